Background: an optimization exercise with open tools, aiming at small area. Do not read the settings as production practice.
In this exercise RTL edits were held to simulation tests only and were not proved equivalent to the original.
Runs are listed by start time; runs that overlapped did not see each other's results, and the first one shown may already differ from the original design.
The series may have gaps, and a smaller design here may also do less where the tests do not look.

<file path="flow/config.mk">
export PLATFORM = sky130hd
export DESIGN_NAME = linked_list_fsm
export DESIGN_NICKNAME = linked_list_fsm
export VERILOG_FILES = /design/flow/design.v
export SDC_FILE = /design/flow/constraint.sdc
export NUM_CORES = 4
export LEC_CHECK = 0
export CAP_MARGIN = 20
export CORE_MARGIN = 2
export CORE_UTILIZATION = 40
export SLEW_MARGIN = 20
</file>
<file path="flow/constraint.sdc">
create_clock -name core_clock -period 10.0 [get_ports {clk}]
set_input_delay 2.0000 -clock core_clock [delete_from_list [all_inputs] [get_ports {clk}]]
set_output_delay 2.0000 -clock core_clock [all_outputs]
set_load 0.01 [all_outputs]
</file>
<file path="flow/design.v">
`timescale 1ns / 1ps
module seven_segment_driver(
    input wire clk,
    input wire reset,
    input wire [7:0] data_in,
    output reg [6:0] seg,
    output reg [3:0] an
);
    localparam S_NORMAL_DISPLAY   = 1'b0;
    localparam S_RESET_DISPLAY    = 1'b1;
    parameter FIVE_SECONDS_COUNT = 40;                 
    localparam RST_W = $clog2(FIVE_SECONDS_COUNT+1);
    reg state;
    reg [RST_W-1:0] reset_timer;
    reg [2:0] refresh_counter;                       
    always @(posedge clk) begin
        refresh_counter <= refresh_counter + 1;
        if (reset) begin
            state <= S_RESET_DISPLAY;
            reset_timer <= 0;
            refresh_counter <= 0;                     
        end else if (state == S_RESET_DISPLAY) begin
            if (reset_timer < FIVE_SECONDS_COUNT) begin
                reset_timer <= reset_timer + 1;
            end else begin
                state <= S_NORMAL_DISPLAY; 
            end
        end
    end
    wire [1:0] digit_select = refresh_counter[2:1];
    reg [4:0] digit_data;
    always @(*) begin
        an = 4'b1111;
        digit_data = 5'hF;
        case(digit_select)
            2'b00: begin 
                an = 4'b1110;
                if (state == S_RESET_DISPLAY) digit_data = 5'h10; 
                else                          digit_data = data_in[3:0];
            end
            2'b01: begin 
                an = 4'b1101;
                if (state == S_RESET_DISPLAY) digit_data = 5'h11; 
                else                          digit_data = data_in[7:4];
            end
            2'b10: begin 
                an = 4'b1011;
                if (state == S_RESET_DISPLAY) digit_data = 5'h12; 
                else                          digit_data = 5'hF;
            end
            2'b11: begin
                an = 4'b0111;
                if (state == S_RESET_DISPLAY) digit_data = 5'h13; 
                else                          digit_data = 5'hF;
            end
        endcase
        case(digit_data)
            5'h0: seg = 7'b1000000;
            5'h1: seg = 7'b1111001;
            5'h2: seg = 7'b0100100;
            5'h3: seg = 7'b0110000;
            5'h4: seg = 7'b0011001;
            5'h5: seg = 7'b0010010;
            5'h6: seg = 7'b0000010;
            5'h7: seg = 7'b1111000;
            5'h8: seg = 7'b0000000;
            5'h9: seg = 7'b0010000;
            5'hA: seg = 7'b0001000;
            5'hB: seg = 7'b0000011; 
            5'hC: seg = 7'b1000110; 
            5'hD: seg = 7'b0100001; 
            5'hE: seg = 7'b0000110; 
            5'h10: seg = 7'b0000111; 
            5'h11: seg = 7'b0010010; 
            5'h12: seg = 7'b0101111; 
            5'h13: seg = 7'b0111111;
            default: seg = 7'b1111111;
        endcase
    end
endmodule
module linked_list_fsm #(
    parameter MAX_NODES         = 32,                   
    parameter ADDR_WIDTH        = $clog2(MAX_NODES),    
    parameter MAX_DISPLAY_COUNT = 7,                    
    parameter TWO_SECONDS_COUNT = 15                    
)(
    input  wire clk,
    input  wire BTNC, 
    input  wire [7:0] SW_data,                         
    input  wire [2:0] SW_op,                           
    output reg  LED0,                                  
    output reg  LED1,                                  
    output wire [6:0] seg,
    output wire [3:0] an
);
    reg [7:0] node_data_mem [0:MAX_NODES-1];
    reg [ADDR_WIDTH:0] next_ptr_mem [0:MAX_NODES-1];
    localparam [ADDR_WIDTH:0] NULL_PTR = MAX_NODES;
    reg [ADDR_WIDTH:0] head_ptr, free_ptr;
    reg [ADDR_WIDTH:0] traverse_ptr, prev_ptr, new_node_addr;
    localparam ERR_W = $clog2(TWO_SECONDS_COUNT+1);
    reg [ERR_W-1:0] error_timer;
    reg        is_overflow_error;  
    localparam [3:0] S_IDLE              = 4'd0,
                     S_INSERT_H          = 4'd1,
                     S_INSERT_T_START    = 4'd2,
                     S_INSERT_T_FIND     = 4'd3,
                     S_INSERT_T_FINISH   = 4'd4,
                     S_DELETE_START      = 4'd5,
                     S_DELETE_FIND       = 4'd6,
                     S_DELETE_FINISH     = 4'd7,
                     S_TRAVERSE_START    = 4'd8,
                     S_TRAVERSE_SHOW     = 4'd9,
                     S_ERROR_DISPLAY     = 4'd10;
    reg [3:0] current_state, next_state;
    reg [2:0] prev_op;
    reg op_pending;
    wire op_changed = (SW_op != prev_op);
    always @(posedge clk or posedge BTNC) begin
        if (BTNC) op_pending <= 1'b0;
        else if (op_changed) op_pending <= 1'b1;
        else if (current_state != S_IDLE) op_pending <= 1'b0;
    end
    localparam DISP_W = $clog2(MAX_DISPLAY_COUNT+1);
    reg [DISP_W-1:0] traverse_display_counter;
    always @(*) begin
        next_state = current_state;
        LED0 = 1'b0;
        LED1 = 1'b0;
        case (current_state)
            S_IDLE: begin
                LED0 = 1'b0;
                LED1 = 1'b0;
                if (op_pending) begin
                    case (SW_op)
                        3'b100: next_state = S_INSERT_H;
                        3'b101: next_state = S_INSERT_T_START;
                        3'b110: next_state = S_DELETE_START;
                        3'b111: next_state = S_TRAVERSE_START;
                        default: next_state = S_IDLE;
                    endcase
                end
            end
            S_INSERT_H:        if (free_ptr == NULL_PTR) next_state = S_ERROR_DISPLAY; else next_state = S_IDLE;
            S_INSERT_T_START:  if (free_ptr == NULL_PTR) next_state = S_ERROR_DISPLAY; else next_state = (head_ptr == NULL_PTR) ? S_INSERT_H : S_INSERT_T_FIND;
            S_INSERT_T_FIND:   if (next_ptr_mem[traverse_ptr] == NULL_PTR) next_state = S_INSERT_T_FINISH; else next_state = S_INSERT_T_FIND;
            S_INSERT_T_FINISH: next_state = S_IDLE;
            S_DELETE_START:    if (head_ptr == NULL_PTR) next_state = S_ERROR_DISPLAY; else next_state = S_DELETE_FIND;
            S_DELETE_FIND:     if (traverse_ptr == NULL_PTR || node_data_mem[traverse_ptr] == SW_data) next_state = S_DELETE_FINISH; else next_state = S_DELETE_FIND;
            S_DELETE_FINISH:   if (traverse_ptr == NULL_PTR && head_ptr != NULL_PTR) next_state = S_ERROR_DISPLAY; else next_state = S_IDLE;
            S_TRAVERSE_START:  next_state = (head_ptr == NULL_PTR) ? S_IDLE : S_TRAVERSE_SHOW;
            S_TRAVERSE_SHOW:   if (traverse_ptr == NULL_PTR) next_state = S_IDLE; else next_state = S_TRAVERSE_SHOW;
            S_ERROR_DISPLAY:   if (error_timer >= TWO_SECONDS_COUNT) next_state = S_IDLE; else next_state = S_ERROR_DISPLAY;
            default:           next_state = S_IDLE;
        endcase
        if (current_state == S_ERROR_DISPLAY) begin
            if (is_overflow_error) LED0 = 1'b1;
            else LED1 = 1'b1;
        end
    end
    always @(posedge clk or posedge BTNC) begin
        if (BTNC) prev_op <= 3'b000;
        else if (op_changed) prev_op <= SW_op;
    end
    integer i;
    always @(posedge clk or posedge BTNC) begin
        if (BTNC) begin
            current_state <= S_IDLE;
            head_ptr <= NULL_PTR;
            free_ptr <= 0;
            traverse_display_counter <= 0;
            traverse_ptr <= NULL_PTR;
            error_timer <= 0;
            is_overflow_error <= 1'b0;
            for (i = 0; i < MAX_NODES; i = i + 1) begin
                next_ptr_mem[i] <= (i == MAX_NODES-1) ? NULL_PTR : i + 1;
                node_data_mem[i] <= 0;
            end
        end else begin
            current_state <= next_state;
            if (next_state == S_ERROR_DISPLAY && current_state != S_ERROR_DISPLAY) begin
                error_timer <= 0;
                if ((current_state == S_INSERT_H || current_state == S_INSERT_T_START) && free_ptr == NULL_PTR)
                    is_overflow_error <= 1'b1;
                else
                    is_overflow_error <= 1'b0;
            end else if (current_state == S_ERROR_DISPLAY) begin
                error_timer <= error_timer + 1;
            end
            if (current_state == S_TRAVERSE_SHOW) begin
                if (traverse_display_counter >= MAX_DISPLAY_COUNT) begin
                    traverse_display_counter <= 0;
                    traverse_ptr <= next_ptr_mem[traverse_ptr];
                end else begin
                    traverse_display_counter <= traverse_display_counter + 1;
                end
            end else begin
                traverse_display_counter <= 0;
            end
            case (current_state)
                S_INSERT_H: begin
                    if (free_ptr != NULL_PTR) begin
                        new_node_addr = free_ptr;
                        node_data_mem[new_node_addr] <= SW_data;
                        next_ptr_mem[new_node_addr] <= head_ptr;
                        head_ptr <= new_node_addr;
                        free_ptr <= next_ptr_mem[free_ptr];
                    end
                end
                S_INSERT_T_START: begin
                    if (free_ptr != NULL_PTR) begin
                        new_node_addr = free_ptr;
                        node_data_mem[new_node_addr] <= SW_data;
                        next_ptr_mem[new_node_addr] <= NULL_PTR;
                        free_ptr <= next_ptr_mem[free_ptr];
                        traverse_ptr <= head_ptr;
                    end
                end
                S_INSERT_T_FIND: begin
                    if (next_ptr_mem[traverse_ptr] != NULL_PTR)
                        traverse_ptr <= next_ptr_mem[traverse_ptr];
                end
                S_INSERT_T_FINISH:
                    next_ptr_mem[traverse_ptr] <= new_node_addr;
                S_DELETE_START: begin
                    traverse_ptr <= head_ptr;
                    prev_ptr <= NULL_PTR;
                end
                S_DELETE_FIND: begin
                    if (traverse_ptr != NULL_PTR && node_data_mem[traverse_ptr] != SW_data) begin
                        prev_ptr <= traverse_ptr;
                        traverse_ptr <= next_ptr_mem[traverse_ptr];
                    end
                end
                S_DELETE_FINISH: begin
                    if (traverse_ptr != NULL_PTR && node_data_mem[traverse_ptr] == SW_data) begin
                        if (prev_ptr == NULL_PTR)
                            head_ptr <= next_ptr_mem[traverse_ptr];
                        else
                            next_ptr_mem[prev_ptr] <= next_ptr_mem[traverse_ptr];
                        next_ptr_mem[traverse_ptr] <= free_ptr;
                        free_ptr <= traverse_ptr;
                    end
                end
                S_TRAVERSE_START: begin
                    traverse_ptr <= head_ptr;
                end
            endcase
        end
    end
    reg [7:0] ssd_data;
    always @(*) begin
        if (current_state == S_TRAVERSE_SHOW && traverse_ptr != NULL_PTR)
            ssd_data = node_data_mem[traverse_ptr];
        else
            ssd_data = 8'hFF;
    end
    seven_segment_driver display (
        .clk(clk),
        .reset(BTNC),
        .data_in(ssd_data),
        .seg(seg),
        .an(an)
    );
endmodule
</file>
<file path="flow/run.sh">
#!/bin/bash
# synth_recipe.tcl (not shown) runs the flow's synth.tcl, then flattens the netlist and writes it again
# the make line also repeats each setting of config.mk as NAME=value (left out here)
make -C /OpenROAD-flow-scripts/flow DESIGN_CONFIG=/design/flow/config.mk WORK_HOME=/design/flow/orfs CLKGATE_MAP_FILE= SYNTH_SCRIPT=/design/flow/synth_recipe.tcl finish
</file>
==> qor.yml, run 1 <==
logic_synthesis:
  netlist_area_um2: 29200
  syn_inst: 2959
  yosysWarnings: 4
  synthFlopType: "dfrtp_1"
  synth-edff-count: 12
  ys_ff_latch: 504
  synth.largest_area_cell: "dfrtp_1"
  yosysUniqueCellTypes: 77
  synth_area_leaders: "dfrtp_1 34%, mux2_2 16%, dfstp_2 7.5%"
  yosysTopAreaCellShare_pct: 34.3
  ys_seq_area_share_pct: 43.7
  synthArstFlopShare_pct: 95.6
  syn_area_per_cell_um2: 9.85
sta:
  max_slew_margin_pct: 15.4
  clock_skew_ns: 0.0501
  finalCritPeriodShare_pct: 79.7
  drv_slew: 0
  timing.final.hold_violations: 0
  rsz0062_at_grt: "false"
  holdWs_ns: 0.437
  setup_violations: 0
  fin_crit_ns: 7.97
  max_freq_mhz: 125
  tightestPinTransition_ns: 1.26
  fin_tns_setup_ns: 0
route:
  vias: 27276
  viasPerCell: 6.99
  post_drt_wl_per_cell_um: 38.3
  wl_um: 149000
  drc: 0
  ant_nets: 0
  drt_iter0_drc: 4640
  dr.pass1.iters: 6
place:
  placed_area_um2: 30700
  place_hpwl_um: 104000
  portBuffers: 25
  gp_congestion: 1.06
clock_network:
  clk_pin_slew_ns: 0.06
  cts_hold_buf: 0
  clock_sinks: 504
  clockRootBuffer: "clkbuf_16"
  cts_setup_buffers: 0
  clock_latency_ns: 0.67
  cts_buffer_depth: 3
  h-tree-depth: 2
  postCtsResizedCells: 0
  numCtsBuffers: 57
  cts_tree: "yes"
worst_setup_path:
  cp_data_arrival_time_ns: 5.97
  r2r_setup_slack_ns: 3.93
  r2r-start: "traverse_ptr[4]"
  critPathKind: "reg2out"
  cp.required_ns: 8.00
  crit_fanout: 50
  cp-start-kind: "flip-flop"
  startpoint: "traverse_ptr[0]"
  cp-end-kind: "output pin"
grt:
  grt_max_degree: 171
  grt_pass1_wl_um: 207000
  grt_pass1_vias: 25393
  overflow: 0
  grt_usage_pct: 39.2
  antenna_found_initial: 9
cells_and_area:
  stdcell_area_um2: 32700
  area.growth.synth_to_final_pct: 12.3
  fillers: 6829
  drive_gt1_share_pct: 26.6
  fin_nets: 2929
job:
  cap_viol_max_count: 0
floorplan:
  dieArea_um2: 75100
  start_util_pct: 40.6
  io_pins: 26
  rows: 98
  die_h_um: 274
  die_w_um: 274
  core_area_um2: 71900
min_path:
  hold_path_class: "reg2reg"
  hp-start: "display.refresh_counter[0]"
status:
  outcome: "finished clean"
## registers in the layout, indices dropped and copies added (netlist names)
register                  count
traverse_display_counter      3
display.reset_timer           6
error_timer                   4
display.refresh_counter       3
node_data_mem               256
display.state                 1
free_ptr                      6
prev_ptr                      6
op_pending                    1
traverse_ptr                  6
is_overflow_error             1
head_ptr                      6
new_node_addr                 6
prev_op                       3
next_ptr_mem                192
current_state                 4
## path summary, 6_finish.rpt
check | to | depth (start not counted)
worst max-delay path | seg[3] | 13
worst min-delay path | display.refresh_counter[0] | 1
worst max register to register | next_ptr_mem[14][5] | 12
worst min register to register | display.refresh_counter[0] | 1
max in group asynchronous | next_ptr_mem[2][5] | 3
min in group asynchronous | node_data_mem[17][6] | 2
## logic make-up (layout without fill, tap and decap cells)
kind of cell | after synthesis | in the layout | share of synthesized area, %
other | 0 | 3 | 0
buffers and inverters | 294 | 284 | 3.87
AND/OR/NAND/NOR | 826 | 826 | 14.0
multiplexers | 495 | 495 | 18.8
XOR/XNOR | 14 | 14 | 0.421
adder cells (fa/ha/maj) | 11 | 11 | 0.472
flip-flops | 504 | 504 | 43.7
AO/OA/AOI/OAI | 815 | 815 | 18.8
## through the flow
| step | setup slack (ns) | cells | util, % |
|---|---|---|---|
| detailed placement | 2.81 | 3795 | 42.7 |
| floorplan | 0.0164 | 2959 | - |
| global route | 1.90 | 3899 | 45.5 |
| global placement | 2.85 | 3794 | 42.7 |
| CTS | 2.12 | 3898 | 45.5 |
| finish | 2.03 | 3902 | 45.6 |
## routing by layer
layer	up-vias	global-route usage [%]	share of wire [%]
met5	-	0	0.025
met4	6	14.1	4.4
met3	379	11.5	12
met2	1900	54.8	40
met1	14053	56.8	43
li1	10938	-	-
## placed cells by master, fill, tap and decap left out, types with 59 or more instances in the layout
master     instances
a21oi_1          155
a22oi_1           64
and3_1            81
buf_4            118
clkbuf_16         59
dfrtp_1          395
dfstp_2           83
mux2_2           402
mux2i_1           78
nand2_1          160
nand3_1          126
nor2_1           235
o21ai_0          280
## critical path, cell delays in order, from the launching register on
cell and delay [ns]:
dfrtp_2 0.99, or3b_2 0.57, nor2_1 0.44, buf_4 0.37
a32oi_1 0.12, nand4_1 0.13, o31a_1 0.27, o21ai_0 0.12
o21ai_1 0.42, inv_1 0.20, ha_1 0.36, or4_1 0.52
a31oi_1 0.21, clkdlybuf4s50_1 0.56
## final cells by class
cell class | instances | area, um2 | area share, %
well taps | 950 | 1190 | 3.63
diodes | 3 | 7.51 | 0.0229
clock buffers | 81 | 1680 | 5.13
inverters | 34 | 131 | 0.401
multi-input cells | 2161 | 15500 | 47.3
clock inverters | 22 | 309 | 0.944
flip-flops and latches | 504 | 12700 | 38.9
repair buffers | 147 | 1210 | 3.69
## cell usage after synthesis, types with 13 or more instances
| master | number |
|---|---|
| o221ai_2 | 23 |
| dfrtp_1 | 399 |
| a21oi_1 | 157 |
| and3_1 | 81 |
| mux2_2 | 402 |
| nor3_1 | 24 |
| mux2_1 | 15 |
| nand3_1 | 127 |
| nor2b_1 | 13 |
| a221oi_1 | 48 |
| nand2_1 | 160 |
| buf_2 | 13 |
| clkbuf_1 | 223 |
| buf_1 | 22 |
| a22o_1 | 46 |
| nand3b_1 | 17 |
| nor2_1 | 244 |
| a2111oi_0 | 19 |
| inv_1 | 34 |
| o21ai_0 | 280 |
| mux2i_1 | 78 |
| dfstp_2 | 83 |
| nor4_1 | 16 |
| o221ai_1 | 17 |
| a21o_1 | 30 |
| nand2b_1 | 21 |
| nand4_1 | 58 |
| a22oi_1 | 70 |
Power of run 1 is not shown: the default activity estimate is doubtful for this run.
==> run 2, diff against run 1 <==
==> flow/design.v (replaced) <==
`timescale 1ns / 1ps
module seven_segment_driver(
    input wire clk,
    input wire reset,
    input wire [7:0] data_in,
    output reg [6:0] seg,
    output reg [3:0] an
);
    localparam S_NORMAL_DISPLAY   = 1'b0;
    localparam S_RESET_DISPLAY    = 1'b1;
    parameter FIVE_SECONDS_COUNT = 40;                 
    localparam RST_W = $clog2(FIVE_SECONDS_COUNT+1);
    reg state;
    reg [RST_W-1:0] reset_timer;
    reg [2:0] refresh_counter;                       
    always @(posedge clk) begin
        refresh_counter <= refresh_counter + 1;
        if (reset) begin
            state <= S_RESET_DISPLAY;
            reset_timer <= 0;
            refresh_counter <= 0;                     
        end else if (state == S_RESET_DISPLAY) begin
            if (reset_timer < FIVE_SECONDS_COUNT) begin
                reset_timer <= reset_timer + 1;
            end else begin
                state <= S_NORMAL_DISPLAY; 
            end
        end
    end
    wire [1:0] digit_select = refresh_counter[2:1];
    reg [4:0] digit_data;
    always @(*) begin
        an = 4'b1111;
        digit_data = 5'hF;
        case(digit_select)
            2'b00: begin 
                an = 4'b1110;
                if (state == S_RESET_DISPLAY) digit_data = 5'h10; 
                else                          digit_data = data_in[3:0];
            end
            2'b01: begin 
                an = 4'b1101;
                if (state == S_RESET_DISPLAY) digit_data = 5'h11; 
                else                          digit_data = data_in[7:4];
            end
            2'b10: begin 
                an = 4'b1011;
                if (state == S_RESET_DISPLAY) digit_data = 5'h12; 
                else                          digit_data = 5'hF;
            end
            2'b11: begin
                an = 4'b0111;
                if (state == S_RESET_DISPLAY) digit_data = 5'h13; 
                else                          digit_data = 5'hF;
            end
        endcase
        case(digit_data)
            5'h0: seg = 7'b1000000;
            5'h1: seg = 7'b1111001;
            5'h2: seg = 7'b0100100;
            5'h3: seg = 7'b0110000;
            5'h4: seg = 7'b0011001;
            5'h5: seg = 7'b0010010;
            5'h6: seg = 7'b0000010;
            5'h7: seg = 7'b1111000;
            5'h8: seg = 7'b0000000;
            5'h9: seg = 7'b0010000;
            5'hA: seg = 7'b0001000;
            5'hB: seg = 7'b0000011; 
            5'hC: seg = 7'b1000110; 
            5'hD: seg = 7'b0100001; 
            5'hE: seg = 7'b0000110; 
            5'h10: seg = 7'b0000111; 
            5'h11: seg = 7'b0010010; 
            5'h12: seg = 7'b0101111; 
            5'h13: seg = 7'b0111111;
            default: seg = 7'b1111111;
        endcase
    end
endmodule
module linked_list_fsm #(
    parameter MAX_NODES         = 32,
    parameter MAX_DISPLAY_COUNT = 7,
    parameter TWO_SECONDS_COUNT = 15
)(
    input  wire clk,
    input  wire BTNC,
    input  wire [7:0] SW_data,
    input  wire [2:0] SW_op,
    output reg  LED0,
    output reg  LED1,
    output wire [6:0] seg,
    output wire [3:0] an
);
    localparam [3:0] S_IDLE            = 4'd0,
                     S_INSERT_H        = 4'd1,
                     S_INSERT_T_START  = 4'd2,
                     S_INSERT_T_FIND   = 4'd3,
                     S_INSERT_T_FINISH = 4'd4,
                     S_DELETE_START    = 4'd5,
                     S_DELETE_FIND     = 4'd6,
                     S_DELETE_FINISH   = 4'd7,
                     S_TRAVERSE_START  = 4'd8,
                     S_TRAVERSE_SHOW   = 4'd9,
                     S_ERROR_DISPLAY   = 4'd10;
    reg [7:0] mem [0:31];
    reg [3:0] state, next_state;
    reg [5:0] len;       
    reg [5:0] used;      
    reg [5:0] k;         
    reg [2:0] cnt;       
    reg       is_ovf;
    reg [2:0] prev_op;
    reg op_pending;
    wire op_changed = (SW_op != prev_op);
    always @(posedge clk or posedge BTNC) begin
        if (BTNC) op_pending <= 1'b0;
        else if (op_changed) op_pending <= 1'b1;
        else if (state != S_IDLE) op_pending <= 1'b0;
    end
    always @(posedge clk or posedge BTNC) begin
        if (BTNC) prev_op <= 3'b000;
        else if (op_changed) prev_op <= SW_op;
    end
    wire full    = used[5];
    wire empty   = (len == 6'd0);
    wire at_end  = (k == len);
    wire [7:0] cur = mem[k[4:0]];
    wire match   = (cur == SW_data);
    always @(*) begin
        next_state = state;
        case (state)
            S_IDLE:
                if (op_pending) begin
                    case (SW_op)
                        3'b100: next_state = S_INSERT_H;
                        3'b101: next_state = S_INSERT_T_START;
                        3'b110: next_state = S_DELETE_START;
                        3'b111: next_state = S_TRAVERSE_START;
                        default: next_state = S_IDLE;
                    endcase
                end
            S_INSERT_H:        next_state = full ? S_ERROR_DISPLAY : S_IDLE;
            S_INSERT_T_START:  next_state = full ? S_ERROR_DISPLAY : (empty ? S_INSERT_H : S_INSERT_T_FIND);
            S_INSERT_T_FIND:   next_state = at_end ? S_INSERT_T_FINISH : S_INSERT_T_FIND;
            S_INSERT_T_FINISH: next_state = S_IDLE;
            S_DELETE_START:    next_state = empty ? S_ERROR_DISPLAY : S_DELETE_FIND;
            S_DELETE_FIND:     next_state = (at_end || match) ? S_DELETE_FINISH : S_DELETE_FIND;
            S_DELETE_FINISH:   next_state = at_end ? S_ERROR_DISPLAY : S_IDLE;
            S_TRAVERSE_START:  next_state = empty ? S_IDLE : S_TRAVERSE_SHOW;
            S_TRAVERSE_SHOW:   next_state = at_end ? S_IDLE : S_TRAVERSE_SHOW;
            S_ERROR_DISPLAY:   next_state = ({k[0], cnt} == 4'd15) ? S_IDLE : S_ERROR_DISPLAY;
            default:           next_state = S_IDLE;
        endcase
        LED0 = (state == S_ERROR_DISPLAY) &  is_ovf;
        LED1 = (state == S_ERROR_DISPLAY) & ~is_ovf;
    end
    wire do_head = (state == S_INSERT_H) & ~full;
    wire do_tail = (state == S_INSERT_T_START) & ~full;
    wire do_del  = (state == S_DELETE_FINISH) & ~at_end & match;
    always @(posedge clk or posedge BTNC) begin
        if (BTNC) begin
            state  <= S_IDLE;
            len    <= 6'd0;
            used   <= 6'd0;
            k      <= 6'd0;
            cnt    <= 3'd0;
            is_ovf <= 1'b0;
        end else begin
            state <= next_state;
            if (next_state == S_ERROR_DISPLAY && state != S_ERROR_DISPLAY)
                is_ovf <= (state == S_INSERT_H) | (state == S_INSERT_T_START);
            if (do_head | do_tail) used <= used + 6'd1;
            else if (do_del)       used <= used - 6'd1;
            if (do_head | (state == S_INSERT_T_FINISH)) len <= len + 6'd1;
            else if (do_del)                            len <= len - 6'd1;
            case (state)
                S_INSERT_T_START: k <= 6'd1;
                S_DELETE_START, S_TRAVERSE_START: begin k <= 6'd0; cnt <= 3'd0; end
                S_INSERT_T_FIND:  k <= k + 6'd1;
                S_DELETE_FIND:    if (!(at_end || match)) k <= k + 6'd1;
                S_TRAVERSE_SHOW:  {k, cnt} <= {k, cnt} + 9'd1;
                S_ERROR_DISPLAY:  {k[0], cnt} <= {k[0], cnt} + 4'd1;
                default: ;
            endcase
            if (next_state == S_ERROR_DISPLAY && state != S_ERROR_DISPLAY) begin
                k[0] <= 1'b0;
                cnt  <= 3'd0;
            end
        end
    end
    integer i;
    always @(posedge clk) begin
        for (i = 0; i < 32; i = i + 1) begin
            if (do_head)
                mem[i] <= (i == 0) ? SW_data : mem[(i + 31) % 32];
            else if (do_del && i >= k[4:0])
                mem[i] <= mem[(i + 1) % 32];
            else if (do_tail && i == len[4:0])
                mem[i] <= SW_data;
        end
    end
    wire [7:0] ssd_data = ((state == S_TRAVERSE_SHOW) && !at_end) ? cur : 8'hFF;
    seven_segment_driver display (
        .clk(clk),
        .reset(BTNC),
        .data_in(ssd_data),
        .seg(seg),
        .an(an)
    );
endmodule
==> run 2 against run 1 <==
- highest routed layer unchanged
- critical endpoint is now seg[1]
- count of clock-buffer cells in the layout down 34
- still clean
- utilization down 1.9 points
- die area down 28%
- final area down 31%
- non-clock buffer count down 75
- flip-flop and latch count down 208
==> qor.yml, run 2 <==
logic_synthesis:
  netlist_area_um2: 21000
  ys_seq_area_share_pct: 41.2
  synth-edff-count: 256
  synth_most_common_cell: "edfxtp_1"
  synthFlopType: "edfxtp_1"
  yosysWarnings: 3
  ys_ff_latch: 296
  yosysTopAreaCellShare_pct: 36.7
  synth_commonest_cells: "256 x edfxtp_1, 224 x nand2_1, 212 x nor2_1"
  synth.largest_area_cell: "edfxtp_1"
  yosysUniqueCellTypes: 89
  syn_inst: 2351
  synth_area_leaders: "edfxtp_1 37%, nand4_1 4.9%, o31ai_1 4.6%"
  synthArstFlopShare_pct: 10.1
  syn_area_per_cell_um2: 8.92
route:
  post_drt_wl_per_cell_um: 34.7
  viasPerCell: 7.26
  dr.pass1.iters: 12
  drc: 0
  drt_iter0_drc: 3830
  wl_um: 101000
  vias: 21118
  ant_nets: 0
sta:
  drv_slew: 0
  tightestPinTransition_ns: 1.11
  fin_tns_setup_ns: 0
  fin_crit_ns: 7.67
  max_slew_margin_pct: 25.3
  holdWs_ns: 0.429
  setup_violations: 0
  clock_skew_ns: 0.0212
  rsz0062_at_grt: "false"
  timing.final.hold_violations: 0
  finalCritPeriodShare_pct: 76.7
  max_freq_mhz: 130
cells_and_area:
  mostFrequentLayoutCell: "edfxtp_1"
  layout_common_cells: "256 x edfxtp_1, 223 x nand2_1, 209 x nor2_1"
  area.growth.synth_to_final_pct: 7.50
  largest_reg_flops: 256
  fin_nets: 2235
  drive_gt1_share_pct: 8.31
  top_register: "mem"
grt:
  grt_usage_pct: 36.5
  grt_pass1_wl_um: 143000
  antenna_found_initial: 5
  grt_pass1_vias: 19326
  overflow: 0
  grt_max_degree: 233
clock_network:
  clockRootBuffer: "clkbuf_16"
  numCtsBuffers: 36
  h-tree-depth: 2
  cts_setup_buffers: 0
  postCtsResizedCells: 0
  cts_hold_buf: 0
  clk_pin_slew_ns: 0.06
  clock_sinks: 296
  cts_tree: "yes"
  clock_latency_ns: 0.58
  cts_buffer_depth: 3
min_path:
  hold_path_class: "reg2reg"
worst_setup_path:
  worstReg2RegEnd: "mem[12][6]"
  cp.required_ns: 8.00
  r2r_setup_slack_ns: 3.86
  crit_fanout: 77
  cp-start-kind: "flip-flop"
  critPathKind: "reg2out"
  cp_data_arrival_time_ns: 5.67
  cp-end-kind: "output pin"
  ff2ff_path_depth: 11
  worstSetupEndpoint: "seg[1]"
  r2r-start: "k[3]"
  startpoint: "k[3]"
floorplan:
  start_util_pct: 40.6
  dieArea_um2: 54300
  die_h_um: 233
  io_pins: 26
  core_area_um2: 51600
  die_w_um: 233
  rows: 83
job:
  cap_viol_max_count: 0
place:
  gp_congestion: 1.08
  portBuffers: 25
  place_hpwl_um: 70000
status:
  outcome: "finished clean"
[run 2: how the worst min path moves through the flow]
stage / from / endpoint / slack (ns) / depth (start not counted)
floorplan: display.refresh_counter[0] / display.refresh_counter[0] / 0.40 / 1
global placement: display.refresh_counter[0] / display.refresh_counter[0] / 0.41 / 1
detailed placement: display.refresh_counter[0] / display.refresh_counter[0] / 0.42 / 1
CTS: display.refresh_counter[0] / display.refresh_counter[0] / 0.43 / 1
global route: display.refresh_counter[0] / display.refresh_counter[0] / 0.46 / 1
finish: display.refresh_counter[0] / display.refresh_counter[0] / 0.43 / 1
[run 2: metal layers]
layer  global-route usage, %  up-vias  share of wire (%)
met2                    53.6     1708                 42
met4                    19.6        4                6.5
li1                        -     8819                  -
met5                       0        -              0.024
met3                    8.77      337                 12
met1                    49.5    10250                 39
[run 2: layout make-up]
cell class	instances	area (um2)
clock buffers	47	1000
clock inverters	18	199
repair buffers	72	616
multi-input cells	1756	11100
flip-flops and latches	296	8650
well taps	680	851
inverters	37	139
fillers	5021	29100
diodes	2	5.00
[run 2: cell families (layout without fill, tap and decap cells)]
group	count (synthesis)	after routing	share of synthesized area, %
XOR/XNOR	26	26	1.09
adder cells (fa/ha/maj)	23	23	1.44
AND/OR/NAND/NOR	969	969	24.0
flip-flops	296	296	41.2
buffers and inverters	299	174	6.18
other	0	2	0
AO/OA/AOI/OAI	657	657	22.0
multiplexers	81	81	4.16
[run 2: worst max-delay path: stages, from the launching register on]
cell and delay, ns:
dfrtp_4 1.10, nor2b_1 0.43, and3_1 0.34, a2111oi_0 0.71, nand4_1 0.27, nor4_1 0.48
a22oi_1 0.25, inv_1 0.23, ha_1 0.30, o311ai_0 0.33, clkdlybuf4s50_1 0.60
[run 2: through the flow]
step	instances	area (um2)	util (%)	worst slack, ns
after global routing	2906	22500	43.7	2.07
after floorplan	2351	21000	-	4.02
after global placement	2841	21300	41.3	3.10
after detailed placement	2841	21300	41.3	3.04
final	2908	22500	43.7	2.33
after CTS	2906	22500	43.7	2.43
Power of run 2 is not shown: the default activity estimate is doubtful for this run.
==> run 3, diff against run 2 <==
--- a/flow/design.v
+++ b/flow/design.v
@@ -104,5 +104,4 @@
                      S_TRAVERSE_SHOW   = 4'd9,
                      S_ERROR_DISPLAY   = 4'd10;
-    reg [7:0] mem [0:31];
     reg [3:0] state, next_state;
     reg [5:0] len;       
@@ -126,5 +125,5 @@
     wire empty   = (len == 6'd0);
     wire at_end  = (k == len);
-    wire [7:0] cur = mem[k[4:0]];
+    wire [7:0] cur;
     wire match   = (cur == SW_data);
     always @(*) begin
@@ -190,15 +189,24 @@
         end
     end
-    integer i;
-    always @(posedge clk) begin
-        for (i = 0; i < 32; i = i + 1) begin
-            if (do_head)
-                mem[i] <= (i == 0) ? SW_data : mem[(i + 31) % 32];
-            else if (do_del && i >= k[4:0])
-                mem[i] <= mem[(i + 1) % 32];
-            else if (do_tail && i == len[4:0])
-                mem[i] <= SW_data;
-        end
-    end
+    wire [255:0] q;
+    wire [31:0]  rsel, ge_k, at_len;
+    ll_decode dec_k (.a(k[4:0]), .onehot(rsel), .ge(ge_k));
+    ll_decode dec_len (.a(len[4:0]), .onehot(at_len), .ge());
+    ll_read rdmux (.sel(rsel), .q(q), .d(cur));
+    genvar p;
+    generate
+        for (p = 0; p < 32; p = p + 1) begin : slot
+            ll_slot s (
+                .clk(clk),
+                .sr(do_head),
+                .sl(do_del & ge_k[p]),
+                .sw(do_tail & at_len[p]),
+                .a(p == 0 ? SW_data : q[8*((p+31)%32) +: 8]),
+                .b(q[8*((p+1)%32) +: 8]),
+                .c(SW_data),
+                .q(q[8*p +: 8])
+            );
+        end
+    endgenerate
     wire [7:0] ssd_data = ((state == S_TRAVERSE_SHOW) && !at_end) ? cur : 8'hFF;
     seven_segment_driver display (
@@ -210,2 +218,37 @@
     );
 endmodule
+module ll_slot (
+    input  wire clk,
+    input  wire sr, sl, sw,
+    input  wire [7:0] a, b, c,
+    output reg  [7:0] q
+);
+    wire sh = ~(sr | sl | sw);
+    always @(posedge clk)
+        q <= ({8{sr}} & a) | ({8{sl}} & b) | ({8{sw}} & c) | ({8{sh}} & q);
+endmodule
+module ll_decode (
+    input  wire [4:0]  a,
+    output wire [31:0] onehot,
+    output wire [31:0] ge
+);
+    genvar i;
+    generate
+        for (i = 0; i < 32; i = i + 1) begin : d
+            assign onehot[i] = (a == i);
+            assign ge[i]     = (i >= a);
+        end
+    endgenerate
+endmodule
+module ll_read (
+    input  wire [31:0]  sel,
+    input  wire [255:0] q,
+    output reg  [7:0]   d
+);
+    integer i;
+    always @(*) begin
+        d = 8'h00;
+        for (i = 0; i < 32; i = i + 1)
+            d = d | ({8{sel[i]}} & q[8*i +: 8]);
+    end
+endmodule
--- a/flow/config.mk
+++ b/flow/config.mk
@@ -10,2 +10,3 @@
 export CORE_UTILIZATION = 40
 export SLEW_MARGIN = 20
+export SYNTH_HIERARCHICAL = 1
==> run 3 against run 2 <==
- register-to-register slack improved by 0.53 ns
- still clean
- non-clock buffer count decreased by 32
- largest cell class unchanged
- utilization decreased by 1.6 points
==> qor.yml, run 3 <==
floorplan:
  core_area_um2: 42200
  io_pins: 26
  die_w_um: 211
  start_util_pct: 40.7
  dieArea_um2: 44700
  rows: 75
  die_h_um: 211
route:
  vias: 16601
  dr.pass1.iters: 14
  post_drt_wl_per_cell_um: 31.6
  ant_nets: 0
  drt_iter0_drc: 4740
  viasPerCell: 6.94
  wl_um: 75600
  drc: 0
worst_setup_path:
  cpPeakStageDelay_ns: 0.87
  cp-start-kind: "flip-flop"
  cp-end-kind: "output pin"
  crit_top_cell: "nor2_1"
  startpoint: "k[2]"
  worstSetupEndpoint: "seg[6]"
  crit_chain: "or2_1 > nor2_1 > a22oi_1 > nand4_1 > or4_1 > nand2b_1 > o21ba_4 > o32ai_4 > inv_4 > ha_1 > mux2_1 > a21oi_1 > nor2_1 > clkdlybuf4s50_1"
  ff2ff_path_depth: 12
  worstReg2RegEnd: "slot[26].s.q[4]"
  critPathTopFamily: "simple AND/OR/NAND/NOR gates"
  crit_buf_inv: 2
  critical_path_cell_count: 14
  r2r_setup_slack_ns: 4.39
  cp.required_ns: 8.00
  critPathKind: "reg2out"
  crit_fanout: 22
  r2r-start: "k[2]"
  crit_slowest_cell: "dfrtp_1"
  cp_data_arrival_time_ns: 5.73
cells_and_area:
  layout_common_cells: "278 x inv_1, 266 x dfxtp_1, 260 x o21ai_1"
  area.growth.synth_to_final_pct: 3.25
  largest_reg_flops: 256
  drive_gt1_share_pct: 7.83
  mostFrequentLayoutCell: "inv_1"
  fin_nets: 1858
  top_register: "slot.s.q"
clock_network:
  clock_sinks: 296
  h-tree-depth: 2
  clk_pin_slew_ns: 0.06
  postCtsResizedCells: 0
  cts_hold_buf: 0
  cts_buffer_depth: 3
  cts_tree: "yes"
  cts_setup_buffers: 0
  numCtsBuffers: 36
  clockRootBuffer: "clkbuf_16"
  clock_latency_ns: 0.57
logic_synthesis:
  netlist_area_um2: 17200
  yosysWarnings: 10
  syn_inst: 1963
  syn_area_per_cell_um2: 8.76
sta:
  fin_crit_ns: 7.73
  rsz0062_at_grt: "false"
  fin_tns_setup_ns: 0
  tightestPinTransition_ns: 1.03
  finalCritPeriodShare_pct: 77.3
  clock_skew_ns: 0.0283
  timing.final.hold_violations: 0
  drv_slew: 0
  max_freq_mhz: 129
  setup_violations: 0
  max_slew_margin_pct: 31.1
status:
  outcome: "finished clean"
grt:
  overflow: 0
  grt_pass1_vias: 14921
  grt_pass1_wl_um: 108000
  grt_max_degree: 118
  antenna_found_initial: 2
  grt_usage_pct: 33.2
place:
  place_hpwl_um: 53500
  gp_congestion: 1.04
  portBuffers: 25
min_path:
  hp-start: "display.refresh_counter[0]"
  hold_path_class: "reg2reg"
job:
  cap_viol_max_count: 0
==> run 3: changes by cell type in the layout (fill, tap and decap cells not counted), sizes merged, moves of 117 or more <==
cell    before  now
a31oi      141   12
a222oi       1  256
inv         39  281
o31ai      129    4
dfxtp       10  266
o21ai      114  271
nand4      164   38
edfxtp     256    0
a22oi       12  129
nor2       213   91
nand2      225   27
==> run 3: per-stage QoR <==
step	cells	hold slack [ns]	utilization, %	setup slack [ns]	area [um2]
after global placement	2328	0.409	39.3	3.14	16600
after floorplan	1963	0.399	-	4.72	17200
after detailed placement	2328	0.420	39.3	3.02	16600
after global routing	2391	0.447	42.1	2.10	17800
after CTS	2391	0.429	42.0	2.43	17800
final	2393	0.426	42.1	2.27	17800
==> run 3: worst register-to-register path: cells and delay by family, from the launching register on <==
family          cells  cell delay (ns)
simple gates        8             3.33
flops               1             0.87
compound gates      2             0.62
buf+inv             1             0.50
xor+xnor            1             0.16
==> run 3: how the worst min path moves through the flow <==
stage / to / slack (ns) / cells past startpoint
floorplan: display.refresh_counter[0] / 0.40 / 1
global placement: display.refresh_counter[0] / 0.41 / 1
global route: display.refresh_counter[0] / 0.45 / 1
detailed placement: display.refresh_counter[0] / 0.42 / 1
CTS: display.refresh_counter[0] / 0.43 / 1
finish: display.refresh_counter[0] / 0.43 / 1
==> run 3: final cells by class <==
class	count	area, um2
multi-input cells	1174	8480
repair buffers	40	327
clock inverters	15	170
inverters	279	1050
clock buffers	48	977
fillers	4184	24500
flip-flops and latches	296	6080
well taps	539	674
diodes	2	5.00
==> run 3: per-layer routing <==
metal	part of all wire, %	GRT usage (%)
met1	40	46.0
met2	42	48.9
met3	12	7.82
met4	4.8	14.6
met5	0.036	0
Power of run 3 is not shown: the default activity estimate is doubtful for this run.
==> run 4, diff against run 3 <==
==> flow/design.v: back to that of run 2 <==
--- a/flow/config.mk
+++ b/flow/config.mk
@@ -9,4 +9,6 @@
 export CORE_MARGIN = 2
 export CORE_UTILIZATION = 40
+export CTS_BUF_LIST = sky130_fd_sc_hd__clkbuf_4 sky130_fd_sc_hd__clkbuf_8
+export CTS_CLUSTER_DIAMETER = 60
+export CTS_CLUSTER_SIZE = 30
 export SLEW_MARGIN = 20
-export SYNTH_HIERARCHICAL = 1
==> run 4 against run 3 <==
- synthesized area up 22%
- cell count up 22%
- clock skew up 0.016 ns
- register-to-register slack worse by 0.55 ns
- critical endpoint is now seg[1]
- sequential share of layout area up 4.9 points
- hold slack better by 0.0051 ns
- setup slack better by 0.0094 ns
- still clean on timing, DRC and antenna
- maximum frequency up 0.12%
- critical path depth down 1
- critical path type unchanged
==> qor.yml, run 4 <==
logic_synthesis:
  synth_commonest_cells: "256 x edfxtp_1, 224 x nand2_1, 212 x nor2_1"
  synth.largest_area_cell: "edfxtp_1"
  syn_inst: 2351
  yosysTopAreaCellShare_pct: 36.7
  ys_seq_area_share_pct: 41.2
  yosysWarnings: 3
  syn_area_per_cell_um2: 8.92
  synth-edff-count: 256
  ys_ff_latch: 296
  synth_most_common_cell: "edfxtp_1"
  synth_area_leaders: "edfxtp_1 37%, nand4_1 4.9%, o31ai_1 4.6%"
  yosysUniqueCellTypes: 89
  synthFlopType: "edfxtp_1"
  netlist_area_um2: 21000
  synthArstFlopShare_pct: 10.1
sta:
  holdWs_ns: 0.431
  drv_slew: 0
  fin_tns_setup_ns: 0
  max_slew_margin_pct: 25.7
  rsz0062_at_grt: "false"
  setup_violations: 0
  fin_crit_ns: 7.72
  clock_skew_ns: 0.0438
  max_freq_mhz: 130
  timing.final.hold_violations: 0
  finalCritPeriodShare_pct: 77.2
  tightestPinTransition_ns: 1.10
cells_and_area:
  stdcell_area_um2: 22100
  largest_reg_flops: 256
  mostFrequentLayoutCell: "edfxtp_1"
  fillers: 5067
  fin_nets: 2234
  area.growth.synth_to_final_pct: 5.47
  drive_gt1_share_pct: 8.67
  layout_common_cells: "256 x edfxtp_1, 223 x nand2_1, 209 x nor2_1"
  top_register: "mem"
route:
  wl_met1_um: 39100
  drc: 0
  ant_nets: 0
  vias: 21097
  post_drt_wl_per_cell_um: 34.6
  wl_met2_um: 42700
  dr_wl_met3_um: 12400
  wl_um: 101000
  dr.pass1.iters: 7
  viasPerCell: 7.25
  top_layer: "met5"
  drt_iter0_drc: 3987
grt:
  grt_pass1_wl_um: 143000
  antenna_found_initial: 6
  grt_pass1_vias: 19385
  grt_usage_pct: 36.5
  grt_max_degree: 233
  overflow: 0
place:
  gp_congestion: 1.08
  placed_area_um2: 21300
  place_hpwl_um: 70000
  portBuffers: 25
clock_network:
  cts_tree: "yes"
  cts_hold_buf: 0
  cts_buffer_depth: 3
  cts_setup_buffers: 0
  clock_latency_ns: 0.65
  h-tree-depth: 2
  numCtsBuffers: 35
  clockRootBuffer: "clkbuf_8"
  clk_pin_slew_ns: 0.08
  postCtsResizedCells: 0
  clock_sinks: 296
floorplan:
  core_area_um2: 51600
  dieArea_um2: 54300
  rows: 83
  die_h_um: 233
  start_util_pct: 40.6
  io_pins: 26
  die_w_um: 233
worst_setup_path:
  cp_data_arrival_time_ns: 5.72
  cp-start-kind: "flip-flop"
  r2r-start: "k[1]"
  critPathKind: "reg2out"
  crit_fanout: 26
  cp-end-kind: "output pin"
  startpoint: "k[1]"
  cp.required_ns: 8.00
min_path:
  hold_path_class: "reg2reg"
  hp-start: "display.refresh_counter[0]"
status:
  outcome: "finished clean"
job:
  cap_viol_max_count: 0
## run 4: final cells by class
| cell class | instances | area [um2] | area share (%) |
|---|---|---|---|
| multi-input cells | 1756 | 11100 | 50.1 |
| clock inverters | 23 | 245 | 1.11 |
| inverters | 37 | 139 | 0.628 |
| clock buffers | 41 | 527 | 2.38 |
| well taps | 680 | 851 | 3.85 |
| flip-flops and latches | 296 | 8650 | 39.1 |
| repair buffers | 72 | 616 | 2.78 |
| diodes | 4 | 10.0 | 0.0453 |
## run 4: routing by layer
layer	up-vias	global-route usage, %
met5	-	0
met4	8	19.5
met3	322	8.49
met2	1700	53.6
met1	10248	49.5
li1	8819	-
## run 4: kinds of logic after synthesis
kind of cell / count (synthesis) / share of synthesized area (%)
mux: 81 / 4.16
simple gates: 969 / 24.0
fa+ha+maj: 23 / 1.44
buf+inv: 299 / 6.18
xor+xnor: 26 / 1.09
compound gates: 657 / 22.0
flops: 296 / 41.2
## run 4: worst max-delay path, cell delays in order (launching register included)
cell	delay [ns]
dfrtp_1	0.81
buf_4	0.41
ha_1	0.30
buf_4	0.38
nor2_1	0.07
a211oi_1	0.43
nor4_4	0.15
a2111o_1	0.47
nor4_1	0.36
a22oi_1	0.25
inv_1	0.22
ha_1	0.30
o311ai_0	0.33
clkdlybuf4s50_1	0.60
## run 4: per-stage QoR
stage,setup WS [ns],util [%],std cells
after floorplan,4.02,-,2351
after global placement,3.10,41.3,2841
after detailed placement,3.04,41.3,2841
after CTS,2.35,42.8,2905
after global routing,2.00,42.8,2905
final,2.28,42.8,2909
## run 4: worst paths after layout
path / endpoint / slack, ns / depth (start not counted)
worst min register to register: display.refresh_counter[0] / 0.43 / 1
max in group asynchronous: k[4] / 7.49 / 3
worst max-delay path: seg[1] / 2.28 / 13
worst max register to register: mem[12][7] / 3.84 / 13
min in group asynchronous: used[1] / 2.14 / 3
worst min-delay path: display.refresh_counter[0] / 0.43 / 1
Power of run 4 is not shown: the default activity estimate is doubtful for this run.
==> run 5, diff against run 4 <==
--- a/flow/design.v
+++ b/flow/design.v
@@ -104,5 +104,4 @@
                      S_TRAVERSE_SHOW   = 4'd9,
                      S_ERROR_DISPLAY   = 4'd10;
-    reg [7:0] mem [0:31];
     reg [3:0] state, next_state;
     reg [5:0] len;       
@@ -126,5 +125,5 @@
     wire empty   = (len == 6'd0);
     wire at_end  = (k == len);
-    wire [7:0] cur = mem[k[4:0]];
+    wire [7:0] cur;
     wire match   = (cur == SW_data);
     always @(*) begin
@@ -156,6 +155,6 @@
         LED1 = (state == S_ERROR_DISPLAY) & ~is_ovf;
     end
-    wire do_head = (state == S_INSERT_H) & ~full;
-    wire do_tail = (state == S_INSERT_T_START) & ~full;
+    wire rotate  = (state == S_INSERT_T_FIND);
+    wire do_head = ((state == S_INSERT_H) | ((state == S_INSERT_T_START) & ~empty)) & ~full;
     wire do_del  = (state == S_DELETE_FINISH) & ~at_end & match;
     always @(posedge clk or posedge BTNC) begin
@@ -171,8 +170,10 @@
             if (next_state == S_ERROR_DISPLAY && state != S_ERROR_DISPLAY)
                 is_ovf <= (state == S_INSERT_H) | (state == S_INSERT_T_START);
-            if (do_head | do_tail) used <= used + 6'd1;
-            else if (do_del)       used <= used - 6'd1;
-            if (do_head | (state == S_INSERT_T_FINISH)) len <= len + 6'd1;
-            else if (do_del)                            len <= len - 6'd1;
+            if (((state == S_INSERT_H) | (state == S_INSERT_T_START)) & ~full)
+                used <= used + 6'd1;
+            else if (do_del)
+                used <= used - 6'd1;
+            if (((state == S_INSERT_H) & ~full) | (state == S_INSERT_T_FINISH)) len <= len + 6'd1;
+            else if (do_del)                                                   len <= len - 6'd1;
             case (state)
                 S_INSERT_T_START: k <= 6'd1;
@@ -190,15 +191,31 @@
         end
     end
-    integer i;
-    always @(posedge clk) begin
-        for (i = 0; i < 32; i = i + 1) begin
-            if (do_head)
-                mem[i] <= (i == 0) ? SW_data : mem[(i + 31) % 32];
-            else if (do_del && i >= k[4:0])
-                mem[i] <= mem[(i + 1) % 32];
-            else if (do_tail && i == len[4:0])
-                mem[i] <= SW_data;
-        end
-    end
+    wire [255:0] q;
+    wire [31:0]  rsel, ge_k;
+    wire [4:0]   raddr = rotate ? len[4:0] : k[4:0];
+    ll_decode dec_r (.a(raddr), .onehot(rsel));
+    ll_therm  th_k (.a(k[4:0]), .ge(ge_k));
+    ll_read rdmux (.sel(rsel), .q(q), .d(cur));
+    wire shr = do_head | rotate;
+    genvar p;
+    generate
+        for (p = 0; p < 32; p = p + 1) begin : slot
+            if (p == 0) begin : s0
+                ll_slot0 s (
+                    .clk(clk), .sn(do_head), .sr(rotate), .sl(do_del & ge_k[0]),
+                    .n(SW_data), .r(cur), .b(q[15:8]), .q(q[7:0])
+                );
+            end else if (p == 31) begin : s31
+                ll_slot1 s (
+                    .clk(clk), .sr(shr), .a(q[8*30 +: 8]), .q(q[8*31 +: 8])
+                );
+            end else begin : sm
+                ll_slot2 s (
+                    .clk(clk), .sr(shr), .sl(do_del & ge_k[p]),
+                    .a(q[8*(p-1) +: 8]), .b(q[8*(p+1) +: 8]), .q(q[8*p +: 8])
+                );
+            end
+        end
+    endgenerate
     wire [7:0] ssd_data = ((state == S_TRAVERSE_SHOW) && !at_end) ? cur : 8'hFF;
     seven_segment_driver display (
@@ -210,2 +227,65 @@
     );
 endmodule
+module ll_slot0 (
+    input  wire clk,
+    input  wire sn, sr, sl,
+    input  wire [7:0] n, r, b,
+    output reg  [7:0] q
+);
+    wire sh = ~(sn | sr | sl);
+    always @(posedge clk)
+        q <= ({8{sn}} & n) | ({8{sr}} & r) | ({8{sl}} & b) | ({8{sh}} & q);
+endmodule
+module ll_slot2 (
+    input  wire clk,
+    input  wire sr, sl,
+    input  wire [7:0] a, b,
+    output reg  [7:0] q
+);
+    wire sh = ~(sr | sl);
+    always @(posedge clk)
+        q <= ({8{sr}} & a) | ({8{sl}} & b) | ({8{sh}} & q);
+endmodule
+module ll_slot1 (
+    input  wire clk,
+    input  wire sr,
+    input  wire [7:0] a,
+    output reg  [7:0] q
+);
+    always @(posedge clk)
+        q <= ({8{sr}} & a) | ({8{~sr}} & q);
+endmodule
+module ll_decode (
+    input  wire [4:0]  a,
+    output wire [31:0] onehot
+);
+    genvar i;
+    generate
+        for (i = 0; i < 32; i = i + 1) begin : d
+            assign onehot[i] = (a == i);
+        end
+    endgenerate
+endmodule
+module ll_therm (
+    input  wire [4:0]  a,
+    output wire [31:0] ge
+);
+    genvar i;
+    generate
+        for (i = 0; i < 32; i = i + 1) begin : d
+            assign ge[i] = (i >= a);
+        end
+    endgenerate
+endmodule
+module ll_read (
+    input  wire [31:0]  sel,
+    input  wire [255:0] q,
+    output reg  [7:0]   d
+);
+    integer i;
+    always @(*) begin
+        d = 8'h00;
+        for (i = 0; i < 32; i = i + 1)
+            d = d | ({8{sel[i]}} & q[8*i +: 8]);
+    end
+endmodule
--- a/flow/config.mk
+++ b/flow/config.mk
@@ -9,6 +9,5 @@
 export CORE_MARGIN = 2
 export CORE_UTILIZATION = 40
-export CTS_BUF_LIST = sky130_fd_sc_hd__clkbuf_4 sky130_fd_sc_hd__clkbuf_8
-export CTS_CLUSTER_DIAMETER = 60
-export CTS_CLUSTER_SIZE = 30
+export CTS_BUF_LIST = sky130_fd_sc_hd__clkbuf_8
 export SLEW_MARGIN = 20
+export SYNTH_HIERARCHICAL = 1
==> run 5 against run 4 <==
- still clean on timing, DRC and antenna
- setup slack got worse by 0.78 ns
- flip-flop and latch count did not move
- synthesized cell count fell by 33%
- non-clock buffer count fell by 36
- count of clock-buffer cells in the layout rose by 28
- critical path depth rose by 6
==> qor.yml, run 5 <==
min_path:
  min_to: "display.refresh_counter[0]"
  hp-start: "display.refresh_counter[0]"
  hold_path_class: "reg2reg"
  min_path_cells: 1
cells_and_area:
  multi_input_area_um2: 8480
  top_register: "slot.genblk1.sm.s.q"
  fin_nets: 1562
  diodes: 0
  stdcell_area_um2: 16800
  area.growth.synth_to_final_pct: 6.34
  drive_gt1_share_pct: 11.0
  fillers: 3769
  ff_latch_area_um2: 6160
  mostFrequentLayoutCell: "dfxtp_1"
  largest_reg_flops: 240
  largestRegisters: "slot.genblk1.sm.s.q: 240 flops, slot.s0.s.q: 8 flops"
  layout_common_cells: "258 x dfxtp_1, 246 x a21o_1, 240 x a22o_1"
worst_setup_path:
  cp.required_ns: 8.00
  ff2ff_path_depth: 16
  crit_fanout: 18
  cp_data_arrival_time_ns: 6.50
  cp-start-kind: "flip-flop"
  critPathKind: "reg2out"
  crit_slowest_cell: "dfrtp_1"
  crit_chain: "nand2_1 > nor3_2 > buf_4 > mux2_2 > nand2b_1 > nor2_1 > a22oi_1 > nand4_1 > or4_1 > or2_2 > o21ba_2 > o21bai_2 > inv_2 > ha_1 > nor3_1 > a32o_2 > a221oi_1 > a311o_1 > clkdlybuf4s50_1"
  worstReg2RegEnd: "slot[18].genblk1.sm.s.q[0]"
  startpoint: "state[1]"
  r2r-start: "state[1]"
  cp-end-kind: "output pin"
  r2r_setup_slack_ns: 4.25
  cpPeakStageDelay_ns: 0.65
clock_network:
  cts_setup_buffers: 0
  h-tree-depth: 2
  clock_latency_ns: 0.62
  clock_sinks: 296
  clockRootBuffer: "clkbuf_8"
  clk_pin_slew_ns: 0.06
  cts_hold_buf: 0
  cts_tree: "yes"
  numCtsBuffers: 53
  postCtsResizedCells: 0
  cts_buffer_depth: 3
route:
  post_drt_wl_per_cell_um: 28.0
  dr.pass1.iters: 7
  drc: 0
  ant_nets: 0
  viasPerCell: 6.37
  vias: 13289
  drt_iter0_drc: 1470
  wl_um: 58400
floorplan:
  dieArea_um2: 41100
  die_w_um: 203
  core_area_um2: 38800
  rows: 72
  start_util_pct: 40.7
  die_h_um: 203
  io_pins: 26
place:
  place_hpwl_um: 43400
  gp_congestion: 0.986
  portBuffers: 25
  placed_area_um2: 15700
sta:
  setup_violations: 0
  clock_skew_ns: 0.0286
  max_freq_mhz: 118
  rsz0062_at_grt: "false"
  fin_crit_ns: 8.50
  finalCritPeriodShare_pct: 85.0
  max_slew_margin_pct: 27.9
  tightestPinTransition_ns: 1.08
  drv_slew: 0
  timing.final.hold_violations: 0
  holdWs_ns: 0.436
  fin_tns_setup_ns: 0
logic_synthesis:
  yosysWarnings: 12
  syn_inst: 1565
  netlist_area_um2: 15800
  syn_area_per_cell_um2: 10.1
grt:
  grt_usage_pct: 28.1
  antenna_found_initial: 0
  grt_pass1_vias: 12481
  overflow: 0
  grt_max_degree: 93
  grt_pass1_wl_um: 85900
job:
  cap_viol_max_count: 0
status:
  outcome: "finished clean"
## run 5: cell type report
type,count,area share [%]
Inverter,22,0.492
Clock buffer,69,5.65
Timing Repair Buffer,36,2.10
Clock inverter,25,0.790
Tap cell,518,3.86
Sequential cell,296,36.6
Multi-Input combinational cell,1119,50.5
## run 5: routing by layer
layer | GRT usage (%) | part of all wire [%] | vias up
li1 | - | - | 5996
met1 | 41.8 | 47 | 6595
met2 | 40.9 | 42 | 598
met3 | 4.40 | 7.4 | 100
met4 | 10.1 | 3.4 | 0
met5 | 0 | 0 | -
## run 5: stage by stage
stage          instances  utilization (%)  setup WS, ns
4_1_cts             2084             43.2          1.51
2_1_floorplan       1565                -          3.44
6_report            2085             43.3          1.50
3_5_place_dp        1990             40.4          2.20
3_3_place_gp        1990             40.4          2.28
5_1_grt             2085             43.3          1.14
## run 5: worst max path at each step
| stage | cells after the start | slack, ns | to |
|---|---|---|---|
| CTS | 19 | 1.51 | seg[0] |
| global route | 18 | 1.14 | seg[0] |
| floorplan | 20 | 3.44 | seg[0] |
| global placement | 19 | 2.28 | seg[0] |
| detailed placement | 19 | 2.20 | seg[0] |
| finish | 19 | 1.50 | seg[0] |
## run 5: critical path: cells and delay by family (launching register included)
kind	cells	cell delay, ns
AOI/OAI and AO/OA	6	1.33
DFF	1	0.65
buffers and inverters	3	0.82
muxes	1	0.40
and+or+nand+nor	8	2.40
adders and majority gates	1	0.27
Power of run 5 is not shown: the default activity estimate is doubtful for this run.
==> run 6, diff against run 5 <==
--- a/flow/design.v
+++ b/flow/design.v
@@ -1,3 +1,2 @@
-`timescale 1ns / 1ps
 module seven_segment_driver(
     input wire clk,
@@ -10,23 +9,14 @@
     localparam S_RESET_DISPLAY    = 1'b1;
     parameter FIVE_SECONDS_COUNT = 40;                 
-    localparam RST_W = $clog2(FIVE_SECONDS_COUNT+1);
     reg state;
-    reg [RST_W-1:0] reset_timer;
-    reg [2:0] refresh_counter;                       
+    reg [5:0] count;
     always @(posedge clk) begin
-        refresh_counter <= refresh_counter + 1;
-        if (reset) begin
+        count <= reset ? 6'd0 : count + 6'd1;
+        if (reset)
             state <= S_RESET_DISPLAY;
-            reset_timer <= 0;
-            refresh_counter <= 0;                     
-        end else if (state == S_RESET_DISPLAY) begin
-            if (reset_timer < FIVE_SECONDS_COUNT) begin
-                reset_timer <= reset_timer + 1;
-            end else begin
-                state <= S_NORMAL_DISPLAY; 
-            end
-        end
-    end
-    wire [1:0] digit_select = refresh_counter[2:1];
+        else if (count == FIVE_SECONDS_COUNT)
+            state <= S_NORMAL_DISPLAY;
+    end
+    wire [1:0] digit_select = count[2:1];
     reg [4:0] digit_data;
     always @(*) begin
@@ -34,22 +24,22 @@
         digit_data = 5'hF;
         case(digit_select)
-            2'b00: begin 
+            2'b00: begin
                 an = 4'b1110;
-                if (state == S_RESET_DISPLAY) digit_data = 5'h10; 
+                if (state == S_RESET_DISPLAY) digit_data = 5'h10;
                 else                          digit_data = data_in[3:0];
             end
-            2'b01: begin 
+            2'b01: begin
                 an = 4'b1101;
-                if (state == S_RESET_DISPLAY) digit_data = 5'h11; 
+                if (state == S_RESET_DISPLAY) digit_data = 5'h11;
                 else                          digit_data = data_in[7:4];
             end
-            2'b10: begin 
+            2'b10: begin
                 an = 4'b1011;
-                if (state == S_RESET_DISPLAY) digit_data = 5'h12; 
+                if (state == S_RESET_DISPLAY) digit_data = 5'h12;
                 else                          digit_data = 5'hF;
             end
             2'b11: begin
                 an = 4'b0111;
-                if (state == S_RESET_DISPLAY) digit_data = 5'h13; 
+                if (state == S_RESET_DISPLAY) digit_data = 5'h13;
                 else                          digit_data = 5'hF;
             end
@@ -67,11 +57,11 @@
             5'h9: seg = 7'b0010000;
             5'hA: seg = 7'b0001000;
-            5'hB: seg = 7'b0000011; 
-            5'hC: seg = 7'b1000110; 
-            5'hD: seg = 7'b0100001; 
-            5'hE: seg = 7'b0000110; 
-            5'h10: seg = 7'b0000111; 
-            5'h11: seg = 7'b0010010; 
-            5'h12: seg = 7'b0101111; 
+            5'hB: seg = 7'b0000011;
+            5'hC: seg = 7'b1000110;
+            5'hD: seg = 7'b0100001;
+            5'hE: seg = 7'b0000110;
+            5'h10: seg = 7'b0000111;
+            5'h11: seg = 7'b0010010;
+            5'h12: seg = 7'b0101111;
             5'h13: seg = 7'b0111111;
             default: seg = 7'b1111111;
@@ -163,11 +153,6 @@
             len    <= 6'd0;
             used   <= 6'd0;
-            k      <= 6'd0;
-            cnt    <= 3'd0;
-            is_ovf <= 1'b0;
         end else begin
             state <= next_state;
-            if (next_state == S_ERROR_DISPLAY && state != S_ERROR_DISPLAY)
-                is_ovf <= (state == S_INSERT_H) | (state == S_INSERT_T_START);
             if (((state == S_INSERT_H) | (state == S_INSERT_T_START)) & ~full)
                 used <= used + 6'd1;
@@ -176,11 +161,16 @@
             if (((state == S_INSERT_H) & ~full) | (state == S_INSERT_T_FINISH)) len <= len + 6'd1;
             else if (do_del)                                                   len <= len - 6'd1;
+        end
+    end
+    always @(posedge clk) begin
+            if (next_state == S_ERROR_DISPLAY && state != S_ERROR_DISPLAY)
+                is_ovf <= (state == S_INSERT_H) | (state == S_INSERT_T_START);
             case (state)
                 S_INSERT_T_START: k <= 6'd1;
                 S_DELETE_START, S_TRAVERSE_START: begin k <= 6'd0; cnt <= 3'd0; end
-                S_INSERT_T_FIND:  k <= k + 6'd1;
-                S_DELETE_FIND:    if (!(at_end || match)) k <= k + 6'd1;
-                S_TRAVERSE_SHOW:  {k, cnt} <= {k, cnt} + 9'd1;
-                S_ERROR_DISPLAY:  {k[0], cnt} <= {k[0], cnt} + 4'd1;
+                S_INSERT_T_FIND:  k <= inc[8:3];
+                S_DELETE_FIND:    if (!(at_end || match)) k <= inc[8:3];
+                S_TRAVERSE_SHOW:  {k, cnt} <= inc;
+                S_ERROR_DISPLAY:  {k[0], cnt} <= inc[3:0];
                 default: ;
             endcase
@@ -189,13 +179,15 @@
                 cnt  <= 3'd0;
             end
-        end
-    end
+    end
+    wire step_k = (state == S_INSERT_T_FIND) | (state == S_DELETE_FIND);
+    wire [8:0] inc = {k, cnt | {3{step_k}}} + 9'd1;
     wire [255:0] q;
-    wire [31:0]  rsel, ge_k;
+    wire [31:0]  rsel;
     wire [4:0]   raddr = rotate ? len[4:0] : k[4:0];
     ll_decode dec_r (.a(raddr), .onehot(rsel));
-    ll_therm  th_k (.a(k[4:0]), .ge(ge_k));
     ll_read rdmux (.sel(rsel), .q(q), .d(cur));
     wire shr = do_head | rotate;
+    wire [31:0] sl, sh;
+    ll_sel sel (.a(k[4:0]), .shr(shr), .del(do_del), .sl(sl), .sh(sh));
     genvar p;
     generate
@@ -203,5 +195,5 @@
             if (p == 0) begin : s0
                 ll_slot0 s (
-                    .clk(clk), .sn(do_head), .sr(rotate), .sl(do_del & ge_k[0]),
+                    .clk(clk), .sn(do_head), .sr(rotate), .sl(sl[0]), .sh(sh[0]),
                     .n(SW_data), .r(cur), .b(q[15:8]), .q(q[7:0])
                 );
@@ -212,5 +204,5 @@
             end else begin : sm
                 ll_slot2 s (
-                    .clk(clk), .sr(shr), .sl(do_del & ge_k[p]),
+                    .clk(clk), .sr(shr), .sl(sl[p]), .sh(sh[p]),
                     .a(q[8*(p-1) +: 8]), .b(q[8*(p+1) +: 8]), .q(q[8*p +: 8])
                 );
@@ -229,9 +221,8 @@
 module ll_slot0 (
     input  wire clk,
-    input  wire sn, sr, sl,
+    input  wire sn, sr, sl, sh,
     input  wire [7:0] n, r, b,
     output reg  [7:0] q
 );
-    wire sh = ~(sn | sr | sl);
     always @(posedge clk)
         q <= ({8{sn}} & n) | ({8{sr}} & r) | ({8{sl}} & b) | ({8{sh}} & q);
@@ -239,9 +230,8 @@
 module ll_slot2 (
     input  wire clk,
-    input  wire sr, sl,
+    input  wire sr, sl, sh,
     input  wire [7:0] a, b,
     output reg  [7:0] q
 );
-    wire sh = ~(sr | sl);
     always @(posedge clk)
         q <= ({8{sr}} & a) | ({8{sl}} & b) | ({8{sh}} & q);
@@ -264,15 +254,4 @@
         for (i = 0; i < 32; i = i + 1) begin : d
             assign onehot[i] = (a == i);
-        end
-    endgenerate
-endmodule
-module ll_therm (
-    input  wire [4:0]  a,
-    output wire [31:0] ge
-);
-    genvar i;
-    generate
-        for (i = 0; i < 32; i = i + 1) begin : d
-            assign ge[i] = (i >= a);
         end
     endgenerate
@@ -290,2 +269,17 @@
     end
 endmodule
+module ll_sel (
+    input  wire [4:0]  a,
+    input  wire        shr,
+    input  wire        del,
+    output wire [31:0] sl,
+    output wire [31:0] sh
+);
+    genvar i;
+    generate
+        for (i = 0; i < 32; i = i + 1) begin : d
+            assign sl[i] = del & (i >= a);
+            assign sh[i] = ~(shr | sl[i]);
+        end
+    endgenerate
+endmodule
--- a/flow/config.mk
+++ b/flow/config.mk
@@ -8,6 +8,8 @@
 export CAP_MARGIN = 20
 export CORE_MARGIN = 2
-export CORE_UTILIZATION = 40
-export CTS_BUF_LIST = sky130_fd_sc_hd__clkbuf_8
+export CORE_UTILIZATION = 45
+export CTS_BUF_LIST = sky130_fd_sc_hd__clkbuf_16
+export CTS_CLUSTER_DIAMETER = 80
+export CTS_CLUSTER_SIZE = 22
 export SLEW_MARGIN = 20
 export SYNTH_HIERARCHICAL = 1
==> run 6 against run 5 <==
- maximum frequency is 2.3% lower
- utilization is 3.4 points higher
- critical endpoint unchanged
- cell count is 9.0% lower
- first-iteration DRC count is 140% higher
- via count is 0.38% lower
- largest cell class unchanged
==> qor.yml, run 6 <==
status:
  outcome: "finished clean"
worst_setup_path:
  cp_data_arrival_time_ns: 6.70
  r2r_setup_slack_ns: 2.32
  cp.required_ns: 8.00
  critPathKind: "reg2out"
  crit_fanout: 17
  cp-end-kind: "output pin"
  ff2ff_path_depth: 18
  cp-start-kind: "flip-flop"
route:
  drc: 0
  drt_iter0_drc: 3456
  viasPerCell: 6.98
  dr.pass1.iters: 14
  post_drt_wl_per_cell_um: 29.9
  ant_nets: 0
  vias: 13238
  wl_um: 56700
place:
  dpl.cell_count: 1869
  gp_congestion: 1.04
  dp_slack_ns: 1.70
  place_hpwl_um: 42400
  portBuffers: 25
cells_and_area:
  top_register: "slot.genblk1.sm.s.q"
  mostFrequentLayoutCell: "inv_1"
  layout_common_cells: "260 x inv_1, 259 x dfxtp_1, 240 x a222oi_1"
  diodes: 0
  fin_nets: 1481
  final_cell_count_no_fill: 1897
  fillers: 3157
  area.growth.synth_to_final_pct: 2.51
  largest_reg_flops: 240
  drive_gt1_share_pct: 6.32
  largestRegisters: "slot.genblk1.sm.s.q: 240 flops, slot.s0.s.q: 8 flops"
sta:
  drv_slew: 0
  clock_skew_ns: 0.0295
  timing.final.hold_violations: 0
  tightestPinTransition_ns: 1.14
  setup_ws_ns: 1.30
  fin_crit_ns: 8.70
  rsz0062_at_grt: "false"
  max_freq_mhz: 115
  fin_tns_setup_ns: 0
  max_slew_margin_pct: 23.3
  setup_violations: 0
  finalCritPeriodShare_pct: 87.0
clock_network:
  cts_buffer_depth: 3
  clock_latency_ns: 0.54
  cts_hold_buf: 0
  clock_sinks: 293
  clk_pin_slew_ns: 0.10
  h-tree-depth: 1
  numCtsBuffers: 18
  cts_tree: "yes"
  cts_setup_buffers: 0
  postCtsResizedCells: 0
  clockRootBuffer: "clkbuf_16"
floorplan:
  rows: 66
  die_h_um: 185
  start_util_pct: 45.5
  io_pins: 26
  die_w_um: 185
  core_area_um2: 32500
  dieArea_um2: 34300
grt:
  overflow: 0
  grt_pass1_vias: 11725
  grt_usage_pct: 32.6
  antenna_found_initial: 1
  grt_max_degree: 198
  grt_pass1_wl_um: 82200
logic_synthesis:
  yosysWarnings: 12
  netlist_area_um2: 14800
  syn_area_per_cell_um2: 9.50
  syn_inst: 1554
min_path:
  hold_path_class: "reg2reg"
  min_path_cells: 1
job:
  cap_viol_max_count: 0
-- run 6: cell type report --
| cell class | instances | area (um2) | share of cell area [%] |
|---|---|---|---|
| well taps | 442 | 553 | 3.65 |
| multi-input cells | 838 | 6610 | 43.7 |
| repair buffers | 38 | 360 | 2.38 |
| clock buffers | 19 | 475 | 3.14 |
| flip-flops and latches | 293 | 6110 | 40.3 |
| clock inverters | 8 | 60.1 | 0.397 |
| inverters | 259 | 972 | 6.42 |
-- run 6: metal layers --
layer	GRT usage, %	wire (um)
met4	8.54	1570
met5	0	0
met3	5.60	6540
met1	49.3	24900
met2	47.4	23800
-- run 6: stage by stage --
| step | hold slack [ns] | area [um2] | utilization [%] |
|---|---|---|---|
| 3_5_place_dp | 0.452 | 14600 | 45.0 |
| 3_3_place_gp | 0.449 | 14600 | 45.0 |
| 4_1_cts | 0.474 | 15100 | 46.6 |
| 2_1_floorplan | 0.426 | 14800 | - |
| 5_1_grt | 0.513 | 15100 | 46.6 |
| 6_report | 0.476 | 15100 | 46.6 |
-- run 6: path summary, 6_finish.rpt --
check                                       from                         to
worst max-delay path                    state[1]                     seg[0]
worst min-delay path            display.count[0]           display.count[0]
worst max register to register          state[1]  slot[9].genblk1.sm.s.q[6]
worst min register to register  display.count[0]           display.count[0]
max in group asynchronous                   BTNC                     len[1]
min in group asynchronous                   BTNC                 prev_op[2]
-- run 6: critical path: stages, from the launching register on --
cell and delay [ns]:
dfrtp_1 0.67, nand2_1 0.32, nor3_4 0.62, mux2_2 0.44, nand2b_1 0.35, nor2_1 0.24
a22oi_1 0.26, nand4_1 0.18, or4_1 0.66, or2_2 0.34, or3_4 0.34, o311ai_4 0.14
inv_1 0.20, ha_1 0.27, nor3b_1 0.14, a2111oi_0 0.39, a221oi_1 0.09, clkdlybuf4s50_1 0.51
Power of run 6 is not shown: the default activity estimate is doubtful for this run.
==> run 7, diff against run 6 <==
--- a/flow/design.v
+++ b/flow/design.v
@@ -2,4 +2,5 @@
     input wire clk,
     input wire reset,
+    input wire show,
     input wire [7:0] data_in,
     output reg [6:0] seg,
@@ -19,52 +20,42 @@
     end
     wire [1:0] digit_select = count[2:1];
-    reg [4:0] digit_data;
+    wire [3:0] nib = digit_select[0] ? data_in[7:4] : data_in[3:0];
+    wire       nib_on = show & ~digit_select[1];
     always @(*) begin
-        an = 4'b1111;
-        digit_data = 5'hF;
-        case(digit_select)
-            2'b00: begin
-                an = 4'b1110;
-                if (state == S_RESET_DISPLAY) digit_data = 5'h10;
-                else                          digit_data = data_in[3:0];
-            end
-            2'b01: begin
-                an = 4'b1101;
-                if (state == S_RESET_DISPLAY) digit_data = 5'h11;
-                else                          digit_data = data_in[7:4];
-            end
-            2'b10: begin
-                an = 4'b1011;
-                if (state == S_RESET_DISPLAY) digit_data = 5'h12;
-                else                          digit_data = 5'hF;
-            end
-            2'b11: begin
-                an = 4'b0111;
-                if (state == S_RESET_DISPLAY) digit_data = 5'h13;
-                else                          digit_data = 5'hF;
-            end
+        case (digit_select)
+            2'b00: an = 4'b1110;
+            2'b01: an = 4'b1101;
+            2'b10: an = 4'b1011;
+            default: an = 4'b0111;
         endcase
-        case(digit_data)
-            5'h0: seg = 7'b1000000;
-            5'h1: seg = 7'b1111001;
-            5'h2: seg = 7'b0100100;
-            5'h3: seg = 7'b0110000;
-            5'h4: seg = 7'b0011001;
-            5'h5: seg = 7'b0010010;
-            5'h6: seg = 7'b0000010;
-            5'h7: seg = 7'b1111000;
-            5'h8: seg = 7'b0000000;
-            5'h9: seg = 7'b0010000;
-            5'hA: seg = 7'b0001000;
-            5'hB: seg = 7'b0000011;
-            5'hC: seg = 7'b1000110;
-            5'hD: seg = 7'b0100001;
-            5'hE: seg = 7'b0000110;
-            5'h10: seg = 7'b0000111;
-            5'h11: seg = 7'b0010010;
-            5'h12: seg = 7'b0101111;
-            5'h13: seg = 7'b0111111;
-            default: seg = 7'b1111111;
-        endcase
+        if (state == S_RESET_DISPLAY) begin
+            case (digit_select)
+                2'b00: seg = 7'b0000111;
+                2'b01: seg = 7'b0010010;
+                2'b10: seg = 7'b0101111;
+                default: seg = 7'b0111111;
+            endcase
+        end else if (!nib_on) begin
+            seg = 7'b1111111;
+        end else begin
+            case (nib)
+                4'h0: seg = 7'b1000000;
+                4'h1: seg = 7'b1111001;
+                4'h2: seg = 7'b0100100;
+                4'h3: seg = 7'b0110000;
+                4'h4: seg = 7'b0011001;
+                4'h5: seg = 7'b0010010;
+                4'h6: seg = 7'b0000010;
+                4'h7: seg = 7'b1111000;
+                4'h8: seg = 7'b0000000;
+                4'h9: seg = 7'b0010000;
+                4'hA: seg = 7'b0001000;
+                4'hB: seg = 7'b0000011;
+                4'hC: seg = 7'b1000110;
+                4'hD: seg = 7'b0100001;
+                4'hE: seg = 7'b0000110;
+                default: seg = 7'b1111111;
+            endcase
+        end
     end
 endmodule
@@ -200,5 +191,5 @@
             end else if (p == 31) begin : s31
                 ll_slot1 s (
-                    .clk(clk), .sr(shr), .a(q[8*30 +: 8]), .q(q[8*31 +: 8])
+                    .clk(clk), .sr(shr), .sh(sh[31]), .a(q[8*30 +: 8]), .q(q[8*31 +: 8])
                 );
             end else begin : sm
@@ -210,9 +201,9 @@
         end
     endgenerate
-    wire [7:0] ssd_data = ((state == S_TRAVERSE_SHOW) && !at_end) ? cur : 8'hFF;
     seven_segment_driver display (
         .clk(clk),
         .reset(BTNC),
-        .data_in(ssd_data),
+        .show((state == S_TRAVERSE_SHOW) && !at_end),
+        .data_in(cur),
         .seg(seg),
         .an(an)
@@ -239,10 +230,10 @@
 module ll_slot1 (
     input  wire clk,
-    input  wire sr,
+    input  wire sr, sh,
     input  wire [7:0] a,
     output reg  [7:0] q
 );
     always @(posedge clk)
-        q <= ({8{sr}} & a) | ({8{~sr}} & q);
+        q <= ({8{sr}} & a) | ({8{sh}} & q);
 endmodule
 module ll_decode (
@@ -260,12 +251,36 @@
     input  wire [31:0]  sel,
     input  wire [255:0] q,
-    output reg  [7:0]   d
-);
+    output wire [7:0]   d
+);
+    wire [8*11-1:0] gn;
+    genvar g;
+    generate
+        for (g = 0; g < 10; g = g + 1) begin : grp
+            ll_rd3 r (.s(sel[3*g +: 3]), .q(q[24*g +: 24]), .n(gn[8*g +: 8]));
+        end
+    endgenerate
+    ll_rd2 r10 (.s(sel[31:30]), .q(q[255:240]), .n(gn[80 +: 8]));
     integer i;
+    reg [7:0] acc;
     always @(*) begin
-        d = 8'h00;
-        for (i = 0; i < 32; i = i + 1)
-            d = d | ({8{sel[i]}} & q[8*i +: 8]);
-    end
+        acc = 8'h00;
+        for (i = 0; i < 11; i = i + 1)
+            acc = acc | ~gn[8*i +: 8];
+    end
+    assign d = acc;
+endmodule
+module ll_rd3 (
+    input  wire [2:0]  s,
+    input  wire [23:0] q,
+    output wire [7:0]  n
+);
+    assign n = ~(({8{s[0]}} & q[7:0]) | ({8{s[1]}} & q[15:8]) | ({8{s[2]}} & q[23:16]));
+endmodule
+module ll_rd2 (
+    input  wire [1:0]  s,
+    input  wire [15:0] q,
+    output wire [7:0]  n
+);
+    assign n = ~(({8{s[0]}} & q[7:0]) | ({8{s[1]}} & q[15:8]));
 endmodule
 module ll_sel (
==> flow/flow/run.sh (new file) <==
#!/bin/bash
# Layout flow: the standard flow (standard.sh) with three changes:
#  1. after the standard synthesis, combinational cells that the mapper
#     upsized are put back to drive strength 1 (timing repair later sizes
#     up whatever needs it; registers are left as synthesis made them);
#  2. port buffers use the smallest buffer cell;
#  3. clock tree synthesis clusters sinks more coarsely and inserts no
#     dummy loads.
# Each step's output goes to a log file of its own in this folder.
set -euo pipefail
export BUFFER_PORTS_ARGS="-buffer_cell sky130_fd_sc_hd__buf_1"
export CTS_ARGS="-sink_clustering_enable -repair_clock_nets -dont_use_dummy_load -sink_clustering_size 22 -sink_clustering_max_diameter 80 -buf_list sky130_fd_sc_hd__clkbuf_16"
RES=$PWD/orfs/results/sky130hd/linked_list_fsm/base

bash standard.sh synth > synth.log 2>&1
python3 flow/downsize.py "$RES/1_2_yosys.v" > downsize.log 2>&1
rm -f "$RES/1_synth.odb" "$RES/1_synth.sdc"
bash standard.sh finish > finish.log 2>&1
==> flow/flow/downsize.py (new file) <==
# Put combinational cells of the synthesized netlist back to drive strength 1
# where the library has that size and it is smaller. Registers, latches and
# clock cells are left alone.
import os, re, sys

net = sys.argv[1]
lib = os.path.join(os.environ.get('FLOW_HOME', '/OpenROAD-flow-scripts/flow'),
                   'platforms/sky130hd/lib/sky130_fd_sc_hd__tt_025C_1v80.lib')
text = open(lib).read()
area = {c: float(a) for c, a in re.findall(
    r'cell \("?(sky130_fd_sc_hd__\w+)"?\)\s*\{.*?area\s*:\s*([\d.]+)', text, re.S)}
skip = re.compile(r'__(df|edf|sdf|dl|clk|lpflow|probe|conb|tap|fill|decap|diode)')

src = open(net).read()
count = {}
def swap(cell):
    mm = re.match(r'(sky130_fd_sc_hd__\w+?)_(\d+)$', cell)
    if not mm or skip.search(cell):
        return cell
    small = mm.group(1) + '_1'
    if small != cell and small in area and area[small] < area.get(cell, 0):
        count[cell] = count.get(cell, 0) + 1
        return small
    return cell
out = re.sub(r'(?m)^(\s*)(sky130_fd_sc_hd__\w+)(\s)',
             lambda m: m.group(1) + swap(m.group(2)) + m.group(3), src)
open(net, 'w').write(out)
for c, n in sorted(count.items()):
    print(f'{c} -> _1: {n}')
print('cells resized:', sum(count.values()))
==> flow/standard.sh (new file) <==
#!/bin/bash
# synth_recipe.tcl (not shown) runs the flow's synth.tcl, then flattens the netlist and writes it again
# the make line also repeats each setting of config.mk as NAME=value (left out here)
make -C /OpenROAD-flow-scripts/flow DESIGN_CONFIG=/design/flow/config.mk WORK_HOME=/design/flow/orfs CLKGATE_MAP_FILE= SYNTH_SCRIPT=/design/flow/synth_recipe.tcl "${@:-finish}"
--- a/flow/config.mk
+++ b/flow/config.mk
@@ -8,8 +8,5 @@
 export CAP_MARGIN = 20
 export CORE_MARGIN = 2
-export CORE_UTILIZATION = 45
-export CTS_BUF_LIST = sky130_fd_sc_hd__clkbuf_16
-export CTS_CLUSTER_DIAMETER = 80
-export CTS_CLUSTER_SIZE = 22
+export CORE_UTILIZATION = 40
 export SLEW_MARGIN = 20
 export SYNTH_HIERARCHICAL = 1
removed: flow/run.sh
==> run 7 against run 6 <==
- global-route usage fell by 10 points
- maximum frequency rose by 8.3%
- setup slack improved by 0.67 ns
- first-iteration DRC count fell by 17%
- still clean
- synthesized area fell by 4.9%
- sequential share of layout area rose by 1.2 points
==> qor.yml, run 7 <==
place:
  portBuffers: 25
  place_hpwl_um: 29900
  gp_congestion: 0.932
cells_and_area:
  largestRegisters: "slot.genblk1.sm.s.q: 240 flops, slot.s0.s.q: 8 flops, slot.genblk1.s31.s.q: 8 flops"
  fin_nets: 1441
  largest_reg_flops: 240
  drive_gt1_share_pct: 3.20
  diodes: 0
  layout_common_cells: "320 x a222oi_1, 267 x dfxtp_1, 255 x inv_1"
  mostFrequentLayoutCell: "a222oi_1"
  top_register: "slot.genblk1.sm.s.q"
  area.growth.synth_to_final_pct: 3.38
logic_synthesis:
  syn_inst: 1514
  syn_area_per_cell_um2: 9.27
  yosysWarnings: 12
  netlist_area_um2: 14000
sta:
  clock_skew_ns: 0.0622
  rsz0062_at_grt: "false"
  timing.final.hold_violations: 0
  max_freq_mhz: 124
  tightestPinTransition_ns: 1.14
  drv_slew: 0
  fin_crit_ns: 8.04
  max_slew_margin_pct: 23.3
  finalCritPeriodShare_pct: 80.4
  fin_tns_setup_ns: 0
  setup_violations: 0
grt:
  antenna_found_initial: 1
  grt_max_degree: 204
  grt_usage_pct: 22.1
  overflow: 0
  grt_pass1_vias: 11485
  grt_pass1_wl_um: 65800
clock_network:
  clock_latency_ns: 0.52
  numCtsBuffers: 18
  h-tree-depth: 1
  clock_sinks: 293
  cts_hold_buf: 0
  cts_buffer_depth: 3
  postCtsResizedCells: 0
  clk_pin_slew_ns: 0.08
  cts_tree: "yes"
  clockRootBuffer: "clkbuf_16"
  cts_setup_buffers: 0
min_path:
  min_to: "display.count[0]"
  hold_path_class: "reg2reg"
  hp-start: "display.count[0]"
  min_path_cells: 1
route:
  wl_um: 41400
  ant_nets: 0
  post_drt_wl_per_cell_um: 22.2
  dr.pass1.iters: 13
  vias: 12491
  drc: 0
  viasPerCell: 6.71
  drt_iter0_drc: 2855
worst_setup_path:
  cp-start-kind: "flip-flop"
  crit_fanout: 18
  critPathKind: "reg2out"
  r2r-start: "state[1]"
  ff2ff_path_depth: 19
  cp.required_ns: 8.00
  cp-end-kind: "output pin"
  r2r_setup_slack_ns: 2.72
  cp_data_arrival_time_ns: 6.04
  worstReg2RegEnd: "slot[10].genblk1.sm.s.q[6]"
job:
  cap_viol_max_count: 0
floorplan:
  core_area_um2: 34500
  io_pins: 26
  die_w_um: 191
  die_h_um: 191
  dieArea_um2: 36600
  start_util_pct: 40.6
  rows: 68
status:
  outcome: "finished clean"
==> run 7: worst max-delay path: stages (launching register included) <==
cell	delay, ns
dfrtp_1	0.69
nand2_1	0.30
or3_1	0.50
inv_2	0.28
nand2_1	0.09
nand2_1	0.18
nand3b_1	0.27
nor2_1	0.20
a222oi_1	0.70
nand4_1	0.30
or3_1	0.52
mux2i_1	0.75
mux2_2	0.41
a21oi_1	0.15
nor2_1	0.05
buf_1	0.12
==> run 7: how the worst max path moves through the flow <==
stage	from	cells after the start	endpoint	slack (ns)
after floorplan	state[1]	19	seg[6]	3.78
after global placement	state[1]	15	seg[6]	2.65
after detailed placement	state[1]	15	seg[6]	2.57
after CTS	state[1]	15	seg[6]	2.01
after global routing	state[1]	17	seg[3]	1.58
final	state[1]	15	seg[6]	1.96
==> run 7: per-layer routing <==
layer	share of wire [%]	vias to the layer above	track usage (%)
met2	45	612	34.7
li1	-	5661	-
met3	8.1	67	3.18
met5	0	-	0
met4	2.6	0	6.48
met1	44	6151	31.5
==> run 7: layout make-up <==
type / instances / area (um2)
Inverter: 258 / 968
Tap cell: 455 / 569
Multi-Input combinational cell: 804 / 6330
Sequential cell: 293 / 6030
Fill cell: 3439 / 20000
Clock buffer: 18 / 450
Timing Repair Buffer: 34 / 166
==> run 7: through the flow <==
stage / hold WS, ns / cell area, um2 / util [%] / instances / setup slack (ns)
2_1_floorplan: 0.426 / 14000 / - / 1514 / 3.78
5_1_grt: 0.491 / 14500 / 42.0 / 1862 / 1.58
6_report: 0.468 / 14500 / 42.0 / 1862 / 1.96
3_5_place_dp: 0.457 / 14000 / 40.7 / 1842 / 2.57
4_1_cts: 0.474 / 14500 / 42.0 / 1860 / 2.01
3_3_place_gp: 0.448 / 14000 / 40.7 / 1841 / 2.65
Power of run 7 is not shown: the default activity estimate is doubtful for this run.
==> run 8, diff against run 7 <==
--- a/flow/design.v
+++ b/flow/design.v
@@ -260,5 +260,5 @@
         end
     endgenerate
-    ll_rd2 r10 (.s(sel[31:30]), .q(q[255:240]), .n(gn[80 +: 8]));
+    ll_rd3 r10 (.s({1'b0, sel[31:30]}), .q({8'h00, q[255:240]}), .n(gn[80 +: 8]));
     integer i;
     reg [7:0] acc;
@@ -277,11 +277,4 @@
     assign n = ~(({8{s[0]}} & q[7:0]) | ({8{s[1]}} & q[15:8]) | ({8{s[2]}} & q[23:16]));
 endmodule
-module ll_rd2 (
-    input  wire [1:0]  s,
-    input  wire [15:0] q,
-    output wire [7:0]  n
-);
-    assign n = ~(({8{s[0]}} & q[7:0]) | ({8{s[1]}} & q[15:8]));
-endmodule
 module ll_sel (
     input  wire [4:0]  a,
==> flow/run.sh (new file) <==
#!/bin/bash
# synth_recipe.tcl (not shown) runs the flow's synth.tcl, then flattens the netlist and writes it again
# the make line also repeats each setting of config.mk as NAME=value (left out here)
make -C /OpenROAD-flow-scripts/flow DESIGN_CONFIG=/design/flow/config.mk WORK_HOME=/design/flow/orfs CLKGATE_MAP_FILE= SYNTH_SCRIPT=/design/flow/synth_recipe.tcl finish
--- a/flow/config.mk
+++ b/flow/config.mk
@@ -8,5 +8,8 @@
 export CAP_MARGIN = 20
 export CORE_MARGIN = 2
-export CORE_UTILIZATION = 40
+export CORE_UTILIZATION = 45
+export CTS_BUF_LIST = sky130_fd_sc_hd__clkbuf_16
+export CTS_CLUSTER_DIAMETER = 80
+export CTS_CLUSTER_SIZE = 22
 export SLEW_MARGIN = 20
 export SYNTH_HIERARCHICAL = 1
removed: flow/flow/run.sh
removed: flow/flow/downsize.py
removed: flow/standard.sh
==> run 8 against run 7 <==
- largest cell class unchanged
- utilization up 4.9 points
- clock skew shrank 0.042 ns
- final area increased by 2.3%
==> qor.yml, run 8 <==
status:
  outcome: "finished clean"
cells_and_area:
  mostFrequentLayoutCell: "a222oi_1"
  largestRegisters: "slot.genblk1.sm.s.q: 240 flops, slot.s0.s.q: 8 flops, slot.genblk1.s31.s.q: 8 flops"
  stdcell_area_um2: 14900
  fillers: 3026
  largest_reg_flops: 240
  diodes: 0
  fin_nets: 1451
  area.growth.synth_to_final_pct: 2.42
  top_register: "slot.genblk1.sm.s.q"
  final_core_util_pct: 46.9
  ff_latch_area_um2: 6030
  layout_common_cells: "328 x a222oi_1, 267 x dfxtp_1, 257 x inv_1"
  drive_gt1_share_pct: 5.12
  multi_input_area_um2: 6470
logic_synthesis:
  yosysWarnings: 12
  netlist_area_um2: 14500
  syn_inst: 1515
  syn_area_per_cell_um2: 9.57
worst_setup_path:
  crit_fanout: 18
  cp_data_arrival_time_ns: 6.27
  worstReg2RegEnd: "slot[5].genblk1.sm.s.q[6]"
  cp-end-kind: "output pin"
  startpoint: "state[1]"
  cp.required_ns: 8.00
  ff2ff_path_depth: 18
  r2r-start: "state[1]"
  r2r_setup_slack_ns: 2.72
  cp-start-kind: "flip-flop"
  critPathKind: "reg2out"
route:
  drc: 0
  vias: 12604
  wl_um: 41600
  ant_nets: 0
  viasPerCell: 6.89
  drt_iter0_drc: 3219
  post_drt_wl_per_cell_um: 22.8
  dr.pass1.iters: 14
grt:
  overflow: 0
  grt_pass1_wl_um: 65800
  grt_max_degree: 281
  grt_pass1_vias: 11305
  antenna_found_initial: 0
  grt_usage_pct: 24.1
clock_network:
  cts_tree: "yes"
  h-tree-depth: 1
  numCtsBuffers: 18
  postCtsResizedCells: 0
  cts_buffer_depth: 3
  clock_sinks: 293
  clockRootBuffer: "clkbuf_16"
  clk_pin_slew_ns: 0.08
  cts_setup_buffers: 0
  clock_latency_ns: 0.52
  cts_hold_buf: 0
min_path:
  hp-start: "display.count[0]"
  hold_path_class: "reg2reg"
  min_path_cells: 1
  min_to: "display.count[0]"
sta:
  clock_skew_ns: 0.0202
  finalCritPeriodShare_pct: 82.7
  fin_tns_setup_ns: 0
  fin_crit_ns: 8.27
  tightestPinTransition_ns: 1.09
  setup_violations: 0
  rsz0062_at_grt: "false"
  max_freq_mhz: 121
  max_slew_margin_pct: 26.6
  timing.final.hold_violations: 0
  drv_slew: 0
floorplan:
  rows: 65
  io_pins: 26
  start_util_pct: 45.8
  die_h_um: 184
  dieArea_um2: 33700
  die_w_um: 184
  core_area_um2: 31600
place:
  placed_area_um2: 14300
  portBuffers: 25
  place_hpwl_um: 29900
  gp_congestion: 0.902
job:
  cap_viol_max_count: 0
## run 8: worst max-delay path by stage
stage,cells past startpoint,slack (ns),end
CTS,16,1.78,seg[6]
floorplan,18,3.93,seg[6]
finish,16,1.73,seg[6]
global placement,16,2.41,seg[6]
global route,16,1.22,seg[6]
detailed placement,16,2.34,seg[6]
## run 8: final cells by class
class                   instances  share of cell area [%]
well taps                     402                    3.39
clock buffers                  19                    3.20
multi-input cells             813                    43.6
clock inverters                 9                   0.379
inverters                     258                    6.52
repair buffers                 35                    2.38
flip-flops and latches        293                    40.6
## run 8: metrics by stage
step                      setup slack [ns]  std cells  hold slack [ns]
after floorplan                       3.93       1523            0.426
after detailed placement              2.34       1799            0.457
final                                 1.73       1829            0.468
after global placement                2.41       1798            0.450
after global routing                  1.22       1829            0.533
after CTS                             1.78       1827            0.475
## run 8: per-layer routing
metal  routed length, um  GRT usage [%]  vias to the layer above
met5                   0              0                        -
met1               18400           35.1                     6209
met2               19000           38.0                      618
li1                    -              -                     5711
met4                1050           6.43                        0
met3                3150           2.32                       66
## run 8: worst max-delay path: stages, from the launching register on
cell and delay, ns:
dfrtp_1 0.72, nand2_4 0.14, or3_1 0.47, inv_2 0.29, nand2_1 0.08, o21ai_0 0.18
nand2b_1 0.40, nor2_1 0.22, a222oi_1 0.45, nand4_1 0.17, or3_1 0.47, mux2i_1 0.65
ha_1 0.39, o311ai_0 0.32, a21oi_1 0.07, nor2_1 0.14, clkdlybuf4s50_1 0.55
Power of run 8 is not shown: the default activity estimate is doubtful for this run.
==> run 9, diff against run 8 <==
--- a/flow/design.v
+++ b/flow/design.v
@@ -84,11 +84,11 @@
                      S_TRAVERSE_START  = 4'd8,
                      S_TRAVERSE_SHOW   = 4'd9,
-                     S_ERROR_DISPLAY   = 4'd10;
+                     S_ERROR_OVF       = 4'd10,    
+                     S_ERROR_UNF       = 4'd11;    
     reg [3:0] state, next_state;
     reg [5:0] len;       
-    reg [5:0] used;      
+    reg [5:0] cap;       
     reg [5:0] k;         
     reg [2:0] cnt;       
-    reg       is_ovf;
     reg [2:0] prev_op;
     reg op_pending;
@@ -103,5 +103,5 @@
         else if (op_changed) prev_op <= SW_op;
     end
-    wire full    = used[5];
+    wire full    = (len == cap);
     wire empty   = (len == 6'd0);
     wire at_end  = (k == len);
@@ -121,19 +121,22 @@
                     endcase
                 end
-            S_INSERT_H:        next_state = full ? S_ERROR_DISPLAY : S_IDLE;
-            S_INSERT_T_START:  next_state = full ? S_ERROR_DISPLAY : (empty ? S_INSERT_H : S_INSERT_T_FIND);
+            S_INSERT_H:        next_state = full ? S_ERROR_OVF : S_IDLE;
+            S_INSERT_T_START:  next_state = full ? S_ERROR_OVF : (empty ? S_INSERT_H : S_INSERT_T_FIND);
             S_INSERT_T_FIND:   next_state = at_end ? S_INSERT_T_FINISH : S_INSERT_T_FIND;
             S_INSERT_T_FINISH: next_state = S_IDLE;
-            S_DELETE_START:    next_state = empty ? S_ERROR_DISPLAY : S_DELETE_FIND;
+            S_DELETE_START:    next_state = empty ? S_ERROR_UNF : S_DELETE_FIND;
             S_DELETE_FIND:     next_state = (at_end || match) ? S_DELETE_FINISH : S_DELETE_FIND;
-            S_DELETE_FINISH:   next_state = at_end ? S_ERROR_DISPLAY : S_IDLE;
+            S_DELETE_FINISH:   next_state = at_end ? S_ERROR_UNF : S_IDLE;
             S_TRAVERSE_START:  next_state = empty ? S_IDLE : S_TRAVERSE_SHOW;
             S_TRAVERSE_SHOW:   next_state = at_end ? S_IDLE : S_TRAVERSE_SHOW;
-            S_ERROR_DISPLAY:   next_state = ({k[0], cnt} == 4'd15) ? S_IDLE : S_ERROR_DISPLAY;
+            S_ERROR_OVF,
+            S_ERROR_UNF:       next_state = ({k[0], cnt} == 4'd15) ? S_IDLE : state;
             default:           next_state = S_IDLE;
         endcase
-        LED0 = (state == S_ERROR_DISPLAY) &  is_ovf;
-        LED1 = (state == S_ERROR_DISPLAY) & ~is_ovf;
-    end
+        LED0 = (state == S_ERROR_OVF);
+        LED1 = (state == S_ERROR_UNF);
+    end
+    wire in_error    = (state == S_ERROR_OVF) | (state == S_ERROR_UNF);
+    wire enter_error = ~in_error & ((next_state == S_ERROR_OVF) | (next_state == S_ERROR_UNF));
     wire rotate  = (state == S_INSERT_T_FIND);
     wire do_head = ((state == S_INSERT_H) | ((state == S_INSERT_T_START) & ~empty)) & ~full;
@@ -143,11 +146,9 @@
             state  <= S_IDLE;
             len    <= 6'd0;
-            used   <= 6'd0;
+            cap    <= 6'd32;
         end else begin
             state <= next_state;
-            if (((state == S_INSERT_H) | (state == S_INSERT_T_START)) & ~full)
-                used <= used + 6'd1;
-            else if (do_del)
-                used <= used - 6'd1;
+            if ((state == S_INSERT_T_START) & ~full & empty)
+                cap <= cap - 6'd1;
             if (((state == S_INSERT_H) & ~full) | (state == S_INSERT_T_FINISH)) len <= len + 6'd1;
             else if (do_del)                                                   len <= len - 6'd1;
@@ -155,19 +156,18 @@
     end
     always @(posedge clk) begin
-            if (next_state == S_ERROR_DISPLAY && state != S_ERROR_DISPLAY)
-                is_ovf <= (state == S_INSERT_H) | (state == S_INSERT_T_START);
-            case (state)
-                S_INSERT_T_START: k <= 6'd1;
-                S_DELETE_START, S_TRAVERSE_START: begin k <= 6'd0; cnt <= 3'd0; end
-                S_INSERT_T_FIND:  k <= inc[8:3];
-                S_DELETE_FIND:    if (!(at_end || match)) k <= inc[8:3];
-                S_TRAVERSE_SHOW:  {k, cnt} <= inc;
-                S_ERROR_DISPLAY:  {k[0], cnt} <= inc[3:0];
-                default: ;
-            endcase
-            if (next_state == S_ERROR_DISPLAY && state != S_ERROR_DISPLAY) begin
-                k[0] <= 1'b0;
-                cnt  <= 3'd0;
-            end
+        case (state)
+            S_INSERT_T_START: k <= 6'd1;
+            S_DELETE_START, S_TRAVERSE_START: begin k <= 6'd0; cnt <= 3'd0; end
+            S_INSERT_T_FIND:  k <= inc[8:3];
+            S_DELETE_FIND:    if (!(at_end || match)) k <= inc[8:3];
+            S_TRAVERSE_SHOW:  {k, cnt} <= inc;
+            S_ERROR_OVF,
+            S_ERROR_UNF:      {k[0], cnt} <= inc[3:0];
+            default: ;
+        endcase
+        if (enter_error) begin
+            k[0] <= 1'b0;
+            cnt  <= 3'd0;
+        end
     end
     wire step_k = (state == S_INSERT_T_FIND) | (state == S_DELETE_FIND);
==> run 9 against run 8 <==
- global-route usage up 1.1 points
- final area down 1.3%
- critical endpoint unchanged
- synthesized area down 1.7%
- first-iteration DRC count down 6.9%
- non-clock buffer count unchanged
- via count down 1.4%
- die area down 1.7%
- hold slack worse by 0.0011 ns
- count of clock-buffer cells in the layout up 1
- cell count down 1.5%
==> qor.yml, run 9 <==
job:
  cap_viol_max_count: 0
sta:
  fin_crit_ns: 8.34
  rsz0062_at_grt: "false"
  tightestPinTransition_ns: 1.10
  timing.final.hold_violations: 0
  clock_skew_ns: 0.0284
  fin_tns_setup_ns: 0
  finalCritPeriodShare_pct: 83.4
  max_slew_margin_pct: 26.0
  max_freq_mhz: 120
  setup_ws_ns: 1.66
  drv_slew: 0
  setup_violations: 0
worst_setup_path:
  cp-end-kind: "output pin"
  critPathKind: "reg2out"
  startpoint: "state[3]"
  cp_data_arrival_time_ns: 6.34
  ff2ff_path_depth: 17
  worstReg2RegEnd: "slot[6].genblk1.sm.s.q[6]"
  r2r_setup_slack_ns: 3.34
  cp-start-kind: "flip-flop"
  cp.required_ns: 8.00
  crit_fanout: 12
  worstSetupEndpoint: "seg[6]"
  r2r-start: "state[3]"
grt:
  grt_pass1_vias: 11267
  grt_max_degree: 107
  grt_pass1_wl_um: 67400
  overflow: 0
  antenna_found_initial: 0
  grt_usage_pct: 25.2
place:
  dp_slack_ns: 2.36
  place_hpwl_um: 31000
  gp_congestion: 1.01
  dpl.cell_count: 1775
  portBuffers: 25
  placed_area_um2: 14100
route:
  drc: 0
  wl_met2_um: 19000
  ant_nets: 0
  top_layer: "met4"
  post_drt_wl_per_cell_um: 23.7
  vias: 12422
  wl_um: 42700
  wl_met1_um: 18900
  viasPerCell: 6.90
  dr_wl_met3_um: 3690
  drt_iter0_drc: 2997
  dr.pass1.iters: 12
floorplan:
  die_w_um: 182
  die_h_um: 182
  io_pins: 26
  dieArea_um2: 33100
  core_area_um2: 31400
  rows: 65
  start_util_pct: 45.4
cells_and_area:
  area.growth.synth_to_final_pct: 2.89
  fin_nets: 1421
  mostFrequentLayoutCell: "a222oi_1"
  drive_gt1_share_pct: 4.93
  largest_reg_flops: 240
  layout_common_cells: "328 x a222oi_1, 267 x dfxtp_1, 263 x inv_1"
  stdcell_area_um2: 14700
  largestRegisters: "slot.genblk1.sm.s.q: 240 flops, slot.s0.s.q: 8 flops, slot.genblk1.s31.s.q: 8 flops"
  diodes: 0
  top_register: "slot.genblk1.sm.s.q"
  final_cell_count_no_fill: 1801
clock_network:
  h-tree-depth: 1
  numCtsBuffers: 18
  postCtsResizedCells: 0
  clk_pin_slew_ns: 0.09
  clock_sinks: 292
  cts_setup_buffers: 0
  clockRootBuffer: "clkbuf_16"
  cts_tree: "yes"
  clock_latency_ns: 0.52
  cts_hold_buf: 0
  cts_buffer_depth: 3
logic_synthesis:
  syn_inst: 1486
  syn_area_per_cell_um2: 9.59
  yosysWarnings: 12
  netlist_area_um2: 14200
status:
  outcome: "finished clean"
min_path:
  hold_path_class: "reg2reg"
[run 9: critical path: stages (launching register included)]
cell,delay (ns)
dfrtp_1,0.58
nor2_1,0.12
nand3_1,0.29
inv_1,0.28
o21ai_0,0.71
nand3b_1,0.34
nor2_1,0.20
a222oi_1,0.47
nand4_1,0.18
or3_1,0.46
mux2i_1,0.67
ha_1,0.39
o311ai_0,0.35
a21oi_1,0.08
nor2_1,0.14
clkdlybuf4s50_1,0.55
[run 9: how the worst min path moves through the flow]
stage / start / end / slack (ns) / depth (start not counted)
after floorplan: display.count[0] / display.count[0] / 0.43 / 1
after CTS: cap[5] / cap[5] / 0.47 / 1
after detailed placement: display.count[0] / display.count[0] / 0.46 / 1
final: cap[5] / cap[5] / 0.47 / 1
after global placement: display.count[0] / display.count[0] / 0.44 / 1
after global routing: cap[5] / cap[5] / 0.48 / 1
[run 9: routing by layer]
metal	up-vias	global-route usage [%]
met5	-	0
met4	0	6.71
met3	65	2.45
met2	718	39.4
met1	6035	37.1
li1	5604	-
[run 9: cell type report]
cell class                      count  area, um2
Fill cell                        2991      16700
Multi-Input combinational cell    782       6290
Sequential cell                   292       6000
Inverter                          264        991
Tap cell                          402        503
Clock buffer                       20        500
Timing Repair Buffer               35        323
Clock inverter                      6       51.3
[run 9: through the flow]
stage / utilization [%] / hold WS (ns)
after detailed placement: 44.9 / 0.459
after floorplan: - / 0.426
after global routing: 46.7 / 0.483
final: 46.7 / 0.467
after global placement: 44.9 / 0.445
after CTS: 46.7 / 0.470
Power of run 9 is not shown: the default activity estimate is doubtful for this run.
==> run 10, diff against run 9 <==
==> flow/flow/run.sh (new file) <==
#!/bin/bash
# Layout flow: the standard flow (standard.sh) with three changes:
#  1. after the standard synthesis, combinational cells that the mapper
#     upsized are put back to drive strength 1 (timing repair later sizes
#     up whatever needs it; registers are left as synthesis made them);
#  2. port buffers use the smallest buffer cell;
#  3. clock tree synthesis clusters sinks more coarsely and inserts no
#     dummy loads.
# Each step's output goes to a log file of its own in this folder.
set -euo pipefail
export BUFFER_PORTS_ARGS="-buffer_cell sky130_fd_sc_hd__buf_1"
export CTS_ARGS="-sink_clustering_enable -repair_clock_nets -dont_use_dummy_load -sink_clustering_size 22 -sink_clustering_max_diameter 80 -buf_list sky130_fd_sc_hd__clkbuf_16"
RES=$PWD/orfs/results/sky130hd/linked_list_fsm/base

bash standard.sh synth > synth.log 2>&1
python3 flow/downsize.py "$RES/1_2_yosys.v" > downsize.log 2>&1
rm -f "$RES/1_synth.odb" "$RES/1_synth.sdc"
bash standard.sh finish > finish.log 2>&1
==> flow/flow/downsize.py (new file) <==
# Put combinational cells of the synthesized netlist back to drive strength 1
# where the library has that size and it is smaller. Registers, latches and
# clock cells are left alone.
import os, re, sys

net = sys.argv[1]
lib = os.path.join(os.environ.get('FLOW_HOME', '/OpenROAD-flow-scripts/flow'),
                   'platforms/sky130hd/lib/sky130_fd_sc_hd__tt_025C_1v80.lib')
text = open(lib).read()
area = {c: float(a) for c, a in re.findall(
    r'cell \("?(sky130_fd_sc_hd__\w+)"?\)\s*\{.*?area\s*:\s*([\d.]+)', text, re.S)}
skip = re.compile(r'__(df|edf|sdf|dl|clk|lpflow|probe|conb|tap|fill|decap|diode)')

src = open(net).read()
count = {}
def swap(cell):
    mm = re.match(r'(sky130_fd_sc_hd__\w+?)_(\d+)$', cell)
    if not mm or skip.search(cell):
        return cell
    small = mm.group(1) + '_1'
    if small != cell and small in area and area[small] < area.get(cell, 0):
        count[cell] = count.get(cell, 0) + 1
        return small
    return cell
out = re.sub(r'(?m)^(\s*)(sky130_fd_sc_hd__\w+)(\s)',
             lambda m: m.group(1) + swap(m.group(2)) + m.group(3), src)
open(net, 'w').write(out)
for c, n in sorted(count.items()):
    print(f'{c} -> _1: {n}')
print('cells resized:', sum(count.values()))
==> flow/standard.sh (new file) <==
#!/bin/bash
# synth_recipe.tcl (not shown) runs the flow's synth.tcl, then flattens the netlist and writes it again
# the make line also repeats each setting of config.mk as NAME=value (left out here)
make -C /OpenROAD-flow-scripts/flow DESIGN_CONFIG=/design/flow/config.mk WORK_HOME=/design/flow/orfs CLKGATE_MAP_FILE= SYNTH_SCRIPT=/design/flow/synth_recipe.tcl "${@:-finish}"
--- a/flow/config.mk
+++ b/flow/config.mk
@@ -8,8 +8,5 @@
 export CAP_MARGIN = 20
 export CORE_MARGIN = 2
-export CORE_UTILIZATION = 45
-export CTS_BUF_LIST = sky130_fd_sc_hd__clkbuf_16
-export CTS_CLUSTER_DIAMETER = 80
-export CTS_CLUSTER_SIZE = 22
+export CORE_UTILIZATION = 40
 export SLEW_MARGIN = 20
 export SYNTH_HIERARCHICAL = 1
removed: flow/run.sh
==> run 10 against run 9 <==
- register-to-register slack better by 0.11 ns
- flip-flop and latch count is the same
- setup slack improved by 0.36 ns
- synthesized cell count stayed put
- highest routed layer unchanged
==> qor.yml, run 10 <==
status:
  outcome: "finished clean"
sta:
  setup_violations: 0
  tightestPinTransition_ns: 1.12
  max_slew_margin_pct: 25.1
  max_freq_mhz: 125
  drv_slew: 0
  clock_skew_ns: 0.0399
  finalCritPeriodShare_pct: 79.9
  fin_tns_setup_ns: 0
  setup_ws_ns: 2.01
  holdWs_ns: 0.461
  timing.final.hold_violations: 0
  rsz0062_at_grt: "false"
  fin_crit_ns: 7.99
worst_setup_path:
  critPathTopFamily: "simple AND/OR/NAND/NOR gates"
  crit_top_cell: "nor2_1"
  worstReg2RegEnd: "slot[10].genblk1.sm.s.q[6]"
  crit_buf_inv: 3
  crit_slowest_cell: "o21ai_0"
  critPathKind: "reg2out"
  critical_path_cell_count: 16
  cp-start-kind: "flip-flop"
  cp-end-kind: "output pin"
  ff2ff_path_depth: 18
  worstSetupEndpoint: "seg[6]"
  cp.required_ns: 8.00
  r2r-start: "state[3]"
  r2r_setup_slack_ns: 3.45
  startpoint: "state[3]"
  cpPeakStageDelay_ns: 0.69
  crit_fanout: 12
  crit_chain: "nor2_1 > nand3_1 > inv_1 > o21ai_0 > or3_1 > nor2_1 > a222oi_1 > nand4_1 > or3_1 > mux2i_1 > inv_1 > ha_1 > mux2_2 > a21oi_1 > nor2_1 > buf_1"
  cp_data_arrival_time_ns: 5.99
floorplan:
  dieArea_um2: 36100
  core_area_um2: 34300
  die_w_um: 190
  die_h_um: 190
  io_pins: 26
  start_util_pct: 40.4
  rows: 68
grt:
  grt_pass1_wl_um: 67100
  grt_usage_pct: 22.9
  antenna_found_initial: 0
  grt_pass1_vias: 11351
  grt_max_degree: 107
  overflow: 0
job:
  cap_viol_max_count: 0
cells_and_area:
  largest_reg_flops: 240
  fin_nets: 1423
  fillers: 3353
  multi_input_area_um2: 6230
  ff_latch_area_um2: 6000
  top_register: "slot.genblk1.sm.s.q"
  largestRegisters: "slot.genblk1.sm.s.q: 240 flops, slot.s0.s.q: 8 flops, slot.genblk1.s31.s.q: 8 flops"
  mostFrequentLayoutCell: "a222oi_1"
  layout_common_cells: "328 x a222oi_1, 267 x dfxtp_1, 262 x inv_1"
  drive_gt1_share_pct: 3.66
  diodes: 0
  final_cell_count_no_fill: 1848
  area.growth.synth_to_final_pct: 4.15
logic_synthesis:
  syn_inst: 1486
  yosysWarnings: 12
  netlist_area_um2: 13800
  syn_area_per_cell_um2: 9.32
clock_network:
  clockRootBuffer: "clkbuf_16"
  h-tree-depth: 1
  cts_setup_buffers: 0
  clk_pin_slew_ns: 0.08
  cts_buffer_depth: 3
  clock_sinks: 292
  cts_hold_buf: 0
  postCtsResizedCells: 0
  numCtsBuffers: 18
  cts_tree: "yes"
  clock_latency_ns: 0.52
route:
  vias: 12587
  viasPerCell: 6.81
  dr.pass1.iters: 17
  post_drt_wl_per_cell_um: 23.0
  wl_um: 42600
  drt_iter0_drc: 2927
  drc: 0
  ant_nets: 0
place:
  dpl.cell_count: 1828
  portBuffers: 25
  place_hpwl_um: 30600
  dp_slack_ns: 2.70
  gp_congestion: 0.956
min_path:
  hold_path_class: "reg2reg"
[run 10: cell count changes in the layout (fill, tap and decap cells not counted), sizes merged]
cell and delta:
clkdlybuf4s50 -25, inv -2, buf +25, clkinv -3
clkinvlp -1
[run 10: area by class of cell]
cell class	count	share of cell area [%]
Clock buffer	18	3.12
Sequential cell	292	41.6
Multi-Input combinational cell	782	43.2
Timing Repair Buffer	37	1.24
Tap cell	455	3.95
Inverter	264	6.87
[run 10: worst min-delay path by stage]
stage / start / endpoint / slack [ns] / cells past startpoint
floorplan: display.count[0] / display.count[0] / 0.43 / 1
global placement: display.count[0] / display.count[0] / 0.44 / 1
detailed placement: display.count[0] / display.count[0] / 0.45 / 1
CTS: display.count[0] / display.count[0] / 0.47 / 1
global route: cap[5] / cap[5] / 0.49 / 1
finish: display.count[0] / display.count[0] / 0.46 / 1
[run 10: worst reg2reg max path, cell delays in order, from the launching register on]
cell and delay, ns:
dfrtp_1 0.56, nor2_1 0.13, nand3_1 0.33, inv_1 0.30
o21ai_0 0.69, or3b_1 0.31, nor2_1 0.19, a222oi_1 0.68
nand4_1 0.18, or3_1 0.50, xnor2_1 0.20, nand4_1 0.19
nor4_2 0.24, buf_4 0.30, nand2b_1 0.26, inv_2 0.48
a31oi_1 0.42, a222oi_1 0.45, inv_1 0.07
[run 10: per-layer routing]
| metal | GRT usage [%] | up-vias | part of all wire (%) |
|---|---|---|---|
| met5 | 0 | - | 0 |
| met2 | 36.7 | 704 | 46 |
| met3 | 2.86 | 92 | 8.3 |
| met4 | 6.77 | 0 | 3.1 |
| met1 | 32.3 | 6197 | 43 |
| li1 | - | 5594 | - |
[run 10: stage by stage]
step	utilization, %	area (um2)
6_report	42.1	14400
5_1_grt	42.1	14400
4_1_cts	42.0	14400
3_5_place_dp	40.7	13900
3_3_place_gp	40.7	13900
2_1_floorplan	-	13900
Power of run 10 is not shown: the default activity estimate is doubtful for this run.
==> run 11, diff against run 10 <==
--- a/flow/flow/run.sh
+++ b/flow/flow/run.sh
@@ -10,5 +10,5 @@
 set -euo pipefail
 export BUFFER_PORTS_ARGS="-buffer_cell sky130_fd_sc_hd__buf_1"
-export CTS_ARGS="-sink_clustering_enable -repair_clock_nets -dont_use_dummy_load -sink_clustering_size 22 -sink_clustering_max_diameter 80 -buf_list sky130_fd_sc_hd__clkbuf_16"
+export CTS_ARGS="-sink_clustering_enable -repair_clock_nets -dont_use_dummy_load -sink_clustering_size 12 -sink_clustering_max_diameter 70 -buf_list sky130_fd_sc_hd__clkbuf_8"
 RES=$PWD/orfs/results/sky130hd/linked_list_fsm/base
 
==> run 11 against run 10 <==
- final area shrank 0.39%
- synthesized cell count is the same
- cell count grew 0.60%
- via count grew 0.27%
- utilization shrank 0.16 points
- non-clock buffer count is the same
- clock skew grew 0.0048 ns
- register-to-register slack lost 0.07 ns
- critical endpoint unchanged
==> qor.yml, run 11 <==
status:
  outcome: "finished clean"
worst_setup_path:
  critPathKind: "reg2out"
  cp-end-kind: "output pin"
  r2r-start: "state[2]"
  cp-start-kind: "flip-flop"
  cp_data_arrival_time_ns: 6.12
  startpoint: "state[2]"
  crit_fanout: 12
  cp.required_ns: 8.00
job:
  cap_viol_max_count: 0
sta:
  clock_skew_ns: 0.0447
  tightestPinTransition_ns: 1.14
  timing.final.hold_violations: 0
  max_freq_mhz: 123
  rsz0062_at_grt: "false"
  fin_tns_setup_ns: 0
  finalCritPeriodShare_pct: 81.2
  setup_violations: 0
  fin_crit_ns: 8.12
  max_slew_margin_pct: 23.7
  holdWs_ns: 0.464
  drv_slew: 0
clock_network:
  clk_pin_slew_ns: 0.08
  cts_buffer_depth: 3
  h-tree-depth: 1
  postCtsResizedCells: 0
  numCtsBuffers: 29
  cts_hold_buf: 0
  cts_tree: "yes"
  cts_setup_buffers: 0
  clock_sinks: 292
  clock_latency_ns: 0.61
  clockRootBuffer: "clkbuf_8"
cells_and_area:
  largest_reg_flops: 240
  diodes: 0
  area.growth.synth_to_final_pct: 3.74
  layout_common_cells: "328 x a222oi_1, 267 x dfxtp_1, 262 x inv_1"
  drive_gt1_share_pct: 4.34
  ff_latch_area_um2: 6000
  fillers: 3369
  fin_nets: 1434
  mostFrequentLayoutCell: "a222oi_1"
  largestRegisters: "slot.genblk1.sm.s.q: 240 flops, slot.s0.s.q: 8 flops, slot.genblk1.s31.s.q: 8 flops"
  top_register: "slot.genblk1.sm.s.q"
  multi_input_area_um2: 6230
route:
  drt_iter0_drc: 2597
  viasPerCell: 6.79
  vias: 12621
  dr.pass1.iters: 14
  post_drt_wl_per_cell_um: 23.0
  wl_um: 42800
  drc: 0
  ant_nets: 0
floorplan:
  rows: 68
  core_area_um2: 34300
  dieArea_um2: 36100
  die_w_um: 190
  start_util_pct: 40.4
  die_h_um: 190
  io_pins: 26
grt:
  grt_usage_pct: 23.1
  antenna_found_initial: 1
  grt_max_degree: 107
  grt_pass1_wl_um: 67500
  grt_pass1_vias: 11451
  overflow: 0
place:
  place_hpwl_um: 30600
  portBuffers: 25
  gp_congestion: 0.956
logic_synthesis:
  yosysWarnings: 12
  syn_area_per_cell_um2: 9.32
  syn_inst: 1486
  netlist_area_um2: 13800
min_path:
  hold_path_class: "reg2reg"
  hp-start: "display.count[0]"
## run 11: cell types whose count changed in the layout (fill, tap and decap cells not counted)
cell       change
clkbuf_8      +29
clkbuf_16     -18
a211oi_1       +1
a211oi_2       -1
## run 11: critical path: stages (launching register included)
cell and delay [ns]:
dfrtp_1 0.55, nor2_1 0.13, nand3_1 0.32, inv_1 0.30
o21ai_0 0.71, or3_1 0.33, nor2_1 0.20, a222oi_1 0.60
nand4_1 0.31, or3_1 0.54, mux2i_1 0.44, inv_1 0.18
ha_1 0.28, mux2_2 0.27, a21oi_1 0.15, nor2_1 0.06
buf_1 0.13
## run 11: area by class of cell
type | instances | share of cell area, %
clock buffers | 29 | 2.78
inverters | 264 | 6.90
multi-input cells | 782 | 43.4
flip-flops and latches | 292 | 41.8
well taps | 455 | 3.96
repair buffers | 37 | 1.25
## run 11: worst paths after layout
path,endpoint,slack (ns),depth (start not counted)
worst max register to register,slot[28].genblk1.sm.s.q[6],3.38,18
max in group asynchronous,state[0],7.80,2
worst max-delay path,seg[6],1.88,16
worst min-delay path,display.count[0],0.46,1
worst min register to register,display.count[0],0.46,1
min in group asynchronous,cap[0],1.69,2
## run 11: per-stage QoR
stage	area [um2]	utilization (%)	instances	worst slack, ns
after floorplan	13900	-	1494	4.08
after global placement	13900	40.7	1828	2.80
after detailed placement	13900	40.7	1828	2.70
after CTS	14300	41.8	1857	1.99
after global routing	14400	41.9	1859	1.61
final	14400	41.9	1859	1.88
## run 11: per-layer routing
metal	share of wire, %	global-route usage [%]	vias to the layer above
li1	-	-	5610
met1	42	32.2	6231
met2	45	36.5	665
met3	9.0	3.43	115
met4	3.6	8.08	0
met5	0	0	-
Power of run 11 is not shown: the default activity estimate is doubtful for this run.
==> run 12, diff against run 11 <==
--- a/flow/design.v
+++ b/flow/design.v
@@ -101,5 +101,5 @@
     always @(posedge clk or posedge BTNC) begin
         if (BTNC) prev_op <= 3'b000;
-        else if (op_changed) prev_op <= SW_op;
+        else prev_op <= SW_op;       
     end
     wire full    = (len == cap);
--- a/flow/flow/run.sh
+++ b/flow/flow/run.sh
@@ -10,5 +10,5 @@
 set -euo pipefail
 export BUFFER_PORTS_ARGS="-buffer_cell sky130_fd_sc_hd__buf_1"
-export CTS_ARGS="-sink_clustering_enable -repair_clock_nets -dont_use_dummy_load -sink_clustering_size 12 -sink_clustering_max_diameter 70 -buf_list sky130_fd_sc_hd__clkbuf_8"
+export CTS_ARGS="-sink_clustering_enable -repair_clock_nets -dont_use_dummy_load -sink_clustering_size 22 -sink_clustering_max_diameter 80 -buf_list sky130_fd_sc_hd__clkbuf_16"
 RES=$PWD/orfs/results/sky130hd/linked_list_fsm/base
 
==> run 12 against run 11 <==
- still clean
- sequential share of layout area down 0.31 points
- hold slack gained 0.0019 ns
- largest cell class unchanged
- critical path depth is 2 lower
- final area grew 0.74%
- setup slack better by 0.29 ns
- critical path type unchanged
- critical endpoint unchanged
- clock skew up 0.0084 ns
- synthesized cell count hardly changed
==> qor.yml, run 12 <==
status:
  outcome: "finished clean"
grt:
  grt_pass1_wl_um: 64800
  grt_usage_pct: 22.0
  antenna_found_initial: 1
  grt_pass1_vias: 11334
  grt_max_degree: 281
  overflow: 0
route:
  dr.pass1.iters: 17
  drc: 0
  ant_nets: 0
  post_drt_wl_per_cell_um: 22.0
  vias: 12221
  wl_um: 40800
  drt_iter0_drc: 2835
  viasPerCell: 6.60
sta:
  max_slew_margin_pct: 31.0
  fin_tns_setup_ns: 0
  setup_violations: 0
  drv_slew: 0
  rsz0062_at_grt: "false"
  fin_crit_ns: 7.83
  max_freq_mhz: 128
  timing.final.hold_violations: 0
  finalCritPeriodShare_pct: 78.3
  tightestPinTransition_ns: 1.03
  clock_skew_ns: 0.0531
  holdWs_ns: 0.465
cells_and_area:
  fin_nets: 1428
  largestRegisters: "slot.genblk1.sm.s.q: 240 flops, slot.s0.s.q: 8 flops, slot.genblk1.s31.s.q: 8 flops"
  mostFrequentLayoutCell: "a222oi_1"
  top_register: "slot.genblk1.sm.s.q"
  layout_common_cells: "328 x a222oi_1, 267 x dfxtp_1, 261 x inv_1"
  area.growth.synth_to_final_pct: 4.48
  largest_reg_flops: 240
  diodes: 0
  drive_gt1_share_pct: 4.22
clock_network:
  clk_pin_slew_ns: 0.09
  clock_latency_ns: 0.53
  numCtsBuffers: 18
  postCtsResizedCells: 0
  clock_sinks: 292
  cts_buffer_depth: 3
  h-tree-depth: 1
  clockRootBuffer: "clkbuf_16"
  cts_tree: "yes"
  cts_setup_buffers: 0
  cts_hold_buf: 0
worst_setup_path:
  worstReg2RegEnd: "slot[10].genblk1.sm.s.q[6]"
  crit_fanout: 16
  critPathKind: "reg2out"
  cp-end-kind: "output pin"
  cp.required_ns: 8.00
  cp-start-kind: "flip-flop"
  r2r_setup_slack_ns: 3.07
  ff2ff_path_depth: 18
  cp_data_arrival_time_ns: 5.83
  r2r-start: "state[2]"
place:
  portBuffers: 25
  gp_congestion: 0.894
  place_hpwl_um: 29100
floorplan:
  io_pins: 26
  die_h_um: 190
  die_w_um: 190
  rows: 68
  dieArea_um2: 36100
  core_area_um2: 34300
  start_util_pct: 40.4
job:
  cap_viol_max_count: 0
min_path:
  min_to: "display.count[0]"
  hold_path_class: "reg2reg"
  hp-start: "display.count[0]"
  min_path_cells: 1
logic_synthesis:
  syn_area_per_cell_um2: 9.31
  netlist_area_um2: 13800
  syn_inst: 1487
  yosysWarnings: 12
==> run 12: how the worst max path moves through the flow <==
stage / from / end / cells after the start
2_1_floorplan: state[2] / seg[6] / 17
3_3_place_gp: state[2] / seg[6] / 14
3_5_place_dp: state[2] / seg[6] / 14
4_1_cts: state[2] / seg[6] / 14
5_1_grt: state[2] / seg[6] / 14
6_report: state[2] / seg[6] / 14
==> run 12: metal layers <==
| layer | track usage [%] | part of all wire (%) | vias up |
|---|---|---|---|
| met1 | 31.7 | 44 | 5978 |
| met4 | 6.86 | 2.7 | 0 |
| met5 | 0 | 0 | - |
| li1 | - | - | 5601 |
| met2 | 34.9 | 46 | 572 |
| met3 | 2.01 | 7.3 | 70 |
==> run 12: stage by stage <==
step                setup WS (ns)  area, um2  std cells  util [%]
floorplan                    3.75      13900       1495         -
global placement             2.85      14000       1832      40.7
detailed placement           2.75      14000       1833      40.7
CTS                          2.23      14400       1851      42.1
global route                 1.76      14500       1853      42.2
finish                       2.17      14500       1853      42.2
==> run 12: cell type report <==
cell class | instances | area (um2)
Fill cell | 3354 | 19800
Timing Repair Buffer | 38 | 219
Inverter | 263 | 987
Multi-Input combinational cell | 787 | 6250
Tap cell | 455 | 569
Clock buffer | 18 | 450
Sequential cell | 292 | 6000
==> run 12: worst max-delay path: stages, from the launching register on <==
cell      delay [ns]
dfrtp_1         0.46
nor2_1          0.32
and3_1          0.65
mux2_2          0.45
nand2b_1        0.30
nor2_1          0.25
a222oi_1        0.54
nand4_1         0.21
or3_1           0.50
mux2i_1         0.56
ha_1            0.38
o311ai_0        0.32
a21oi_1         0.08
nor2_1          0.13
buf_1           0.17
Power of run 12 is not shown: the default activity estimate is doubtful for this run.
==> run 13, diff against run 12 <==
--- a/flow/flow/run.sh
+++ b/flow/flow/run.sh
@@ -10,5 +10,5 @@
 set -euo pipefail
 export BUFFER_PORTS_ARGS="-buffer_cell sky130_fd_sc_hd__buf_1"
-export CTS_ARGS="-sink_clustering_enable -repair_clock_nets -dont_use_dummy_load -sink_clustering_size 22 -sink_clustering_max_diameter 80 -buf_list sky130_fd_sc_hd__clkbuf_16"
+export CTS_ARGS="-sink_clustering_enable -repair_clock_nets -dont_use_dummy_load -sink_clustering_size 12 -sink_clustering_max_diameter 70 -buf_list sky130_fd_sc_hd__clkbuf_8"
 RES=$PWD/orfs/results/sky130hd/linked_list_fsm/base
 
==> run 13 against run 12 <==
- critical endpoint unchanged
- via count increased by 0.21%
- highest routed layer unchanged
- hold slack worse by 0.00054 ns
- register-to-register slack better by 0.12 ns
- cell count is 0.54% higher
- critical path type unchanged
- critical path depth fell by 1
- still clean on timing, DRC and antenna
- die area unchanged
==> qor.yml, run 13 <==
clock_network:
  cts_tree: "yes"
  clk_pin_slew_ns: 0.10
  clock_latency_ns: 0.60
  h-tree-depth: 1
  cts_setup_buffers: 0
  clock_sinks: 292
  postCtsResizedCells: 0
  cts_hold_buf: 0
  cts_buffer_depth: 3
  clockRootBuffer: "clkbuf_8"
  numCtsBuffers: 28
sta:
  tightestPinTransition_ns: 1.04
  setup_violations: 0
  max_freq_mhz: 126
  clock_skew_ns: 0.0220
  fin_tns_setup_ns: 0
  fin_crit_ns: 7.92
  drv_slew: 0
  timing.final.hold_violations: 0
  max_slew_margin_pct: 30.3
  finalCritPeriodShare_pct: 79.2
  rsz0062_at_grt: "false"
cells_and_area:
  top_register: "slot.genblk1.sm.s.q"
  largest_reg_flops: 240
  mostFrequentLayoutCell: "a222oi_1"
  drive_gt1_share_pct: 4.97
  diodes: 0
  largestRegisters: "slot.genblk1.sm.s.q: 240 flops, slot.s0.s.q: 8 flops, slot.genblk1.s31.s.q: 8 flops"
  area.growth.synth_to_final_pct: 4.05
  layout_common_cells: "328 x a222oi_1, 267 x dfxtp_1, 261 x inv_1"
  fillers: 3356
  ff_latch_area_um2: 6000
  multi_input_area_um2: 6250
  fin_nets: 1438
floorplan:
  die_w_um: 190
  dieArea_um2: 36100
  die_h_um: 190
  core_area_um2: 34300
  io_pins: 26
  start_util_pct: 40.4
  rows: 68
worst_setup_path:
  cp-end-kind: "output pin"
  cp.required_ns: 8.00
  critPathKind: "reg2out"
  cp-start-kind: "flip-flop"
  crit_fanout: 16
  cp_data_arrival_time_ns: 5.92
job:
  cap_viol_max_count: 0
route:
  drt_iter0_drc: 2864
  viasPerCell: 6.57
  wl_um: 41100
  dr.pass1.iters: 14
  vias: 12247
  ant_nets: 0
  post_drt_wl_per_cell_um: 22.0
  drc: 0
logic_synthesis:
  netlist_area_um2: 13800
  syn_area_per_cell_um2: 9.31
  yosysWarnings: 12
  syn_inst: 1487
grt:
  grt_pass1_wl_um: 65100
  grt_max_degree: 281
  antenna_found_initial: 1
  grt_usage_pct: 22.1
  overflow: 0
  grt_pass1_vias: 11371
status:
  outcome: "finished clean"
place:
  gp_congestion: 0.894
  portBuffers: 25
  place_hpwl_um: 29100
min_path:
  hold_path_class: "reg2reg"
## run 13: metal layers
| metal | share of wire (%) | global-route usage, % |
|---|---|---|
| met1 | 44 | 31.9 |
| met5 | 0 | 0 |
| met2 | 45 | 34.3 |
| met3 | 7.4 | 2.58 |
| met4 | 3.0 | 7.36 |
## run 13: worst paths after layout
kind | slack (ns) | startpoint | to | depth (start not counted)
setup reg to reg | 3.19 | state[2] | slot[10].genblk1.sm.s.q[6] | 18
max in group asynchronous | 7.78 | BTNC | len[0] | 2
hold reg to reg | 0.46 | display.count[0] | display.count[0] | 1
setup / recovery | 2.08 | state[2] | seg[6] | 13
hold / removal | 0.46 | display.count[0] | display.count[0] | 1
min in group asynchronous | 1.68 | BTNC | state[0] | 2
## run 13: final cells by class
class | count | area share [%]
multi-input combinational | 787 | 43.4
sequential | 292 | 41.6
inverter | 263 | 6.85
tap | 455 | 3.95
clock buffer | 28 | 2.67
timing repair buffer | 38 | 1.52
## run 13: stage by stage
stage                     hold slack (ns)  cell area [um2]  setup WS, ns  std cells  util, %
after floorplan                     0.426            13900          3.75       1495        -
after global placement              0.441            14000          2.85       1832     40.7
after detailed placement            0.450            14000          2.75       1833     40.7
after CTS                           0.470            14400          2.10       1861     41.9
after global routing                0.500            14400          1.62       1863     42.0
final                               0.465            14400          2.08       1863     42.0
## run 13: critical path: stages (launching register included)
cell	delay, ns
dfrtp_1	0.48
nor2_1	0.32
and3_1	0.66
mux2_2	0.45
nand2b_1	0.29
nor2_1	0.22
a222oi_1	0.69
nand4_1	0.18
or3_1	0.49
mux2i_1	0.78
mux2_2	0.41
a21oi_1	0.15
nor2_1	0.06
buf_1	0.12
Power of run 13 is not shown: the default activity estimate is doubtful for this run.

## what the ideal ports hide
Ports are ideal in the flow. The routed layouts listed here were re-timed in OpenROAD.
Step 1 (the two cells are an assumption about what drives the block):
set clk [get_ports {clk}]
set_driving_cell -lib_cell sky130_fd_sc_hd__clkbuf_16 $clk
set_driving_cell -lib_cell sky130_fd_sc_hd__buf_2 [delete_from_list [all_inputs] $clk]
Step 2 also shifts input and output timing later by t, the mid clock arrival at the registers, as if the neighbouring blocks saw the same clock.
Three values: ideal, step 1, step 2; two values: the first two.
run | t (ns) | slack for setup (ns) | worst setup path at the end
run 1 | 0.712 | 2.032 / 1.967 / 2.679 | register to output
run 2 | 0.631 | 2.331 / 2.266 / 2.897 | register to output
run 3 | 0.609 | 2.270 / 2.212 / 2.822 | register to output
run 4 | 0.686 | 2.279 / 2.218 / 2.905 | register to output
run 5 | 0.658 | 1.496 / 1.445 / 2.103 | register to output
run 6 | 0.572 | 1.297 / 1.245 / 1.817 | register to output
run 7 | 0.537 | 1.965 / 1.917 / 2.454 | register to output
run 8 | 0.566 | 1.734 / 1.683 / 2.249 | register to output
run 9 | 0.563 | 1.659 / 1.607 / 2.170 | register to output
run 10 | 0.558 | 2.014 / 1.959 / 2.517 | register to output
run 11 | 0.645 | 1.881 / 1.828 / 2.474 | register to output
run 12 | 0.559 | 2.171 / 2.116 / 2.676 | register to output
run 13 | 0.642 | 2.081 / 2.029 / 2.671 | register to output
After both steps every run listed still meets setup and hold.
